Background: an optimization exercise with open tools, aiming at small area and a short achievable clock period. Do not read the settings as production practice. In this exercise RTL edits were held to simulation tests only and were not proved equivalent to the original. The runs stand in the order in which they began. Some may have run side by side, so a run need not build on the results above it, and the first need not be the original design. The series may have gaps, and a smaller design here may also do less where the tests do not look. No activity file was given, so power comes from the tool's default toggle rates.

**flow/config.mk**
```make
export PLATFORM = sky130hd
export DESIGN_NAME = four_ports_fifo
export DESIGN_NICKNAME = four_ports_fifo
export VERILOG_FILES = /design/flow/design.v
export SDC_FILE = /design/flow/constraint.sdc
export NUM_CORES = 4
export LEC_CHECK = 0
export CAP_MARGIN = 20
export CORE_MARGIN = 2
export CORE_UTILIZATION = 22
export PLACE_DENSITY = 0.4
export SLEW_MARGIN = 20
```
**flow/constraint.sdc**
```tcl
create_clock -name core_clock -period 6.0 [get_ports {clk}]
set_input_delay 1.2000 -clock core_clock [delete_from_list [all_inputs] [get_ports {clk}]]
set_output_delay 1.2000 -clock core_clock [all_outputs]
set_load 0.01 [all_outputs]
```
**flow/design.v**
```verilog
module four_ports_fifo(
	input wire clk,
	input wire resetn,
	input wire [31:0] data0,
	input wire [31:0] data1,
	input wire [31:0] data2,
	input wire [31:0] data3,
	input wire [2:0] wen,
	input wire [2:0] ren,
	output reg [32:0] dout0,
	output reg [32:0] dout1,
	output reg [32:0] dout2,
	output reg [32:0] dout3,
	output wire empty,
	output wire full
);
	reg [31:0] bank0 [0:7];
	reg [31:0] bank1 [0:7];
	reg [31:0] bank2 [0:7];
	reg [31:0] bank3 [0:7];
	reg [4:0] wp;
	reg [4:0] rp;
	reg [5:0] count;
	reg        empty_r;    
	reg        full_r;     
	reg  [3:0] has;        
	reg  [3:0] room;       
	assign empty = empty_r;
	assign full  = full_r;
	wire [3:0] wgt;     
	assign wgt[0] = wen != 3'd0;
	assign wgt[1] = wen[2] | wen[1];
	assign wgt[2] = wen[2] | (wen[1] & wen[0]);
	assign wgt[3] = wen[2];
	reg acc;
	always @(*) begin
		case (wen)
			3'd1: acc = room[0];
			3'd2: acc = room[1];
			3'd3: acc = room[2];
			3'd4: acc = room[3];
			default: acc = 1'b0;
		endcase
	end
	wire [2:0] wa = acc ? wen : 3'd0;
	wire [1:0] wsel0 = 2'd0 - wp[1:0];
	wire [1:0] wsel1 = 2'd1 - wp[1:0];
	wire [1:0] wsel2 = 2'd2 - wp[1:0];
	wire [1:0] wsel3 = 2'd3 - wp[1:0];
	function [31:0] pick4;
		input [1:0] s;
		input [31:0] a, b, c, d;
		case (s)
			2'd0: pick4 = a;
			2'd1: pick4 = b;
			2'd2: pick4 = c;
			default: pick4 = d;
		endcase
	endfunction
	function sel_gt;
		input [1:0] s;
		input [3:0] g;
		case (s)
			2'd0: sel_gt = g[0];
			2'd1: sel_gt = g[1];
			2'd2: sel_gt = g[2];
			default: sel_gt = g[3];
		endcase
	endfunction
	wire [31:0] wd0 = pick4(wsel0, data0, data1, data2, data3);
	wire [31:0] wd1 = pick4(wsel1, data0, data1, data2, data3);
	wire [31:0] wd2 = pick4(wsel2, data0, data1, data2, data3);
	wire [31:0] wd3 = pick4(wsel3, data0, data1, data2, data3);
	wire bwe0 = acc & sel_gt(wsel0, wgt);
	wire bwe1 = acc & sel_gt(wsel1, wgt);
	wire bwe2 = acc & sel_gt(wsel2, wgt);
	wire bwe3 = acc & sel_gt(wsel3, wgt);
	wire [2:0] wrow0 = wp[4:2] + {2'b00, wp[1:0] > 2'd0};
	wire [2:0] wrow1 = wp[4:2] + {2'b00, wp[1:0] > 2'd1};
	wire [2:0] wrow2 = wp[4:2] + {2'b00, wp[1:0] > 2'd2};
	wire [2:0] wrow3 = wp[4:2];
	integer i;
	always @(posedge clk) begin
		for (i = 0; i < 8; i = i + 1) begin
			if (bwe0 && wrow0 == i) bank0[i] <= wd0;
			if (bwe1 && wrow1 == i) bank1[i] <= wd1;
			if (bwe2 && wrow2 == i) bank2[i] <= wd2;
			if (bwe3 && wrow3 == i) bank3[i] <= wd3;
		end
	end
	wire [2:0] rrow0 = rp[4:2] + {2'b00, rp[1:0] > 2'd0};
	wire [2:0] rrow1 = rp[4:2] + {2'b00, rp[1:0] > 2'd1};
	wire [2:0] rrow2 = rp[4:2] + {2'b00, rp[1:0] > 2'd2};
	wire [2:0] rrow3 = rp[4:2];
	wire [31:0] rd0 = bank0[rrow0];
	wire [31:0] rd1 = bank1[rrow1];
	wire [31:0] rd2 = bank2[rrow2];
	wire [31:0] rd3 = bank3[rrow3];
	wire [31:0] q0 = pick4(rp[1:0],        rd0, rd1, rd2, rd3);
	wire [31:0] q1 = pick4(rp[1:0] + 2'd1, rd0, rd1, rd2, rd3);
	wire [31:0] q2 = pick4(rp[1:0] + 2'd2, rd0, rd1, rd2, rd3);
	wire [31:0] q3 = pick4(rp[1:0] + 2'd3, rd0, rd1, rd2, rd3);
	wire [3:0] rgt;     
	assign rgt[0] = ren != 3'd0;
	assign rgt[1] = ren[2] | ren[1];
	assign rgt[2] = ren[2] | (ren[1] & ren[0]);
	assign rgt[3] = ren[2];
	wire [3:0] v = rgt & has;           
	wire [2:0] n = {v[3], v[1] & ~v[3], (v[0] & ~v[1]) | (v[2] & ~v[3])};
	always @(posedge clk) begin
		if (~resetn) begin
			dout0 <= 33'd0;
			dout1 <= 33'd0;
			dout2 <= 33'd0;
			dout3 <= 33'd0;
		end else begin
			dout0 <= v[0] ? {1'b1, q0} : 33'd0;
			dout1 <= v[1] ? {1'b1, q1} : 33'd0;
			dout2 <= v[2] ? {1'b1, q2} : 33'd0;
			dout3 <= v[3] ? {1'b1, q3} : 33'd0;
		end
	end
	wire [5:0] cnext = count + {3'b000, wa} - {3'b000, n};
	always @(posedge clk) begin
		if (~resetn) begin
			wp      <= 5'd0;
			rp      <= 5'd0;
			count   <= 6'd0;
			empty_r <= 1'b1;
			full_r  <= 1'b0;
			has     <= 4'b0000;
			room    <= 4'b1111;
		end else begin
			wp      <= wp + {2'b00, wa};
			rp      <= rp + {2'b00, n};
			count   <= cnext;
			empty_r <= cnext == 6'd0;
			full_r  <= cnext == 6'd32;
			has     <= {cnext > 6'd3, cnext > 6'd2, cnext > 6'd1, cnext > 6'd0};
			room    <= {cnext <= 6'd28, cnext <= 6'd29, cnext <= 6'd30, cnext <= 6'd31};
		end
	end
endmodule
```
**flow/run.sh**
```bash
#!/bin/bash
# synth_recipe.tcl (not shown) runs the flow's synth.tcl, then flattens the netlist and writes it again
# the make line also repeats each setting of config.mk as NAME=value (left out here)
make -C /OpenROAD-flow-scripts/flow DESIGN_CONFIG=/design/flow/config.mk WORK_HOME=/design/flow/orfs CLKGATE_MAP_FILE= SYNTH_SCRIPT=/design/flow/synth_recipe.tcl finish
```
==> results of run 1 <==
-- cells by family (layout without fill, tap and decap cells) --
kind of cell,Yosys count,in the layout
AOI/OAI and AO/OA,717,717
other,0,5
adders and majority gates,29,29
buffers and inverters,279,696
xor gates and xnor gates,20,20
and+or+nand+nor,638,638
DFF,1182,1182
muxes,363,363
-- per-stage QoR --
step	cell area (µm²)	hold WS (ns)
after CTS	61240	0.6143
after detailed placement	56780	0.5972
final	61250	0.6098
after global placement	56780	0.5951
after global routing	61240	0.6310
after floorplan	49980	0.5099
-- worst min-delay path by stage --
| stage | cells after the start | end | start | slack (ns) |
|---|---|---|---|---|
| after global routing | 2 | rp[3] | rp[3] | 0.63 |
| after floorplan | 2 | dout2[32] | has[2] | 0.51 |
| after global placement | 2 | rp[3] | rp[3] | 0.60 |
| after CTS | 2 | rp[3] | rp[3] | 0.61 |
| after detailed placement | 2 | rp[3] | rp[3] | 0.60 |
| final | 2 | rp[3] | rp[3] | 0.61 |
-- power breakdown --
| group | leakage (nW) | switching (mW) | internal [mW] | total [mW] |
|---|---|---|---|---|
| combinational | 6.60 | 8.49 | 3.80 | 12.3 |
| sequential | 10.5 | 0.389 | 9.88 | 10.3 |
| clock | 2.18 | 3.50 | 4.93 | 8.43 |
-- cell type report --
cell class | count | area share
diodes | 5 | 0.0002043
clock buffers | 193 | 0.06425
clock inverters | 59 | 0.008518
inverters | 42 | 0.002615
multi-input cells | 1767 | 0.2470
flip-flops and latches | 1182 | 0.5540
well taps | 2992 | 0.06112
repair buffers | 402 | 0.06230
-- cell usage in the layout, fill, tap and decap left out, types with 26 or more instances in the layout --
| cell | count |
|---|---|
| a21oi_1 | 114 |
| o2bb2ai_1 | 29 |
| dfxtp_1 | 152 |
| o22ai_1 | 89 |
| clkinv_1 | 26 |
| nor2b_1 | 42 |
| clkdlybuf4s50_1 | 269 |
| buf_4 | 123 |
| nor3_1 | 36 |
| o21ai_0 | 112 |
| edfxtp_1 | 1024 |
| o22a_1 | 27 |
| mux2i_1 | 140 |
| nand2b_1 | 34 |
| mux4_2 | 180 |
| inv_1 | 36 |
| a221oi_1 | 56 |
| a31oi_1 | 31 |
| a22o_1 | 26 |
| mux2_2 | 37 |
| nand3_1 | 85 |
| and3_1 | 30 |
| o21ai_1 | 27 |
| nand2_1 | 151 |
| nor2_1 | 121 |
| clkbuf_16 | 149 |
| clkbuf_1 | 39 |
-- sequential cells by signal, summed over array words and instances, names as in the netlist, 5 cells and up --
register and count:
rp 5, bank0 256, count 6, dout1 33
wp 5, dout0 33, dout2 33, bank3 256
bank2 256, dout3 33, bank1 256
-- metal layers --
metal,vias to the layer above,part of all wire
met2,875,0.53
met1,16870,0.41
met3,207,0.037
met5,-,0
li1,13610,-
met4,0,0.029
-- tightest hold or removal path, stage by stage, from the launching register on --
cell and delay, ns:
dfxtp_2 0.34, xnor2_1 0.13, and2_1 0.11
==> results.ini, run 1 <==
[routing]
via_count = 31550
initialDrtViolationCount = 2939
antenna_left = 0
wl_mm = 205.4
via_per_inst = 4.751
route.detailed.drc = 0
dr.pass1.iters = 5
routedWlPerCell_um = 30.93

[synth]
synth_top_family_by_area = multiplexers
yosysMostFrequentCell = edfxtp_1
synth_compound_area_frac = 0.1016
syn_inst = 3228
synthAdderAreaFrac = 0.008012
yosys-top-cells-count = edfxtp_1, mux4_2, dfxtp_1
synth_cell_types = 88
ys_warn_count = 5
synth_top_area_frac = 0.6153
synthFlopType = edfxtp_1
syn_nets = 3393
yosysSeqAreaShare = 0.6786
synth_mux_area_frac = 0.1189
synth_xor_area_frac = 0.004707
postSynthAreaPerCell_um2 = 15.48
synth_edf_count = 1024
synthArstFlopShare = 0
synthSimpleGateAreaFrac = 0.06272
ys_ff_latch = 1182
yosys.area.top_type = edfxtp_1
ys_top_cells_by_area = edfxtp_1, mux4_2, dfxtp_1, mux2i_1, o21ai_0
netlist_area_um2 = 49980

[flow_run]
max_cap_violations = 0

[critical_path]
critPathCaptureType = register
timing.rr.start = rp[1]
cp-start-kind = register
cpPeakStageDelay_ns = 0.84
worstPathCellList = inv_4 -> nand2_1 -> ha_4 -> ha_4 -> nor2b_1 -> a221oi_1 -> o21ai_0 -> o22ai_1 -> o221a_2 -> o21ai_0
critPathMaxFanout = 39
rr_endpoint = dout1[20]
cp.arrival_ns = 5.11
path_buf_inv = 1
crit_start = rp[1]
cp-endpoint = dout1[20]
criticalPathCategory = register to register
critPathTopFamily = compound AO/OA/AOI/OAI gates
crit_required_ns = 6.64
reg2reg_depth = 10
rrSetupSlack_ns = 1.52
cp.depth = 10
cpMaxStageDelayCell = nor2b_1

[power]
peakVddDrop_v = 0.0002779
power_density_nw_per_um2 = 505.9
leakage_nw = 19.32
finalPower_mw = 30.99

[die]
io_pins = 270
die_x_um = 480.6
core_um2 = 225300
die_h_um = 480.6
rows = 174
floorplan.initialDensity = 0.2218
die_area_um2 = 231000

[place]
dp.cells = 6385
post-place-ws_ns = 0.8628
place.gp.congestion = 0.8429
place_hpwl_mm = 146.8
io_buffers = 269

[cells_and_area]
final_cells = 6642
multi_input_area_um2 = 15130
nNetsFinal = 3697
drive_gt1_frac = 0.1756
fillerInstances = 22840
utilization = 0.2718
area_delta_synth_final_pct = 22.56
regArea_um2 = 33930

[global_routing]
grtUsageMet2 = 0.3158
grt_overflow = 0
antenna_found_initial = 9
grt_pass1_wl_mm = 276.1
grtUsageTotal = 0.1737
grt_busiest_layer = met2
use_met3 = 0.02177
grt_pass1_vias = 30930
grt_max_degree = 113
grt_use_met1 = 0.2122

[clocking]
ctsResizeCount = 0
cts_root_buffer = clkbuf_16
cts.sinks = 1182
clock_latency_ns = 0.79
cts.path.max_buffers = 3
tritoncts = yes
htreeDepth = 4
cts_buffers = 137
cts_setup_buffers = 0
cts_hold_buf = 0
path_clk_slew_ns = 0.05

[timing]
final-max-slew-violation-count = 0
period_share = 0.7463
relSlewSlack = 0.2000
rsz0062_at_grt = false
min_period_ns = 4.478
finalClockSkew_ns = 0.02782
hold_viol = 0
worst_slack_ns = 1.522
setup_violations = 0
max_freq_mhz = 223.3
tns_ns = 0
tightest_slew_ns = 1.200

[status]
status = finished clean

[hold_path]
holdCritPathClass = register to register

==> run 2: changes to the inputs <==
==> flow/design.v (replaced) <==
module four_ports_fifo(
	input wire clk,
	input wire resetn,
	input wire [31:0] data0,
	input wire [31:0] data1,
	input wire [31:0] data2,
	input wire [31:0] data3,
	input wire [2:0] wen,
	input wire [2:0] ren,
	output reg [32:0] dout0,
	output reg [32:0] dout1,
	output reg [32:0] dout2,
	output reg [32:0] dout3,
	output wire empty,
	output wire full
);
	reg [31:0] mem [0:31];    
	reg [3:0] wlo, rlo;
	reg [7:0] wsel [0:3];
	reg [7:0] rsel [0:3];
	reg [5:0] count;
	reg        empty_r;    
	reg        full_r;     
	reg  [3:0] has;        
	reg  [3:0] room;       
	assign empty = empty_r;
	assign full  = full_r;
	integer b, k, r, d, w, m;
	wire [3:0] wgt;     
	assign wgt[0] = wen != 3'd0;
	assign wgt[1] = wen[2] | wen[1];
	assign wgt[2] = wen[2] | (wen[1] & wen[0]);
	assign wgt[3] = wen[2];
	reg acc;
	always @(*) begin
		case (wen)
			3'd1: acc = room[0];
			3'd2: acc = room[1];
			3'd3: acc = room[2];
			3'd4: acc = room[3];
			default: acc = 1'b0;
		endcase
	end
	reg [31:0] wd [0:3];
	reg [3:0]  bwe;
	always @(*) begin
		for (b = 0; b < 4; b = b + 1) begin
			bwe[b] = 1'b0;
			for (k = 0; k < 4; k = k + 1)
				bwe[b] = bwe[b] | (wlo[(b - k) & 3] & wgt[k]);
			bwe[b] = bwe[b] & acc;
			wd[b] = ({32{wlo[(b - 0) & 3]}} & data0) |
			        ({32{wlo[(b - 1) & 3]}} & data1) |
			        ({32{wlo[(b - 2) & 3]}} & data2) |
			        ({32{wlo[(b - 3) & 3]}} & data3);
		end
	end
	always @(posedge clk) begin
		for (b = 0; b < 4; b = b + 1)
			for (r = 0; r < 8; r = r + 1)
				if (bwe[b] && wsel[b][r]) mem[4*r + b] <= wd[b];
	end
	reg [31:0] rd [0:3];
	always @(*) begin
		for (b = 0; b < 4; b = b + 1) begin
			rd[b] = 32'd0;
			for (r = 0; r < 8; r = r + 1)
				rd[b] = rd[b] | ({32{rsel[b][r]}} & mem[4*r + b]);
		end
	end
	wire [3:0] rgt;     
	assign rgt[0] = ren != 3'd0;
	assign rgt[1] = ren[2] | ren[1];
	assign rgt[2] = ren[2] | (ren[1] & ren[0]);
	assign rgt[3] = ren[2];
	wire [3:0] v = rgt & has & {4{resetn}};    
	reg [31:0] q [0:3];
	reg [3:0]  rc;      
	always @(*) begin
		for (k = 0; k < 4; k = k + 1) begin
			q[k] = 32'd0;
			for (b = 0; b < 4; b = b + 1)
				q[k] = q[k] | ({32{v[k] & rlo[(b - k) & 3]}} & rd[b]);
		end
		for (b = 0; b < 4; b = b + 1) begin
			rc[b] = 1'b0;
			for (k = 0; k < 4; k = k + 1)
				rc[b] = rc[b] | (rlo[(b - k) & 3] & v[k]);
		end
	end
	always @(posedge clk) begin
		dout0 <= {v[0], q[0]};
		dout1 <= {v[1], q[1]};
		dout2 <= {v[2], q[2]};
		dout3 <= {v[3], q[3]};
	end
	wire [4:0] wis;     
	assign wis[0] = ~acc;
	assign wis[1] = acc & (wen == 3'd1);
	assign wis[2] = acc & (wen == 3'd2);
	assign wis[3] = acc & (wen == 3'd3);
	assign wis[4] = acc & (wen == 3'd4);
	wire [4:0] nis;     
	assign nis[0] = ~v[0];
	assign nis[1] = v[0] & ~v[1];
	assign nis[2] = v[1] & ~v[2];
	assign nis[3] = v[2] & ~v[3];
	assign nis[4] = v[3];
	function ceq;
		input [5:0] cnt;
		input integer c;
		ceq = (c >= 0 && c <= 63) ? (cnt == c[5:0]) : 1'b0;
	endfunction
	function cge;
		input [5:0] cnt;
		input integer c;
		cge = (c <= 0) ? 1'b1 : (c > 63) ? 1'b0 : (cnt >= c[5:0]);
	endfunction
	reg [8:0] dis;      
	reg [5:0] cnext;
	reg       empty_n, full_n;
	reg [3:0] has_n, room_n;
	reg [3:0] wlo_n, rlo_n;
	always @(*) begin
		for (d = 0; d < 9; d = d + 1) begin
			dis[d] = 1'b0;
			for (w = 0; w < 5; w = w + 1)
				for (m = 0; m < 5; m = m + 1)
					if (w - m + 4 == d) dis[d] = dis[d] | (wis[w] & nis[m]);
		end
		cnext = 6'd0;
		empty_n = 1'b0;
		full_n = 1'b0;
		has_n = 4'd0;
		room_n = 4'd0;
		for (d = 0; d < 9; d = d + 1) begin
			cnext = cnext | ({6{dis[d]}} & (count + d - 4));
			empty_n = empty_n | (dis[d] & ceq(count, 4 - d));
			full_n  = full_n  | (dis[d] & ceq(count, 36 - d));
			for (k = 0; k < 4; k = k + 1) begin
				has_n[k]  = has_n[k]  | (dis[d] & cge(count, k + 5 - d));
				room_n[k] = room_n[k] | (dis[d] & ~cge(count, 36 - k - d));
			end
		end
		wlo_n = 4'd0;
		rlo_n = 4'd0;
		for (w = 0; w < 4; w = w + 1)
			for (b = 0; b < 4; b = b + 1) begin
				wlo_n[b] = wlo_n[b] | ((wis[w] | (w == 0 && wis[4])) & wlo[(b - w) & 3]);
				rlo_n[b] = rlo_n[b] | ((nis[w] | (w == 0 && nis[4])) & rlo[(b - w) & 3]);
			end
	end
	always @(posedge clk) begin
		if (~resetn) begin
			wlo     <= 4'b0001;
			rlo     <= 4'b0001;
			for (b = 0; b < 4; b = b + 1) begin
				wsel[b] <= 8'b00000001;
				rsel[b] <= 8'b00000001;
			end
			count   <= 6'd0;
			empty_r <= 1'b1;
			full_r  <= 1'b0;
			has     <= 4'b0000;
			room    <= 4'b1111;
		end else begin
			wlo     <= wlo_n;
			rlo     <= rlo_n;
			for (b = 0; b < 4; b = b + 1) begin
				if (bwe[b]) wsel[b] <= {wsel[b][6:0], wsel[b][7]};
				if (rc[b])  rsel[b] <= {rsel[b][6:0], rsel[b][7]};
			end
			count   <= cnext;
			empty_r <= empty_n;
			full_r  <= full_n;
			has     <= has_n;
			room    <= room_n;
		end
	end
endmodule
==> flow/flow/run.sh (new file) <==
#!/bin/bash
# The standard layout, with plain buffers (instead of the resizer's default pick,
# a delay cell) on the input and output ports.
set -euo pipefail
cat >> config.mk <<'EOC'
export BUFFER_PORTS_ARGS = -buffer_cell sky130_fd_sc_hd__buf_2
EOC
bash standard.sh > make_finish.log 2>&1
==> flow/standard.sh (new file) <==
#!/bin/bash
# synth_recipe.tcl (not shown) runs the flow's synth.tcl, then flattens the netlist and writes it again
# the make line also repeats each setting of config.mk as NAME=value (left out here)
make -C /OpenROAD-flow-scripts/flow DESIGN_CONFIG=/design/flow/config.mk WORK_HOME=/design/flow/orfs CLKGATE_MAP_FILE= SYNTH_SCRIPT=/design/flow/synth_recipe.tcl "${@:-finish}"
--- a/flow/config.mk
+++ b/flow/config.mk
@@ -9,4 +9,9 @@
 export CORE_MARGIN = 2
-export CORE_UTILIZATION = 22
-export PLACE_DENSITY = 0.4
+export CORE_UTILIZATION = 40
+export CTS_CLUSTER_DIAMETER = 100
+export CTS_CLUSTER_SIZE = 25
+export PLACE_DENSITY = 0.6
+export SETUP_SLACK_MARGIN = 3.4
 export SLEW_MARGIN = 20
+export TNS_END_PERCENT = 20
+export BUFFER_PORTS_ARGS = -buffer_cell sky130_fd_sc_hd__buf_2
removed: flow/run.sh
==> results.ini, run 2 <==
[die]
rows = 128  ; -26%
core_um2 = 121900  ; -46%
io_pins = 270  ; unchanged
die_h_um = 354.4  ; -26%
die_x_um = 354.4  ; -26%
die_area_um2 = 125600  ; -46%
floorplan.initialDensity = 0.4030  ; +0.1812

[critical_path]
cp.arrival_ns = 1.53  ; -3.58 ns
critPathCaptureType = output pin
criticalPathCategory = register to output pin
cp-start-kind = register
critPathMaxFanout = 1  ; -97%
critPathTopFamily = flip-flops
crit_required_ns = 4.80  ; -1.84 ns
cpMaxStageDelayCell = dfxtp_1
cpPeakStageDelay_ns = 0.61  ; -0.23 ns
path_buf_inv = 1  ; unchanged
worstPathCellList = buf_2
rrSetupSlack_ns = 3.33  ; +1.81 ns

[synth]
synthAdderAreaFrac = 0.003312  ; -0.004700
yosysMostFrequentCell = edfxtp_1
synthArstFlopShare = 0  ; unchanged
synth_xor_area_frac = 0.0007133  ; -0.003994
synth_top_area_frac = 0.6261  ; +0.01080
yosysSeqAreaShare = 0.7158  ; +0.03718
synth_compound_area_frac = 0.1820  ; +0.08043
synthSimpleGateAreaFrac = 0.06224  ; -0.0004787
synth_top_family_by_area = compound AO/OA/AOI/OAI gates
synth_cell_types = 75  ; -15%
yosys.area.top_type = edfxtp_1
ys_warn_count = 7  ; +2
synthFlopType = edfxtp_1
synth_edf_count = 1024  ; unchanged
ys_top_cells_by_area = edfxtp_1, a22oi_1, dfxtp_1, clkbuf_1, nand2_1
syn_nets = 3562  ; +5.0%
syn_inst = 3413  ; +5.7%
ys_ff_latch = 1244  ; +5.2%
postSynthAreaPerCell_um2 = 14.39  ; -7.1%
synth_mux_area_frac = 0.01246  ; -0.1064
netlist_area_um2 = 49110  ; -1.7%
yosys-top-cells-count = edfxtp_1, a22oi_1, clkbuf_1

[routing]
dr.pass1.iters = 7  ; +2
via_count = 35070  ; +11%
initialDrtViolationCount = 6650  ; +130%
routedWlPerCell_um = 34.55  ; +12%
via_per_inst = 6.642  ; +40%
antenna_left = 0  ; unchanged
route.detailed.drc = 0  ; unchanged
wl_mm = 182.5  ; -11%

[global_routing]
antenna_found_initial = 25  ; +16
grt_pass1_vias = 31120  ; +0.61%
grt_pass1_wl_mm = 248.1  ; -10%
grtUsageTotal = 0.2784  ; +0.1047
grt_overflow = 0  ; unchanged
grt_max_degree = 91  ; -19%

[power]
power_density_nw_per_um2 = 360.3  ; -29%
leakage_nw = 17.60  ; -8.9%
peakVddDrop_v = 0.0002421  ; -13%

[hold_path]
holdCritPathClass = register to register

[clocking]
cts.path.max_buffers = 3  ; unchanged
cts_root_buffer = clkbuf_16
tritoncts = yes
cts_hold_buf = 0  ; unchanged
cts_buffers = 57  ; -58%
cts.sinks = 1244  ; +5.2%
clock_latency_ns = 0.72  ; -0.07 ns
htreeDepth = 2  ; -2
path_clk_slew_ns = 0.10  ; +0.05 ns

[status]
status = finished clean

[timing]
rsz0062_at_grt = true
finalClockSkew_ns = 0.03300  ; +0.005179 ns
max_freq_mhz = 365.7  ; +64%
period_share = 0.4557  ; -0.2906
worst_slack_ns = 3.266  ; +1.744 ns
setup_violations = 0  ; unchanged
tns_ns = 0  ; unchanged
tightest_slew_ns = 1.163  ; -0.03683 ns
hold_viol = 0  ; unchanged
final-max-slew-violation-count = 0  ; unchanged
relSlewSlack = 0.2246  ; +0.02456
min_period_ns = 2.734  ; -1.744 ns

[cells_and_area]
final_common_cell = edfxtp_1
final_cells = 5281  ; -20%
fillerInstances = 10780  ; -53%
largest_reg_flops = 1024
nNetsFinal = 3752  ; +1.5%
drive_gt1_frac = 0.1608  ; -0.01476
area_delta_synth_final_pct = 11.79
final_cell_mix = edfxtp_1, a22oi_1, buf_2, nand2_1, dfxtp_1
regMostFlops = mem
final_area_um2 = 54900  ; -10%

[place]
post-place-ws_ns = 1.823  ; +0.9606 ns
place_hpwl_mm = 112.7  ; -23%
io_buffers = 269  ; unchanged
place_area_um2 = 51950  ; -8.5%
place.gp.congestion = 0.9168  ; +8.8%
dp.cells = 5075  ; -21%

[flow_run]
max_cap_violations = 0  ; unchanged

## run 2: metrics by stage
stage                     hold slack (ns)  total power, mW  utilization
after global placement             0.4790            14.74       0.4262
after global routing               0.6063            20.24       0.4504
after detailed placement           0.4908            14.77       0.4262
final                              0.5727            19.78       0.4505
after CTS                          0.5752            19.45       0.4468
after floorplan                    0.4604            12.74            -
## run 2: worst reg2reg max path, cell delays in order (launching register included)
cell and delay, ns:
dfxtp_4 0.78, buf_6 0.64, a22oi_1 0.23, nand2_1 0.68
## run 2: final timing paths
path | cells past startpoint | endpoint | start
min | 2 | wsel[2][7] | wsel[2][7]
max reg2reg | 3 | mem[16][19] | wlo[2]
max | 1 | empty | empty_r
min reg2reg | 2 | wsel[2][7] | wsel[2][7]
## run 2: repair_timing
item,CTS,global route
buffers inserted,30,26
pin swaps,42,12
endpoints found under the setup margin,1320,1012
gates resized for setup,73,47
cloned,36,2
## run 2: kinds of logic after synthesis
family                   count (synthesis)
AO/OA/AOI/OAI                         1190
XOR/XNOR                                 4
adder cells (fa/ha/maj)                 13
buffers and inverters                  299
flip-flops                            1244
multiplexers                            61
AND/OR/NAND/NOR                        602
## run 2: final cells by class
| type | count | area [µm²] | share of cell area |
|---|---|---|---|
| Clock inverter | 7 | 102.6 | 0.001869 |
| Inverter | 11 | 60.06 | 0.001094 |
| Antenna cell | 6 | 15.01 | 0.0002735 |
| Clock buffer | 99 | 1594 | 0.02903 |
| Timing Repair inverter | 1 | 7.507 | 0.0001367 |
| Multi-Input combinational cell | 1906 | 13470 | 0.2454 |
| Sequential cell | 1244 | 35180 | 0.6408 |
| Timing Repair Buffer | 382 | 2439 | 0.04442 |
| Tap cell | 1625 | 2033 | 0.03703 |
## run 2: report_power, final
group,leakage (nW),switching [mW],internal (mW)
combinational,5.76,3.34,1.29
clock,0.808,2.77,1.86
sequential,11.0,0.417,10.1
## run 2: layer usage
metal,up-vias,track usage,share of wire
li1,14330,-,-
met2,2710,0.4043,0.43
met4,10,0.07686,0.033
met1,17740,0.4102,0.40
met5,-,0,0.00035
met3,281,0.07491,0.14
==> run 3: changes to the inputs <==
==> flow/flow/run.sh (replaced) <==
#!/bin/bash
# The standard layout (standard.sh) with three changes to how it is made:
#  - the input and output ports get plain buf_2 buffers instead of the resizer's
#    default pick, a delay cell;
#  - after global placement, each register that drives an output port is moved
#    next to that port's buffer (pull_out_ffs.tcl); detailed placement legalizes it;
#  - timing repair may resize cells across footprints (MATCH_CELL_FOOTPRINT=0).
# make's full output goes to make_finish.log; ORFS writes each step's log under orfs/logs/.
set -euo pipefail
here=$(pwd)
cat >> config.mk <<EOC
export BUFFER_PORTS_ARGS = -buffer_cell sky130_fd_sc_hd__buf_2
export POST_GLOBAL_PLACE_TCL = $here/flow/pull_out_ffs.tcl
EOC
bash standard.sh MATCH_CELL_FOOTPRINT=0 finish > make_finish.log 2>&1
==> flow/flow/pull_out_ffs.tcl (new file) <==
# After global placement: move each register that drives an output port (through
# the port's buffer) next to that buffer, so the register-to-port wire is short.
# Detailed placement legalizes the moved cells afterwards.
set block [ord::get_db_block]
set moved 0
foreach bterm [$block getBTerms] {
  if {[$bterm getIoType] != "OUTPUT"} { continue }
  set net [$bterm getNet]
  if {$net == "NULL"} { continue }
  set buf "NULL"
  foreach it [$net getITerms] {
    if {[$it isOutputSignal]} { set buf [$it getInst] }
  }
  if {$buf == "NULL"} { continue }
  set ff "NULL"
  foreach it [$buf getITerms] {
    if {[$it isInputSignal]} {
      set n2 [$it getNet]
      if {$n2 == "NULL"} { continue }
      foreach it2 [$n2 getITerms] {
        if {[$it2 isOutputSignal]} { set ff [$it2 getInst] }
      }
    }
  }
  if {$ff == "NULL"} { continue }
  if {![[$ff getMaster] isSequential]} { continue }
  set loc [$buf getLocation]
  $ff setLocation [lindex $loc 0] [lindex $loc 1]
  incr moved
}
puts "pull_out_ffs: moved $moved registers next to their output buffers"
--- a/flow/config.mk
+++ b/flow/config.mk
@@ -13,5 +13,6 @@
 export PLACE_DENSITY = 0.6
-export SETUP_SLACK_MARGIN = 3.4
+export SETUP_SLACK_MARGIN = 3.6
 export SLEW_MARGIN = 20
-export TNS_END_PERCENT = 20
+export TNS_END_PERCENT = 100
 export BUFFER_PORTS_ARGS = -buffer_cell sky130_fd_sc_hd__buf_2
+export POST_GLOBAL_PLACE_TCL = /design/flow/flow/pull_out_ffs.tcl
==> results.ini, run 3 <==
[status]
status = finished clean

[die]
io_pins = 270  ; unchanged
floorplan.initialDensity = 0.4030  ; unchanged
die_h_um = 354.4  ; unchanged
rows = 128  ; unchanged
die_area_um2 = 125600  ; unchanged
die_x_um = 354.4  ; unchanged
core_um2 = 121900  ; unchanged

[routing]
met1_length_mm = 72.03  ; -1.2%
initialDrtViolationCount = 6050  ; -9.0%
wl_met3_mm = 27.36  ; +5.8%
via_per_inst = 6.584  ; -0.87%
routedWlPerCell_um = 33.96  ; -1.7%
antenna_left = 0  ; unchanged
dr.pass1.iters = 6  ; -1
highest_layer = met5
route.detailed.drc = 0  ; unchanged
wl_mm = 184.8  ; +1.3%
wl_met2_mm = 78.75  ; +1.4%
via_count = 35840  ; +2.2%

[hold_path]
hold_depth = 2  ; unchanged
holdCritPathClass = register to register

[timing]
tns_ns = 0  ; unchanged
min_period_ns = 2.636  ; -0.09792 ns
rsz0062_at_grt = true
final-max-slew-violation-count = 0  ; unchanged
max_freq_mhz = 379.3  ; +3.7%
finalClockSkew_ns = 0.03371  ; +0.0007142 ns
tightest_slew_ns = 0.9223  ; -0.2409 ns
relSlewSlack = 0.3852  ; +0.1606
setup_violations = 0  ; unchanged
holdWs_ns = 0.4993  ; -0.07337 ns
hold_viol = 0  ; unchanged
period_share = 0.4394  ; -0.01632

[global_routing]
grt_max_degree = 102  ; +12%
antenna_found_initial = 17  ; -32%
grt_pass1_wl_mm = 249.1  ; +0.38%
grtUsageTotal = 0.2775  ; -0.0009178
grt_overflow = 0  ; unchanged
grt_pass1_vias = 31780  ; +2.1%

[cells_and_area]
drive_gt1_frac = 0.2330  ; +0.07214
regMostFlops = mem
largest_reg_flops = 1024  ; unchanged
fillerInstances = 10310  ; -4.4%
nNetsFinal = 3917  ; +4.4%
final_area_um2 = 58450  ; +6.5%
final_cell_mix = edfxtp_1, a22oi_1, nand2_1, buf_2, buf_6
final_cells = 5443  ; +3.1%
final_common_cell = edfxtp_1
utilization = 0.4796  ; +0.02909
area_delta_synth_final_pct = 19.01

[synth]
synthFlopType = edfxtp_1
synth_top_area_frac = 0.6261  ; unchanged
synth_cell_types = 75  ; unchanged
synthArstFlopShare = 0  ; unchanged
synth_edf_count = 1024  ; unchanged
netlist_area_um2 = 49110  ; unchanged
syn_inst = 3413  ; unchanged
ys_top_cells_by_area = edfxtp_1, a22oi_1, dfxtp_1, clkbuf_1, nand2_1
syn_nets = 3562  ; unchanged
yosysSeqAreaShare = 0.7158  ; unchanged
postSynthAreaPerCell_um2 = 14.39  ; unchanged
yosysMostFrequentCell = edfxtp_1
ys_ff_latch = 1244  ; unchanged
yosys.area.top_type = edfxtp_1
yosys-top-cells-count = edfxtp_1, a22oi_1, clkbuf_1
ys_warn_count = 7  ; unchanged

[critical_path]
cp-start-kind = input port
cp.arrival_ns = 3.10  ; +1.57 ns
reg2reg_depth = 5  ; +2
criticalPathCategory = input port to register
critPathMaxFanout = 15  ; +14
critPathCaptureType = register
crit_required_ns = 6.47  ; +1.67 ns

[place]
dp.cells = 5071  ; -0.079%
place_area_um2 = 51930  ; about the same
io_buffers = 269  ; unchanged
place_hpwl_mm = 110.4  ; -2.0%

[flow_run]
max_cap_violations = 0  ; unchanged

[clocking]
cts.sinks = 1244  ; unchanged
clock_latency_ns = 0.73  ; about the same
htreeDepth = 2  ; unchanged
cts_buffers = 58  ; +1.8%
path_clk_slew_ns = 0.10  ; about the same
cts_hold_buf = 0  ; unchanged
cts.path.max_buffers = 3  ; unchanged
tritoncts = yes
cts_root_buffer = clkbuf_16

[power]
peakVddDrop_v = 0.0002843  ; +17%
leakage_nw = 19.00  ; +7.9%
power_density_nw_per_um2 = 348.1  ; -3.4%

## run 3: cell counts after synthesis
No cell type changed its count.
## run 3: critical path: stages
cell,delay (ns)
buf_12,0.11
mux2_4,0.32
a211oi_4,0.48
buf_6,0.22
buf_6,0.11
a21oi_4,0.07
clkbuf_16,0.24
and2_4,0.17
buf_12,0.15
## run 3: kinds of logic after synthesis
logic type | after synthesis | synth area share
multiplexers | 61 | 0.01246
flip-flops | 1244 | 0.7158
AND/OR/NAND/NOR | 602 | 0.06224
buffers and inverters | 299 | 0.02351
XOR/XNOR | 4 | 0.0007135
adder cells (fa/ha/maj) | 13 | 0.003312
AO/OA/AOI/OAI | 1190 | 0.1820
## run 3: cell type report
cell class / instances / area [µm²] / share of cell area
antenna: 2 / 5.005 / 0.00008563
clock buffer: 97 / 1598 / 0.02734
clock inverter: 11 / 160.2 / 0.002740
inverter: 11 / 58.81 / 0.001006
multi-input combinational: 1917 / 13860 / 0.2372
sequential: 1244 / 35290 / 0.6037
tap: 1625 / 2033 / 0.03479
timing repair buffer: 536 / 5445 / 0.09316
## run 3: worst paths after layout
path	from	end	slack [ns]
setup / recovery	wen[0]	mem[26][9]	3.36
hold / removal	rsel[3][7]	rsel[3][0]	0.50
setup reg to reg	count[3]	room[0]	3.52
hold reg to reg	rsel[3][7]	rsel[3][0]	0.50
## run 3: timing repair
item / CTS / global route
pin swaps: 83 / 45
buffers inserted: 113 / 89
resized for setup: 243 / 169
gates cloned: 41 / 19
endpoints found under the setup margin: 1647 / 1294
## run 3: layer usage
layer / vias to the layer above / global-route usage
met5: - / 0
met4: 10 / 0.06924
met3: 356 / 0.09254
met2: 2593 / 0.4058
met1: 18200 / 0.3974
li1: 14680 / -
## run 3: per-stage QoR
stage | worst slack, ns | power (mW)
2_1_floorplan | 2.855 | 12.76
3_5_place_dp | 1.769 | 14.66
6_report | 3.364 | 20.35
4_1_cts | 3.465 | 19.76
3_3_place_gp | 2.000 | 14.62
5_1_grt | 3.386 | 20.87
## run 3: report_power, final
part | total [mW] | internal, mW | switching, mW
clock network | 4.70 | 1.92 | 2.78
logic | 5.18 | 1.68 | 3.50
registers | 10.5 | 10.1 | 0.345
==> run 4: changes to the inputs <==
==> flow/design.v (replaced) <==
module four_ports_fifo(
	input wire clk,
	input wire resetn,
	input wire [31:0] data0,
	input wire [31:0] data1,
	input wire [31:0] data2,
	input wire [31:0] data3,
	input wire [2:0] wen,
	input wire [2:0] ren,
	output reg [32:0] dout0,
	output reg [32:0] dout1,
	output reg [32:0] dout2,
	output reg [32:0] dout3,
	output wire empty,
	output wire full
);
	reg [31:0] mem [0:31];    
	reg [3:0] wlo, rlo;
	reg [7:0] wsel [0:3];
	reg [7:0] rsel [0:3];
	reg [31:0] th;
	wire [3:0] has  = th[3:0];                           
	wire [4:1] room = ~{th[28], th[29], th[30], th[31]};   
	assign empty = ~th[0];
	assign full  = th[31];
	integer b, k, r, w, m, j;
	reg [32:0] crg;
	wire [4:1] wdec;
	assign wdec[4] = wen[2];
	assign wdec[3] = ~wen[2] & (wen[1:0] == 2'd3);
	assign wdec[2] = ~wen[2] & (wen[1:0] == 2'd2);
	assign wdec[1] = ~wen[2] & (wen[1:0] == 2'd1);
	wire [4:1] acw = wdec & room;
	wire acc = |acw;
	reg [31:0] wd [0:3];
	reg [3:0]  bwe;
	reg [4:1]  qb [0:3];
	always @(*) begin
		for (b = 0; b < 4; b = b + 1) begin
			for (w = 1; w < 5; w = w + 1) begin
				qb[b][w] = 1'b0;
				for (k = 0; k < w; k = k + 1)
					qb[b][w] = qb[b][w] | wlo[(b - k) & 3];
				qb[b][w] = qb[b][w] & room[w];
			end
			bwe[b] = |(wdec & qb[b]);
			wd[b] = ({32{wlo[(b - 0) & 3]}} & data0) |
			        ({32{wlo[(b - 1) & 3]}} & data1) |
			        ({32{wlo[(b - 2) & 3]}} & data2) |
			        ({32{wlo[(b - 3) & 3]}} & data3);
		end
	end
	always @(posedge clk) begin
		for (b = 0; b < 4; b = b + 1)
			for (r = 0; r < 8; r = r + 1)
				if (bwe[b] && wsel[b][r]) mem[4*r + b] <= wd[b];
	end
	reg [31:0] rd [0:3];
	always @(*) begin
		for (b = 0; b < 4; b = b + 1) begin
			rd[b] = 32'd0;
			for (r = 0; r < 8; r = r + 1)
				rd[b] = rd[b] | ({32{rsel[b][r]}} & mem[4*r + b]);
		end
	end
	wire [4:0] rdec;
	assign rdec[4] = ren[2];
	assign rdec[3] = ~ren[2] & (ren[1:0] == 2'd3);
	assign rdec[2] = ~ren[2] & (ren[1:0] == 2'd2);
	assign rdec[1] = ~ren[2] & (ren[1:0] == 2'd1);
	assign rdec[0] = ~ren[2] & (ren[1:0] == 2'd0);
	wire [3:0] rgt = {rdec[4], |rdec[4:3], |rdec[4:2], |rdec[4:1]};    
	wire [3:0] v = rgt & has & {4{resetn}};    
	reg [31:0] q [0:3];
	reg [3:0]  rc;      
	always @(*) begin
		for (k = 0; k < 4; k = k + 1) begin
			q[k] = 32'd0;
			for (b = 0; b < 4; b = b + 1)
				q[k] = q[k] | ({32{v[k] & rlo[(b - k) & 3]}} & rd[b]);
		end
		for (b = 0; b < 4; b = b + 1) begin
			rc[b] = 1'b0;
			for (k = 0; k < 4; k = k + 1)
				rc[b] = rc[b] | (rlo[(b - k) & 3] & v[k]);
		end
	end
	always @(posedge clk) begin
		dout0 <= {v[0], q[0]};
		dout1 <= {v[1], q[1]};
		dout2 <= {v[2], q[2]};
		dout3 <= {v[3], q[3]};
	end
	wire [4:0] wis = {acw, ~acc};    
	wire [4:0] nis;     
	assign nis[0] = ~v[0];
	assign nis[1] = v[0] & ~v[1];
	assign nis[2] = v[1] & ~v[2];
	assign nis[3] = v[2] & ~v[3];
	assign nis[4] = v[3];
	reg [31:0] th_n;
	reg [3:0] wlo_nx, rlo_nx;
	integer c;
	always @(*) begin
		for (j = 1; j < 33; j = j + 1) begin
			crg[j] = 1'b0;
			for (m = 0; m < 5; m = m + 1)
				if (m + j <= 32) crg[j] = crg[j] | (rdec[m] & th[m + j - 1]);
		end
		for (c = 1; c < 33; c = c + 1) begin
			th_n[c - 1] = 1'b0;
			for (w = 0; w < 5; w = w + 1)
				th_n[c - 1] = th_n[c - 1] | (wis[w] & ((c - w <= 0) ? 1'b1 : crg[(c - w) & 63]));
		end
		wlo_nx = 4'd0;
		rlo_nx = 4'd0;
		for (w = 0; w < 4; w = w + 1)
			for (b = 0; b < 4; b = b + 1) begin
				wlo_nx[b] = wlo_nx[b] | ((wis[w] | (w == 0 && wis[4])) & wlo[(b - w) & 3]);
				rlo_nx[b] = rlo_nx[b] | ((nis[w] | (w == 0 && nis[4])) & rlo[(b - w) & 3]);
			end
	end
	always @(posedge clk) begin
		if (~resetn) begin
			wlo     <= 4'b0001;
			rlo     <= 4'b0001;
			for (b = 0; b < 4; b = b + 1) begin
				wsel[b] <= 8'b00000001;
				rsel[b] <= 8'b00000001;
			end
			th      <= 32'd0;
		end else begin
			wlo     <= wlo_nx;
			rlo     <= rlo_nx;
			for (b = 0; b < 4; b = b + 1) begin
				if (bwe[b]) wsel[b] <= {wsel[b][6:0], wsel[b][7]};
				if (rc[b])  rsel[b] <= {rsel[b][6:0], rsel[b][7]};
			end
			th      <= th_n;
		end
	end
endmodule
--- a/flow/flow/run.sh
+++ b/flow/flow/run.sh
@@ -1,3 +1,3 @@
 #!/bin/bash
-# The standard layout (standard.sh) with three changes to how it is made:
+# The standard layout (standard.sh) with these changes to how it is made:
 #  - the input and output ports get plain buf_2 buffers instead of the resizer's
@@ -6,3 +6,5 @@
 #    next to that port's buffer (pull_out_ffs.tcl); detailed placement legalizes it;
-#  - timing repair may resize cells across footprints (MATCH_CELL_FOOTPRINT=0).
+#  - timing repair may resize cells across footprints (MATCH_CELL_FOOTPRINT=0);
+#  - after global routing, cells off the critical paths are downsized while the
+#    worst slack stays as reached (recover_area.tcl).
 # make's full output goes to make_finish.log; ORFS writes each step's log under orfs/logs/.
@@ -13,2 +15,3 @@
 export POST_GLOBAL_PLACE_TCL = $here/flow/pull_out_ffs.tcl
+export POST_GLOBAL_ROUTE_TCL = $here/flow/recover_area.tcl
 EOC
==> flow/flow/recover_area.tcl (new file) <==
# Area recovery at the timing already reached (runs after global routing): for this
# step only, add setup clock uncertainty equal to the current worst setup slack (less a
# small guard), let the resizer downsize cells on paths that keep non-negative slack
# under it, then remove the uncertainty again. Routing guides are updated afterwards.
set ws [sta::worst_slack -max]
puts "recover_area: worst slack before [format %.3f $ws] ns"
set u [expr {$ws - 0.02}]
if {$u > 0} {
  global_route -start_incremental
  set_clock_uncertainty -setup $u [all_clocks]
  repair_timing -recover_power 100 -verbose
  set_clock_uncertainty -setup 0 [all_clocks]
  global_route -end_incremental
  estimate_parasitics -global_routing
  write_guides $::env(RESULTS_DIR)/route.guide
}
puts "recover_area: worst slack after [format %.3f [sta::worst_slack -max]] ns"
--- a/flow/config.mk
+++ b/flow/config.mk
@@ -18 +18,2 @@
 export POST_GLOBAL_PLACE_TCL = /design/flow/flow/pull_out_ffs.tcl
+export POST_GLOBAL_ROUTE_TCL = /design/flow/flow/recover_area.tcl
==> results.ini, run 4 <==
[die]
floorplan.initialDensity = 0.4026  ; about the same
core_um2 = 123600  ; +1.4%
die_x_um = 356.8  ; +0.67%
io_pins = 270  ; unchanged
die_area_um2 = 127300  ; +1.3%
rows = 129  ; +0.78%
die_h_um = 356.8  ; +0.67%

[clocking]
cts.path.max_buffers = 3  ; unchanged
path_clk_slew_ns = 0.10  ; about the same
ctsResizeCount = 189  ; -22%
cts_setup_buffers = 114  ; +0.88%
htreeDepth = 2  ; unchanged
cts_root_buffer = clkbuf_16
cts.sinks = 1260  ; +1.3%
clock_latency_ns = 0.72  ; about the same
cts_buffers = 57  ; -1.7%
tritoncts = yes
cts_hold_buf = 0  ; unchanged

[routing]
via_count = 35280  ; -1.5%
routedWlPerCell_um = 33.91  ; -0.14%
dr.pass1.iters = 6  ; unchanged
wl_mm = 182.9  ; -1.0%
initialDrtViolationCount = 5739  ; -5.1%
antenna_left = 0  ; unchanged
route.detailed.drc = 0  ; unchanged
via_per_inst = 6.540  ; -0.67%

[cells_and_area]
final_common_cell = edfxtp_1
final_area_um2 = 57410  ; -1.8%
final_cell_mix = edfxtp_1, a22oi_1, dfxtp_1, clkbuf_1, nand2_1
utilization = 0.4643  ; -0.01526
nNetsFinal = 3837  ; -2.0%
regMostFlops = mem
largest_reg_flops = 1024  ; unchanged
final_cells = 5395  ; -0.88%
regArea_um2 = 35510  ; +0.64%
fillerInstances = 10890  ; +5.6%
area_delta_synth_final_pct = 15.32
multi_input_area_um2 = 14000  ; +0.98%
drive_gt1_frac = 0.1837  ; -0.04923

[global_routing]
grt_pass1_wl_mm = 247.3  ; -0.73%
antenna_found_initial = 25  ; +8
grt_pass1_vias = 31320  ; -1.4%
grt_overflow = 0  ; unchanged
grtUsageTotal = 0.2746  ; -0.002877
grt_max_degree = 75  ; -26%

[synth]
synthArstFlopShare = 0  ; unchanged
ys_warn_count = 8  ; +1
yosysMostFrequentCell = edfxtp_1
synthFlopType = edfxtp_1
yosys-top-cells-count = edfxtp_1, a22oi_1, dfxtp_1
syn_nets = 3491  ; -2.0%
yosys.area.top_type = edfxtp_1
synth_top_area_frac = 0.6177  ; -0.008388
postSynthAreaPerCell_um2 = 14.84  ; +3.1%
ys_top_cells_by_area = edfxtp_1, a22oi_1, dfxtp_1, mux2i_1, o221ai_1
netlist_area_um2 = 49780  ; +1.4%
ys_ff_latch = 1260  ; +1.3%
synth_cell_types = 73  ; -2.7%
syn_inst = 3355  ; -1.7%
synth_edf_count = 1024  ; unchanged
yosysSeqAreaShare = 0.7126  ; -0.003154

[power]
power_density_nw_per_um2 = 301.6  ; -13%
leakage_nw = 18.45  ; -2.9%
finalPower_mw = 17.31  ; -15%
peakVddDrop_v = 0.0002404  ; -15%

[timing]
relSlewSlack = 0.3892  ; +0.004011
hold_viol = 0  ; unchanged
period_share = 0.4218  ; -0.01759
final-max-slew-violation-count = 0  ; unchanged
finalClockSkew_ns = 0.03508  ; +0.001374 ns
tns_ns = 0  ; unchanged
min_period_ns = 2.531  ; -0.1055 ns
tightest_slew_ns = 0.9162  ; -0.006016 ns
holdWs_ns = 0.5827  ; +0.08340 ns
max_freq_mhz = 395.1  ; +4.2%
setup_violations = 0  ; unchanged
worst_slack_ns = 3.469  ; +0.1055 ns

[hold_path]
holdCritPathClass = register to register

[critical_path]
criticalPathCategory = input port to register
cp-start-kind = input port
critPathCaptureType = register
critPathMaxFanout = 25  ; +10
cp.arrival_ns = 3.08  ; -0.02 ns
crit_required_ns = 6.55  ; +0.08 ns

[place]
dp.cells = 5032  ; -0.77%
io_buffers = 269  ; unchanged
place_area_um2 = 52710  ; +1.5%
post-place-ws_ns = 1.648  ; -0.1215 ns
place_hpwl_mm = 112.9  ; +2.3%

[flow_run]
max_cap_violations = 0  ; unchanged

[status]
status = finished clean

## run 4: power by group
part | internal, mW | switching, mW | leakage (nW) | total, mW
clock | 1.86 | 2.73 | 0.801 | 4.58
combinational | 0.746 | 1.86 | 6.39 | 2.61
sequential | 9.95 | 0.168 | 11.3 | 10.1
## run 4: cell type report
| class | instances | area share |
|---|---|---|
| diodes | 8 | 0.0003487 |
| inverters | 8 | 0.0006539 |
| well taps | 1637 | 0.03568 |
| repair buffers | 539 | 0.07147 |
| clock inverters | 6 | 0.001417 |
| flip-flops and latches | 1260 | 0.6186 |
| multi-input cells | 1835 | 0.2438 |
| clock buffers | 102 | 0.02796 |
## run 4: logic make-up after synthesis
family,Yosys count,share of synthesized area
AOI/OAI and AO/OA,1211,0.1879
buffers and inverters,296,0.02486
and+or+nand+nor,484,0.05291
DFF,1260,0.7126
muxes,104,0.02172
## run 4: metal layers
layer	global-route usage	share of wire	up-vias
met5	0	0.00019	-
met2	0.4138	0.44	2396
li1	-	-	14630
met1	0.3872	0.39	17950
met3	0.06123	0.13	295
met4	0.1066	0.045	6
## run 4: worst paths after layout
kind | from | endpoint | slack, ns | cells past startpoint
setup / recovery | ren[1] | dout0[14] | 3.47 | 7
hold / removal | wsel[1][4] | wsel[1][5] | 0.58 | 2
setup reg to reg | rsel[2][2] | dout3[30] | 3.48 | 5
hold reg to reg | wsel[1][4] | wsel[1][5] | 0.58 | 2
## run 4: critical path, cell delays in order
cell and delay, ns:
clkbuf_4 0.22, buf_6 0.22, or3_4 0.42, and3_4 0.21
and2_2 0.36, a22oi_1 0.23, o221ai_2 0.20
==> run 5: changes to the inputs <==
--- a/flow/design.v
+++ b/flow/design.v
@@ -18,3 +18,3 @@
 	reg [3:0] wlo, rlo;
-	reg [7:0] wsel [0:3];
+	reg [2:0] wrow [0:3];
 	reg [7:0] rsel [0:3];
@@ -55,3 +55,3 @@
 			for (r = 0; r < 8; r = r + 1)
-				if (bwe[b] && wsel[b][r]) mem[4*r + b] <= wd[b];
+				if (bwe[b] && wrow[b] == r) mem[4*r + b] <= wd[b];
 	end
@@ -127,3 +127,3 @@
 			for (b = 0; b < 4; b = b + 1) begin
-				wsel[b] <= 8'b00000001;
+				wrow[b] <= 3'd0;
 				rsel[b] <= 8'b00000001;
@@ -135,3 +135,3 @@
 			for (b = 0; b < 4; b = b + 1) begin
-				if (bwe[b]) wsel[b] <= {wsel[b][6:0], wsel[b][7]};
+				if (bwe[b]) wrow[b] <= wrow[b] + 3'd1;
 				if (rc[b])  rsel[b] <= {rsel[b][6:0], rsel[b][7]};
--- a/flow/config.mk
+++ b/flow/config.mk
@@ -7,10 +7,10 @@
 export LEC_CHECK = 0
-export CAP_MARGIN = 20
+export CAP_MARGIN = 10
 export CORE_MARGIN = 2
-export CORE_UTILIZATION = 40
+export CORE_UTILIZATION = 50
 export CTS_CLUSTER_DIAMETER = 100
 export CTS_CLUSTER_SIZE = 25
-export PLACE_DENSITY = 0.6
+export PLACE_DENSITY = 0.65
 export SETUP_SLACK_MARGIN = 3.6
-export SLEW_MARGIN = 20
+export SLEW_MARGIN = 10
 export TNS_END_PERCENT = 100
==> results.ini, run 5 <==
[timing]
hold_viol = 0  ; unchanged
min_period_ns = 2.611  ; +0.08056 ns
holdWs_ns = 0.5681  ; -0.01462 ns
finalClockSkew_ns = 0.06791  ; +0.03283 ns
relSlewSlack = 0.1644  ; -0.2248
max_freq_mhz = 383.0  ; -3.1%
tns_ns = 0  ; unchanged
final-max-slew-violation-count = 0  ; unchanged
setup_violations = 0  ; unchanged
tightest_slew_ns = 1.251  ; +0.3352 ns
period_share = 0.4352  ; +0.01343
worst_slack_ns = 3.389  ; -0.08056 ns

[cells_and_area]
final_cells = 4985  ; -7.6%
final_cell_mix = edfxtp_1, a22oi_1, dfxtp_1, clkbuf_1, nand2_1
largest_reg_flops = 1024  ; unchanged
regMostFlops = mem
multi_input_area_um2 = 14100  ; +0.74%
final_common_cell = edfxtp_1
nNetsFinal = 3809  ; -0.73%
final_area_um2 = 56600  ; -1.4%
utilization = 0.5784  ; +0.1141
regArea_um2 = 35120  ; -1.1%
area_delta_synth_final_pct = 15.15
drive_gt1_frac = 0.1737  ; -0.01003
fillerInstances = 7512  ; -31%

[clocking]
htreeDepth = 2  ; unchanged
tritoncts = yes
clock_latency_ns = 0.72  ; about the same
cts_root_buffer = clkbuf_16
cts.sinks = 1240  ; -1.6%
cts.path.max_buffers = 3  ; unchanged
cts_setup_buffers = 121  ; +6.1%
cts_buffers = 56  ; -1.8%
ctsResizeCount = 140  ; -26%
cts_hold_buf = 0  ; unchanged
path_clk_slew_ns = 0.10  ; about the same

[synth]
syn_inst = 3320  ; -1.0%
postSynthAreaPerCell_um2 = 14.80  ; -0.23%
synthFlopType = edfxtp_1
ys_warn_count = 8  ; unchanged
yosysMostFrequentCell = edfxtp_1
yosys.area.top_type = edfxtp_1
ys_top_cells_by_area = edfxtp_1, a22oi_1, dfxtp_1, o221ai_1, clkbuf_1
ys_ff_latch = 1240  ; -1.6%
synth_edf_count = 1024  ; unchanged
synth_top_area_frac = 0.6256  ; +0.007925
yosysSeqAreaShare = 0.7136  ; +0.0009968
yosys-top-cells-count = edfxtp_1, a22oi_1, clkbuf_1
syn_nets = 3480  ; -0.32%
synthArstFlopShare = 0  ; unchanged
synth_cell_types = 69  ; -5.5%
netlist_area_um2 = 49150  ; -1.3%

[hold_path]
hold_start = wrow[1][1]
hold_depth = 2  ; unchanged
holdCritPathClass = register to register
holdPathEnd = wrow[1][1]

[critical_path]
cpMaxStageDelayCell = or2_2
rrSetupSlack_ns = 3.49  ; about the same
worstPathCellList = buf_6 -> nand2_1 -> or2_2 -> o221ai_1
critPathTopFamily = simple AND/OR/NAND/NOR gates
path_buf_inv = 1  ; -1
rr_endpoint = mem[18][19]
crit_required_ns = 6.52  ; -0.03 ns
cp.arrival_ns = 3.13  ; +0.05 ns
critPathMaxFanout = 20  ; -20%
reg2reg_depth = 3  ; -2
cp.depth = 4  ; -3
cpPeakStageDelay_ns = 0.64  ; +0.22 ns
critPathCaptureType = register
timing.rr.start = wlo[1]
criticalPathCategory = input port to register
cp-start-kind = input port

[power]
power_density_nw_per_um2 = 311.0  ; +3.1%
finalPower_mw = 17.60  ; +1.7%
leakage_nw = 18.22  ; -1.2%
peakVddDrop_v = 0.0002195  ; -8.7%

[flow_run]
max_cap_violations = 0  ; unchanged

[routing]
wl_mm = 178.0  ; -2.7%
route.detailed.drc = 0  ; unchanged
initialDrtViolationCount = 6506  ; +13%
antenna_left = 0  ; unchanged
routedWlPerCell_um = 35.70  ; +5.3%
via_per_inst = 7.123  ; +8.9%
dr.pass1.iters = 9  ; +3
via_count = 35510  ; +0.65%

[die]
floorplan.initialDensity = 0.5023  ; +0.09969
die_x_um = 317.5  ; -11%
rows = 115  ; -11%
die_h_um = 317.5  ; -11%
die_area_um2 = 100800  ; -21%
io_pins = 270  ; unchanged
core_um2 = 97840  ; -21%

[global_routing]
grt_overflow = 0  ; unchanged
grt_max_degree = 98  ; +31%
grt_pass1_vias = 32290  ; +3.1%
grt_pass1_wl_mm = 240.8  ; -2.6%
antenna_found_initial = 14  ; -44%
grtUsageTotal = 0.3335  ; +0.05887

[place]
dp.cells = 4621  ; -8.2%
place_area_um2 = 51970  ; -1.4%
post-place-ws_ns = 1.430  ; -0.2177 ns
place_hpwl_mm = 106.2  ; -5.9%
io_buffers = 269  ; unchanged

[status]
status = finished clean

[run 5: changes by cell type after synthesis, moves of 8 or more]
cell      previous run  this run
a22oi_1            891       909
and2_1              46        18
clkbuf_1           229       258
buf_6               10         2
buf_2               25        16
and3_1               6        27
a221o_1             23         0
buf_1               18         5
o221ai_1           107       137
ha_1                 0        24
dfxtp_1            236       216
mux2i_1             95        60
o22ai_1             46        20
inv_1                6        15
[run 5: tightest hold or removal path, stage by stage, from the launching register on]
cell and delay [ns]:
dfxtp_1 0.35, mux2i_1 0.13, nor2_1 0.05
[run 5: cells by family after synthesis]
logic type | Yosys count | synth area share
flops | 1240 | 0.7136
compound gates | 1198 | 0.1862
simple gates | 480 | 0.05290
buf+inv | 299 | 0.02362
mux | 75 | 0.01685
fa+ha+maj | 24 | 0.006110
xor+xnor | 4 | 0.0007127
[run 5: worst max path at each step]
stage          startpoint         end  slack [ns]
6_report           resetn    dout1[7]        3.39
4_1_cts            ren[1]   dout0[29]        3.50
3_5_place_dp       ren[2]    dout2[7]        1.43
2_1_floorplan      wen[0]  mem[10][0]        3.05
3_3_place_gp       wen[2]  mem[3][24]        1.64
[run 5: final cells by class]
class | count | area share
clock inverters | 7 | 0.001901
flip-flops and latches | 1240 | 0.6206
well taps | 1287 | 0.02845
multi-input cells | 1819 | 0.2492
repair buffers | 514 | 0.07046
diodes | 2 | 0.00008843
clock buffers | 98 | 0.02792
repair inverters | 1 | 0.00008843
inverters | 17 | 0.001326
[run 5: where the power goes]
part           leakage [nW]  switching (mW)  internal (mW)
sequential             11.1           0.272           9.99
combinational          6.33            2.04          0.814
clock                 0.797            2.64           1.85
[run 5: metal layers]
layer	track usage	up-vias	share of wire
met5	0	-	0.00036
met4	0.1357	8	0.058
met3	0.09871	480	0.14
met2	0.5087	2718	0.44
met1	0.4497	17820	0.36
li1	-	14490	-
==> run 6: changes to the inputs <==
--- a/flow/design.v
+++ b/flow/design.v
@@ -18,3 +18,3 @@
 	reg [3:0] wlo, rlo;
-	reg [2:0] wrow [0:3];
+	reg [7:0] wsel [0:3];
 	reg [7:0] rsel [0:3];
@@ -55,3 +55,3 @@
 			for (r = 0; r < 8; r = r + 1)
-				if (bwe[b] && wrow[b] == r) mem[4*r + b] <= wd[b];
+				if (bwe[b] && wsel[b][r]) mem[4*r + b] <= wd[b];
 	end
@@ -127,3 +127,3 @@
 			for (b = 0; b < 4; b = b + 1) begin
-				wrow[b] <= 3'd0;
+				wsel[b] <= 8'b00000001;
 				rsel[b] <= 8'b00000001;
@@ -135,3 +135,3 @@
 			for (b = 0; b < 4; b = b + 1) begin
-				if (bwe[b]) wrow[b] <= wrow[b] + 3'd1;
+				if (bwe[b]) wsel[b] <= {wsel[b][6:0], wsel[b][7]};
 				if (rc[b])  rsel[b] <= {rsel[b][6:0], rsel[b][7]};
==> results.ini, run 6 <==
[die]
core_um2 = 98560  ; +0.74%
io_pins = 270  ; unchanged
die_h_um = 319.5  ; +0.63%
die_x_um = 319.5  ; +0.63%
die_area_um2 = 102100  ; +1.3%
floorplan.initialDensity = 0.5051  ; +0.002731
rows = 115  ; unchanged

[global_routing]
grt_overflow = 0  ; unchanged
grtUsageTotal = 0.3347  ; +0.001238
antenna_found_initial = 20  ; +6
grt_pass1_wl_mm = 243.1  ; +0.93%
grt_max_degree = 73  ; -26%
grt_pass1_vias = 31950  ; -1.1%

[cells_and_area]
largest_reg_flops = 1024  ; unchanged
regMostFlops = mem
regArea_um2 = 35520  ; +1.1%
final_cell_mix = edfxtp_1, a22oi_1, dfxtp_1, clkbuf_1, nand2_1
area_delta_synth_final_pct = 14.15
nNetsFinal = 3817  ; +0.21%
drive_gt1_frac = 0.1756  ; +0.001855
final_common_cell = edfxtp_1
fillerInstances = 7494  ; -0.24%
multi_input_area_um2 = 13950  ; -1.0%

[clocking]
cts.sinks = 1260  ; +1.6%
clock_latency_ns = 0.72  ; about the same
cts_root_buffer = clkbuf_16
path_clk_slew_ns = 0.11  ; about the same
cts_buffers = 58  ; +3.6%
cts_setup_buffers = 100  ; -17%
ctsResizeCount = 142  ; +1.4%
cts_hold_buf = 0  ; unchanged
cts.path.max_buffers = 3  ; unchanged
tritoncts = yes
htreeDepth = 2  ; unchanged

[routing]
wl_mm = 179.2  ; +0.71%
routedWlPerCell_um = 35.70  ; about the same
via_per_inst = 7.119  ; about the same
antenna_left = 0  ; unchanged
via_count = 35740  ; +0.64%
initialDrtViolationCount = 6067  ; -6.7%
route.detailed.drc = 0  ; unchanged
dr.pass1.iters = 9  ; unchanged

[synth]
synthArstFlopShare = 0  ; unchanged
ys_ff_latch = 1260  ; +1.6%
synth_edf_count = 1024  ; unchanged
syn_inst = 3355  ; +1.1%
yosysSeqAreaShare = 0.7126  ; -0.0009968
ys_warn_count = 8  ; unchanged
netlist_area_um2 = 49780  ; +1.3%
yosysMostFrequentCell = edfxtp_1
postSynthAreaPerCell_um2 = 14.84  ; +0.23%
ys_top_cells_by_area = edfxtp_1, a22oi_1, dfxtp_1, mux2i_1, o221ai_1
synthFlopType = edfxtp_1
yosys-top-cells-count = edfxtp_1, a22oi_1, dfxtp_1
synth_cell_types = 73  ; +5.8%
syn_nets = 3491  ; +0.32%
synth_top_area_frac = 0.6177  ; -0.007925
yosys.area.top_type = edfxtp_1

[timing]
max_freq_mhz = 393.3  ; +2.7%
worst_slack_ns = 3.457  ; +0.06850 ns
final-max-slew-violation-count = 0  ; unchanged
tns_ns = 0  ; unchanged
hold_viol = 0  ; unchanged
finalClockSkew_ns = 0.02681  ; -0.04111 ns
min_period_ns = 2.543  ; -0.06850 ns
tightest_slew_ns = 1.060  ; -0.1911 ns
relSlewSlack = 0.2931  ; +0.1288
period_share = 0.4238  ; -0.01142
setup_violations = 0  ; unchanged

[power]
power_density_nw_per_um2 = 304.9  ; -2.0%
power.switching_mw = 4.719  ; -4.7%
p_int_mw = 12.60  ; -0.37%
peakVddDrop_v = 0.0002417  ; +10%
p_seq_frac = 0.587  ; +0.004
leakage_nw = 18.33  ; +0.62%
netSwitchingFraction = 0.2724  ; -0.008897
p_comb_frac = 0.144  ; -0.018
p_clk_frac = 0.268  ; +0.013

[critical_path]
critPathTopFamily = buffers and inverters
cpPeakStageDelay_ns = 0.34  ; -0.30 ns
cp.arrival_ns = 2.95  ; -0.18 ns
critPathMaxFanout = 9  ; -55%
worstPathCellList = buf_8 -> nor4b_4 -> buf_6 -> a22oi_2 -> clkbuf_1 -> nand4_4 -> buf_8 -> clkbuf_16 -> and2_2 -> buf_6
criticalPathCategory = input port to register
path_buf_inv = 6  ; +5
critPathCaptureType = register
cp-start-kind = input port
cpMaxStageDelayCell = nor4b_4
crit_required_ns = 6.41  ; -0.11 ns

[place]
post-place-ws_ns = 1.529  ; +0.09848 ns
place_hpwl_mm = 107.2  ; +1.0%
io_buffers = 269  ; unchanged

[hold_path]
holdCritPathClass = register to register

[flow_run]
max_cap_violations = 0  ; unchanged

[status]
status = finished clean

-- run 6: through the flow --
stage	cells	hold WS, ns	utilization	total power [mW]	instance area, µm²
2_1_floorplan	3355	0.4655	-	11.38	50200
3_3_place_gp	4656	0.4944	0.5287	12.39	52110
3_5_place_dp	4656	0.4962	0.5287	12.47	52110
4_1_cts	4907	0.6048	0.5711	17.15	56290
6_report	5020	0.6057	0.5765	17.32	56820
-- run 6: kinds of logic after synthesis --
| group | count (synthesis) | share of synthesized area |
|---|---|---|
| DFF | 1260 | 0.7126 |
| AOI/OAI and AO/OA | 1211 | 0.1879 |
| and+or+nand+nor | 484 | 0.05291 |
| buffers and inverters | 296 | 0.02486 |
| muxes | 104 | 0.02172 |
-- run 6: cell type report --
class,instances,area share
Sequential cell,1260,0.6252
Antenna cell,2,0.00008808
Multi-Input combinational cell,1839,0.2456
Timing Repair Buffer,514,0.06916
Inverter,8,0.0006165
Clock inverter,8,0.001321
Tap cell,1287,0.02834
Clock buffer,102,0.02975
-- run 6: per-layer routing --
layer  vias to the layer above  wire length [µm]  GRT usage
met5                         -               102          0
met4                        14              9584     0.1408
met3                       431             24380    0.08409
met2                      2772             79410     0.5070
met1                     17930             65760     0.4622
li1                      14590                 -          -
-- run 6: path summary, 6_finish.rpt --
path / startpoint / slack [ns] / end / cells after the start
max reg2reg: th[31] / 3.53 / mem[3][7] / 10
min: wsel[3][3] / 0.61 / wsel[3][3] / 2
min reg2reg: wsel[3][3] / 0.61 / wsel[3][3] / 2
max: wen[1] / 3.46 / mem[3][7] / 10
-- run 6: worst register-to-register path, delay by kind of cell, from the launching register on --
family | cells | cell delay, ns
AOI/OAI and AO/OA | 1 | 0.10
buffers and inverters | 6 | 1.04
DFF | 1 | 0.34
and+or+nand+nor | 3 | 0.68
-- run 6: power groups by stage --
stage | clock network, mW | logic (mW) | registers, mW
after floorplan | 0 | 1.13 | 10.3
after global placement | 0 | 2.01 | 10.4
after detailed placement | 0 | 2.11 | 10.4
after CTS | 4.64 | 2.35 | 10.2
final | 4.65 | 2.50 | 10.2
==> run 7: changes to the inputs <==
--- a/flow/flow/run.sh
+++ b/flow/flow/run.sh
@@ -5,3 +5,4 @@
 #  - after global placement, each register that drives an output port is moved
-#    next to that port's buffer (pull_out_ffs.tcl); detailed placement legalizes it;
+#    70% of the way towards that port's buffer (pull_out_ffs.tcl); detailed
+#    placement legalizes it;
 #  - timing repair may resize cells across footprints (MATCH_CELL_FOOTPRINT=0);
--- a/flow/flow/pull_out_ffs.tcl
+++ b/flow/flow/pull_out_ffs.tcl
@@ -1,4 +1,5 @@
 # After global placement: move each register that drives an output port (through
-# the port's buffer) next to that buffer, so the register-to-port wire is short.
-# Detailed placement legalizes the moved cells afterwards.
+# the port's buffer) most of the way (70%) from where it was placed towards that
+# buffer, so the register-to-port wire is short while the wire into the register
+# stays moderate. Detailed placement legalizes the moved cells afterwards.
 set block [ord::get_db_block]
@@ -27,5 +28,8 @@
   set loc [$buf getLocation]
-  $ff setLocation [lindex $loc 0] [lindex $loc 1]
+  set cur [$ff getLocation]
+  set x [expr {int([lindex $cur 0] + 0.7 * ([lindex $loc 0] - [lindex $cur 0]))}]
+  set y [expr {int([lindex $cur 1] + 0.7 * ([lindex $loc 1] - [lindex $cur 1]))}]
+  $ff setLocation $x $y
   incr moved
 }
-puts "pull_out_ffs: moved $moved registers next to their output buffers"
+puts "pull_out_ffs: moved $moved registers towards their output buffers"
==> results.ini, run 7 <==
[place]
place_hpwl_mm = 107.0  ; -0.23%
io_buffers = 269  ; unchanged

[clocking]
ctsResizeCount = 127  ; -11%
cts.path.max_buffers = 3  ; unchanged
cts_root_buffer = clkbuf_16
clock_latency_ns = 0.67  ; -0.05 ns
cts.sinks = 1260  ; unchanged
cts_buffers = 57  ; -1.7%
cts_hold_buf = 0  ; unchanged
tritoncts = yes
path_clk_slew_ns = 0.10  ; about the same
htreeDepth = 2  ; unchanged
cts_setup_buffers = 46  ; -54%

[global_routing]
antenna_found_initial = 16  ; -20%
grt_overflow = 0  ; unchanged
grt_pass1_vias = 31670  ; -0.87%
grt_max_degree = 73  ; unchanged
grt_pass1_wl_mm = 238.8  ; -1.7%
grtUsageTotal = 0.3278  ; -0.006976

[synth]
synth_top_area_frac = 0.6177  ; unchanged
yosysSeqAreaShare = 0.7126  ; unchanged
syn_nets = 3491  ; unchanged
yosysMostFrequentCell = edfxtp_1
yosys-top-cells-count = edfxtp_1, a22oi_1, dfxtp_1
ys_top_cells_by_area = edfxtp_1, a22oi_1, dfxtp_1, mux2i_1, o221ai_1
netlist_area_um2 = 49780  ; unchanged
synth_cell_types = 73  ; unchanged
synth_edf_count = 1024  ; unchanged
postSynthAreaPerCell_um2 = 14.84  ; unchanged
ys_warn_count = 8  ; unchanged
ys_ff_latch = 1260  ; unchanged
synthFlopType = edfxtp_1
syn_inst = 3355  ; unchanged
yosys.area.top_type = edfxtp_1
synthArstFlopShare = 0  ; unchanged

[routing]
via_count = 35650  ; -0.26%
wl_mm = 179.5  ; +0.16%
route.detailed.drc = 0  ; unchanged
routedWlPerCell_um = 35.98  ; +0.77%
initialDrtViolationCount = 6229  ; +2.7%
dr.pass1.iters = 8  ; -1
antenna_left = 0  ; unchanged
via_per_inst = 7.143  ; +0.34%

[cells_and_area]
largest_reg_flops = 1024  ; unchanged
final_cell_mix = edfxtp_1, a22oi_1, dfxtp_1, clkbuf_1, nand2_1
fillerInstances = 7622  ; +1.7%
drive_gt1_frac = 0.1575  ; -0.01809
final_common_cell = edfxtp_1
multi_input_area_um2 = 13830  ; -0.85%
regMostFlops = mem
area_delta_synth_final_pct = 12.99
nNetsFinal = 3784  ; -0.86%
utilization = 0.5707  ; -0.005826
regArea_um2 = 35520  ; about the same

[hold_path]
hold_depth = 2  ; unchanged
holdCritPathClass = register to register

[critical_path]
critPathCaptureType = register
reg2reg_depth = 4  ; -6
cp.arrival_ns = 3.11  ; +0.16 ns
critPathMaxFanout = 29  ; +20
criticalPathCategory = input port to register
cp-start-kind = input port
crit_required_ns = 6.51  ; +0.10 ns

[timing]
period_share = 0.4323  ; +0.008487
finalClockSkew_ns = 0.02409  ; -0.002718 ns
final-max-slew-violation-count = 0  ; unchanged
min_period_ns = 2.594  ; +0.05092 ns
tns_ns = 0  ; unchanged
setup_violations = 0  ; unchanged
max_freq_mhz = 385.6  ; -2.0%
tightest_slew_ns = 1.070  ; +0.009339 ns
hold_viol = 0  ; unchanged
relSlewSlack = 0.2869  ; -0.006227
holdWs_ns = 0.5746  ; -0.03115 ns

[die]
floorplan.initialDensity = 0.5051  ; unchanged
die_area_um2 = 102100  ; unchanged
die_h_um = 319.5  ; unchanged
rows = 115  ; unchanged
core_um2 = 98560  ; unchanged
io_pins = 270  ; unchanged
die_x_um = 319.5  ; unchanged

[power]
finalPower_mw = 17.16  ; -0.94%
leakage_nw = 18.04  ; -1.6%
power_density_nw_per_um2 = 305.1  ; about the same
peakVddDrop_v = 0.0002389  ; -1.2%

[status]
status = finished clean

[flow_run]
max_cap_violations = 0  ; unchanged

-- run 7: cell counts after synthesis --
No cell type changed its count.
-- run 7: cell families after synthesis --
group           after synthesis  share of synthesized area
flops                      1260                     0.7126
mux                         104                    0.02172
simple gates                484                    0.05291
buf+inv                     296                    0.02486
compound gates             1211                     0.1879
-- run 7: final cells by class --
cell class / count / share of cell area
flip-flops and latches: 1260 / 0.6315
multi-input cells: 1849 / 0.2460
repair buffers: 472 / 0.06255
clock buffers: 100 / 0.02898
well taps: 1287 / 0.02863
clock inverters: 7 / 0.001401
inverters: 8 / 0.0006673
diodes: 7 / 0.0003114
-- run 7: path summary, 6_finish.rpt --
check,slack (ns),startpoint,end
max reg2reg,3.43,rsel[0][4],dout2[3]
max,3.41,ren[1],dout1[17]
min reg2reg,0.57,wsel[3][1],wsel[3][1]
min,0.57,wsel[3][1],wsel[3][1]
-- run 7: per-stage QoR --
stage / cell area, µm² / instances / worst slack [ns]
final: 56250 / 4990 / 3.406
after global placement: 52110 / 4656 / 2.061
after detailed placement: 52110 / 4656 / 1.694
after floorplan: 50200 / 3355 / 2.928
after CTS: 55140 / 4846 / 3.324
-- run 7: report_power, final --
group / internal (mW) / switching, mW / leakage, nW
sequential: 9.95 / 0.235 / 11.3
clock: 1.90 / 2.63 / 0.820
combinational: 0.668 / 1.78 / 5.96
total: 12.5 / 4.64 / 18.0
-- run 7: critical path, stage by stage --
cell	delay [ns]
buf_6	0.25
o21a_1	0.43
nand3_2	0.55
o221ai_1	0.65
-- run 7: layer usage --
layer	vias to the layer above	GRT usage	wire length, µm	part of all wire
met5	-	0	76	0.00042
met4	12	0.1316	10580	0.059
met3	435	0.08289	24470	0.14
met2	2800	0.5012	78850	0.44
met1	17860	0.4506	65560	0.37
li1	14540	-	-	-
==> run 8: changes to the inputs <==
--- a/flow/design.v
+++ b/flow/design.v
@@ -72,3 +72,4 @@
 	wire [3:0] rgt = {rdec[4], |rdec[4:3], |rdec[4:2], |rdec[4:1]};    
-	wire [3:0] v = rgt & has & {4{resetn}};    
+	wire [3:0] vr = rgt & has;                 
+	wire [3:0] v = vr & {4{resetn}};           
 	reg [31:0] q [0:3];
@@ -79,3 +80,3 @@
 			for (b = 0; b < 4; b = b + 1)
-				q[k] = q[k] | ({32{v[k] & rlo[(b - k) & 3]}} & rd[b]);
+				q[k] = q[k] | ({32{vr[k] & rlo[(b - k) & 3]}} & rd[b]);
 		end
@@ -88,6 +89,6 @@
 	always @(posedge clk) begin
-		dout0 <= {v[0], q[0]};
-		dout1 <= {v[1], q[1]};
-		dout2 <= {v[2], q[2]};
-		dout3 <= {v[3], q[3]};
+		dout0 <= {v[0], q[0] & {32{resetn}}};
+		dout1 <= {v[1], q[1] & {32{resetn}}};
+		dout2 <= {v[2], q[2] & {32{resetn}}};
+		dout3 <= {v[3], q[3] & {32{resetn}}};
 	end
--- a/flow/flow/run.sh
+++ b/flow/flow/run.sh
@@ -5,4 +5,3 @@
 #  - after global placement, each register that drives an output port is moved
-#    70% of the way towards that port's buffer (pull_out_ffs.tcl); detailed
-#    placement legalizes it;
+#    next to that port's buffer (pull_out_ffs.tcl); detailed placement legalizes it;
 #  - timing repair may resize cells across footprints (MATCH_CELL_FOOTPRINT=0);
--- a/flow/flow/pull_out_ffs.tcl
+++ b/flow/flow/pull_out_ffs.tcl
@@ -1,5 +1,4 @@
 # After global placement: move each register that drives an output port (through
-# the port's buffer) most of the way (70%) from where it was placed towards that
-# buffer, so the register-to-port wire is short while the wire into the register
-# stays moderate. Detailed placement legalizes the moved cells afterwards.
+# the port's buffer) next to that buffer, so the register-to-port wire is short.
+# Detailed placement legalizes the moved cells afterwards.
 set block [ord::get_db_block]
@@ -28,8 +27,5 @@
   set loc [$buf getLocation]
-  set cur [$ff getLocation]
-  set x [expr {int([lindex $cur 0] + 0.7 * ([lindex $loc 0] - [lindex $cur 0]))}]
-  set y [expr {int([lindex $cur 1] + 0.7 * ([lindex $loc 1] - [lindex $cur 1]))}]
-  $ff setLocation $x $y
+  $ff setLocation [lindex $loc 0] [lindex $loc 1]
   incr moved
 }
-puts "pull_out_ffs: moved $moved registers towards their output buffers"
+puts "pull_out_ffs: moved $moved registers next to their output buffers"
==> results.ini, run 8 <==
[status]
status = finished clean

[global_routing]
grt_pass1_wl_mm = 241.6  ; +1.1%
grt_overflow = 0  ; unchanged
grt_max_degree = 94  ; +29%
grt_pass1_vias = 32640  ; +3.1%
grtUsageTotal = 0.3270  ; -0.0007546
antenna_found_initial = 16  ; unchanged

[synth]
yosys-top-cells-count = edfxtp_1, a22oi_1, nor2_1
synth_cell_types = 60  ; -18%
ys_top_cells_by_area = edfxtp_1, a22oi_1, dfxtp_1, o22ai_1, nor2_1
yosysMostFrequentCell = edfxtp_1
netlist_area_um2 = 50320  ; +1.1%
ys_warn_count = 8  ; unchanged
ys_ff_latch = 1260  ; unchanged
syn_nets = 3753  ; +7.5%
synthArstFlopShare = 0  ; unchanged
synthFlopType = edfxtp_1
yosysSeqAreaShare = 0.7049  ; -0.007707
yosys.area.top_type = edfxtp_1
synth_top_area_frac = 0.6110  ; -0.006681
postSynthAreaPerCell_um2 = 13.91  ; -6.2%
synth_edf_count = 1024  ; unchanged
syn_inst = 3617  ; +7.8%

[critical_path]
cpMaxStageDelayCell = nor2_1
critPathMaxFanout = 33  ; +14%
criticalPathCategory = input port to register
critPathTopFamily = simple AND/OR/NAND/NOR gates
worstPathCellList = buf_6 -> or3_4 -> buf_4 -> nand3_2 -> o22ai_1 -> nor2_1 -> nor2_1
rrSetupSlack_ns = 3.47  ; +0.04 ns
cp.arrival_ns = 3.11  ; about the same
crit_required_ns = 6.57  ; +0.06 ns
crit_path_frequent_cell = nor2_1
path_buf_inv = 2  ; +1
critPathCaptureType = register
cp-start-kind = input port
cpPeakStageDelay_ns = 0.52  ; -0.13 ns

[place]
place_hpwl_mm = 101.4  ; -5.2%
dp.cells = 4927  ; +5.8%
place_area_um2 = 52970  ; +1.7%
io_buffers = 269  ; unchanged

[clocking]
cts_setup_buffers = 107  ; +130%
cts_hold_buf = 0  ; unchanged
clock_latency_ns = 0.73  ; +0.06 ns
cts_root_buffer = clkbuf_16
tritoncts = yes
cts.sinks = 1260  ; unchanged
htreeDepth = 2  ; unchanged
cts_buffers = 58  ; +1.8%
ctsResizeCount = 144  ; +13%
path_clk_slew_ns = 0.10  ; about the same
cts.path.max_buffers = 3  ; unchanged

[power]
finalPower_mw = 17.42  ; +1.5%
leakage_nw = 18.22  ; +0.97%
power_density_nw_per_um2 = 306.4  ; +0.41%
p_int_mw = 12.58  ; +0.53%
p_seq_frac = 0.580  ; -0.013
netSwitchingFraction = 0.2775  ; +0.006923
power.switching_mw = 4.834  ; +4.1%
p_clk_frac = 0.266  ; +0.002
peakVddDrop_v = 0.0002157  ; -9.7%
p_comb_frac = 0.153  ; +0.011

[routing]
wl_mm = 176.7  ; -1.6%
routedWlPerCell_um = 33.80  ; -6.1%
via_count = 36620  ; +2.7%
initialDrtViolationCount = 6242  ; +0.21%
dr.pass1.iters = 6  ; -2
antenna_left = 0  ; unchanged
via_per_inst = 7.004  ; -2.0%
route.detailed.drc = 0  ; unchanged

[die]
io_pins = 270  ; unchanged
core_um2 = 100000  ; +1.5%
floorplan.initialDensity = 0.5032  ; -0.001818
die_h_um = 321.3  ; +0.54%
die_area_um2 = 103200  ; +1.1%
die_x_um = 321.3  ; +0.54%
rows = 116  ; +0.87%

[flow_run]
max_cap_violations = 0  ; unchanged

[cells_and_area]
final_common_cell = edfxtp_1
final_area_um2 = 56860  ; +1.1%
regMostFlops = mem
largest_reg_flops = 1024  ; unchanged
drive_gt1_frac = 0.1505  ; -0.006919
final_cell_mix = edfxtp_1, a22oi_1, nor2_1, o22ai_1, dfxtp_1
final_cells = 5229  ; +4.8%
area_delta_synth_final_pct = 12.98  ; about the same
nNetsFinal = 4005  ; +5.8%

[timing]
max_freq_mhz = 393.1  ; +2.0%
min_period_ns = 2.544  ; -0.04968 ns
finalClockSkew_ns = 0.03412  ; +0.01003 ns
final-max-slew-violation-count = 0  ; unchanged
hold_viol = 0  ; unchanged
period_share = 0.4240  ; -0.008280
relSlewSlack = 0.3872  ; +0.1003
tns_ns = 0  ; unchanged
tightest_slew_ns = 0.9114  ; -0.1582 ns
setup_violations = 0  ; unchanged

[hold_path]
holdCritPathClass = register to register

## run 8: metrics by stage
step / hold slack [ns] / worst slack, ns / utilization
after floorplan: 0.4640 / 2.905 / -
after global placement: 0.4757 / 2.011 / 0.5297
after detailed placement: 0.4903 / 1.998 / 0.5297
after CTS: 0.5136 / 3.510 / 0.5710
final: 0.5108 / 3.456 / 0.5686
## run 8: logic make-up after synthesis
| family | count (synthesis) | synth area share |
|---|---|---|
| buf+inv | 321 | 0.02608 |
| mux | 97 | 0.01989 |
| compound gates | 1232 | 0.1787 |
| simple gates | 707 | 0.07046 |
| flops | 1260 | 0.7049 |
## run 8: routing by layer
layer	track usage	up-vias	wire (µm)
li1	-	15130	-
met1	0.4711	18230	67200
met2	0.4777	2855	76230
met3	0.09476	403	26180
met4	0.1067	10	7042
met5	0	-	63
## run 8: power by group through the flow
stage,combinational [mW],sequential (mW),clock (mW)
2_1_floorplan,1.35,10.2,0
3_3_place_gp,2.27,10.3,0
3_5_place_dp,2.31,10.3,0
4_1_cts,2.51,10.1,4.65
6_report,2.67,10.1,4.64
## run 8: worst paths after layout
path,start,end,cells past startpoint
setup reg to reg,wlo[1],mem[13][10],3
hold / removal,rsel[0][3],rsel[0][3],2
setup / recovery,ren[1],dout0[24],7
hold reg to reg,rsel[0][3],rsel[0][3],2
## run 8: layout make-up
type                            count  area [µm²]
Timing Repair Buffer              464        3253
Fill cell                        7869       43150
Multi-Input combinational cell   2078       14660
Timing Repair inverter              1       7.507
Tap cell                         1298        1624
Antenna cell                       12       30.03
Sequential cell                  1260       35500
Clock buffer                      101        1634
Inverter                            6       41.29
Clock inverter                      9       111.4
## run 8: tightest hold or removal path: stages, from the launching register on
cell	delay, ns
dfxtp_1	0.34
mux2i_1	0.07
nor2_1	0.07
==> run 9: changes to the inputs <==
--- a/flow/design.v
+++ b/flow/design.v
@@ -72,4 +72,3 @@
 	wire [3:0] rgt = {rdec[4], |rdec[4:3], |rdec[4:2], |rdec[4:1]};    
-	wire [3:0] vr = rgt & has;                 
-	wire [3:0] v = vr & {4{resetn}};           
+	wire [3:0] v = rgt & has & {4{resetn}};    
 	reg [31:0] q [0:3];
@@ -80,3 +79,3 @@
 			for (b = 0; b < 4; b = b + 1)
-				q[k] = q[k] | ({32{vr[k] & rlo[(b - k) & 3]}} & rd[b]);
+				q[k] = q[k] | ({32{v[k] & rlo[(b - k) & 3]}} & rd[b]);
 		end
@@ -89,6 +88,6 @@
 	always @(posedge clk) begin
-		dout0 <= {v[0], q[0] & {32{resetn}}};
-		dout1 <= {v[1], q[1] & {32{resetn}}};
-		dout2 <= {v[2], q[2] & {32{resetn}}};
-		dout3 <= {v[3], q[3] & {32{resetn}}};
+		dout0 <= {v[0], q[0]};
+		dout1 <= {v[1], q[1]};
+		dout2 <= {v[2], q[2]};
+		dout3 <= {v[3], q[3]};
 	end
--- a/flow/config.mk
+++ b/flow/config.mk
@@ -13,3 +13,3 @@
 export PLACE_DENSITY = 0.65
-export SETUP_SLACK_MARGIN = 3.6
+export SETUP_SLACK_MARGIN = 3.75
 export SLEW_MARGIN = 10
==> results.ini, run 9 <==
[synth]
yosysMostFrequentCell = edfxtp_1
yosysSeqAreaShare = 0.7126  ; +0.007707
ys_ff_latch = 1260  ; unchanged
postSynthAreaPerCell_um2 = 14.84  ; +6.6%
synthFlopType = edfxtp_1
netlist_area_um2 = 49780  ; -1.1%
syn_nets = 3491  ; -7.0%
ys_warn_count = 8  ; unchanged
synth_edf_count = 1024  ; unchanged
yosys-top-cells-count = edfxtp_1, a22oi_1, dfxtp_1
yosys.area.top_type = edfxtp_1
synthArstFlopShare = 0  ; unchanged
ys_top_cells_by_area = edfxtp_1, a22oi_1, dfxtp_1, mux2i_1, o221ai_1
synth_cell_types = 73  ; +22%
synth_top_area_frac = 0.6177  ; +0.006681
syn_inst = 3355  ; -7.2%

[routing]
dr.pass1.iters = 6  ; unchanged
routedWlPerCell_um = 35.62  ; +5.4%
antenna_left = 0  ; unchanged
route.detailed.drc = 0  ; unchanged
met1_length_mm = 67.28  ; +0.13%
highest_layer = met5
via_per_inst = 7.103  ; +1.4%
initialDrtViolationCount = 5938  ; -4.9%
wl_met2_mm = 78.08  ; +2.4%
wl_met3_mm = 25.85  ; -1.3%
wl_mm = 181.0  ; +2.4%
via_count = 36090  ; -1.5%

[critical_path]
timing.rr.start = wlo[3]
rrSetupSlack_ns = 3.48  ; about the same
cp.arrival_ns = 3.23  ; +0.12 ns
critPathMaxFanout = 26  ; -21%
cp-start-kind = input port
cpPeakStageDelay_ns = 0.77  ; +0.25 ns
path_buf_inv = 2  ; unchanged
crit_required_ns = 6.59  ; +0.02 ns
worstPathCellList = buf_8 -> nand2_8 -> nor2_1 -> clkbuf_4 -> a22oi_2 -> o221ai_1
cpMaxStageDelayCell = nor2_1
critPathTopFamily = simple AND/OR/NAND/NOR gates
critPathCaptureType = register
criticalPathCategory = input port to register
reg2reg_depth = 6  ; +3
rr_endpoint = mem[19][4]

[timing]
finalClockSkew_ns = 0.04746  ; +0.01334 ns
max_freq_mhz = 380.0  ; -3.3%
period_share = 0.4386  ; +0.01458
worst_slack_ns = 3.369  ; -0.08748 ns
hold_viol = 0  ; unchanged
setup_violations = 0  ; unchanged
tightest_slew_ns = 1.039  ; +0.1276 ns
relSlewSlack = 0.3073  ; -0.07989
min_period_ns = 2.631  ; +0.08748 ns
holdWs_ns = 0.6002  ; +0.08941 ns
tns_ns = 0  ; unchanged
final-max-slew-violation-count = 0  ; unchanged

[cells_and_area]
nNetsFinal = 3879  ; -3.1%
final_cells = 5081  ; -2.8%
final_cell_mix = edfxtp_1, a22oi_1, dfxtp_1, nand2_1, buf_6
largest_reg_flops = 1024  ; unchanged
area_delta_synth_final_pct = 17.78
regMostFlops = mem
drive_gt1_frac = 0.2131  ; +0.06259
final_common_cell = edfxtp_1
fillerInstances = 7361  ; -6.5%

[global_routing]
grt_overflow = 0  ; unchanged
antenna_found_initial = 21  ; +5
grt_max_degree = 100  ; +6.4%
grt_pass1_wl_mm = 249.0  ; +3.1%
grtUsageTotal = 0.3419  ; +0.01493
grt_pass1_vias = 33300  ; +2.0%

[die]
die_h_um = 319.5  ; -0.54%
core_um2 = 98560  ; -1.4%
rows = 115  ; -0.86%
floorplan.initialDensity = 0.5051  ; +0.001818
die_x_um = 319.5  ; -0.54%
io_pins = 270  ; unchanged
die_area_um2 = 102100  ; -1.1%

[power]
peakVddDrop_v = 0.0002138  ; -0.88%
power_density_nw_per_um2 = 298.4  ; -2.6%
leakage_nw = 19.14  ; +5.1%

[place]
dp.cells = 4642  ; -5.8%
place_hpwl_mm = 106.3  ; +4.8%
post-place-ws_ns = 1.706  ; -0.2928 ns
io_buffers = 269  ; unchanged

[clocking]
cts_root_buffer = clkbuf_16
cts_buffers = 57  ; -1.7%
tritoncts = yes
cts_setup_buffers = 220  ; +110%
cts.sinks = 1260  ; unchanged
cts_hold_buf = 0  ; unchanged
htreeDepth = 2  ; unchanged
cts.path.max_buffers = 3  ; unchanged
clock_latency_ns = 0.69  ; -0.04 ns
ctsResizeCount = 246  ; +71%
path_clk_slew_ns = 0.10  ; about the same

[hold_path]
holdPathEnd = wsel[1][6]
holdCritPathClass = register to register
hold_depth = 2  ; unchanged
hold_start = wsel[1][6]

[flow_run]
max_cap_violations = 0  ; unchanged

[status]
status = finished clean

run 9: changes by cell type after synthesis, sizes merged, moves of 23 or more:
cell,change
nand4,+68
a22oi,+113
nor2,-235
clkbuf,-49
and4,-70
a221o,+23
o221ai,+106
o22ai,-267
run 9: cells by family after synthesis:
| logic type | Yosys count | synth area share |
|---|---|---|
| DFF | 1260 | 0.7126 |
| AOI/OAI and AO/OA | 1211 | 0.1879 |
| and+or+nand+nor | 484 | 0.05291 |
| buffers and inverters | 296 | 0.02486 |
| muxes | 104 | 0.02172 |
run 9: cell type report:
type,count,area [µm²],share of cell area
Clock inverter,5,78.83,0.001344
Timing Repair Buffer,570,5411,0.09230
Sequential cell,1260,35560,0.6064
Clock buffer,102,1659,0.02830
Tap cell,1287,1610,0.02746
Antenna cell,3,7.507,0.0001280
Multi-Input combinational cell,1846,14270,0.2434
Inverter,8,37.54,0.0006402
run 9: per-stage QoR:
stage | utilization | total power, mW | instance area (µm²)
after floorplan | - | 11.44 | 50840
after global placement | 0.5324 | 12.43 | 52470
after detailed placement | 0.5324 | 12.51 | 52470
after CTS | 0.5970 | 17.35 | 58840
final | 0.5949 | 17.50 | 58630
run 9: power by group:
| group | internal, mW | switching [mW] | total [mW] |
|---|---|---|---|
| Combinational | 0.848 | 1.85 | 2.70 |
| Sequential | 9.95 | 0.248 | 10.2 |
| Clock | 1.95 | 2.65 | 4.60 |
run 9: worst max path at each step:
stage	startpoint	end	cells past startpoint
2_1_floorplan	wen[0]	mem[13][0]	6
3_3_place_gp	wen[0]	mem[2][25]	5
4_1_cts	wen[0]	mem[14][17]	11
3_5_place_dp	ren[1]	dout2[12]	5
6_report	resetn	dout0[22]	6
run 9: tightest hold or removal path, stage by stage, from the launching register on:
cell     delay, ns
dfxtp_1       0.37
mux2i_1       0.14
nor2_1        0.05
run 9: per-layer routing:
metal,vias to the layer above,GRT usage
met3,397,0.09359
met2,2744,0.5093
met5,-,0
met4,4,0.1496
met1,18220,0.4722
li1,14730,-
==> run 10: changes to the inputs <==
--- a/flow/config.mk
+++ b/flow/config.mk
@@ -9,7 +9,7 @@
 export CORE_MARGIN = 2
-export CORE_UTILIZATION = 50
+export CORE_UTILIZATION = 60
 export CTS_CLUSTER_DIAMETER = 100
 export CTS_CLUSTER_SIZE = 25
-export PLACE_DENSITY = 0.65
-export SETUP_SLACK_MARGIN = 3.75
+export PLACE_DENSITY = 0.72
+export SETUP_SLACK_MARGIN = 3.6
 export SLEW_MARGIN = 10
==> results.ini, run 10 <==
[synth]
yosys.area.top_type = edfxtp_1
synth_edf_count = 1024  ; unchanged
synthFlopType = edfxtp_1
syn_nets = 3491  ; unchanged
yosysMostFrequentCell = edfxtp_1
syn_inst = 3355  ; unchanged
ys_warn_count = 8  ; unchanged
synthArstFlopShare = 0  ; unchanged
yosysSeqAreaShare = 0.7126  ; unchanged
yosys-top-cells-count = edfxtp_1, a22oi_1, dfxtp_1
synth_cell_types = 73  ; unchanged
netlist_area_um2 = 49780  ; unchanged
ys_ff_latch = 1260  ; unchanged
ys_top_cells_by_area = edfxtp_1, a22oi_1, dfxtp_1, mux2i_1, o221ai_1
synth_top_area_frac = 0.6177  ; unchanged
postSynthAreaPerCell_um2 = 14.84  ; unchanged

[power]
finalPower_mw = 17.04  ; -2.6%
power_density_nw_per_um2 = 303.5  ; +1.7%
p_int_mw = 12.45  ; -2.3%
power.switching_mw = 4.594  ; -3.3%
peakVddDrop_v = 0.0002723  ; +27%
netSwitchingFraction = 0.2696  ; -0.002071
p_seq_frac = 0.597  ; +0.014
leakage_nw = 18.11  ; -5.4%
p_comb_frac = 0.142  ; -0.012
p_clk_frac = 0.261  ; -0.002

[timing]
relSlewSlack = 0.2920  ; -0.01532
min_period_ns = 2.551  ; -0.08043 ns
tightest_slew_ns = 1.062  ; +0.02299 ns
setup_violations = 0  ; unchanged
tns_ns = 0  ; unchanged
hold_viol = 0  ; unchanged
holdWs_ns = 0.6305  ; +0.03033 ns
final-max-slew-violation-count = 0  ; unchanged
max_freq_mhz = 392.0  ; +3.2%
period_share = 0.4252  ; -0.01341
finalClockSkew_ns = 0.04375  ; -0.003708 ns
worst_slack_ns = 3.449  ; +0.08043 ns

[critical_path]
rrSetupSlack_ns = 3.45  ; -0.03 ns
crit_start = rsel[2][4]
critPathCaptureType = register
critPathMaxFanout = 23  ; -12%
cp.arrival_ns = 3.07  ; -0.16 ns
criticalPathCategory = register to register
crit_required_ns = 6.52  ; -0.07 ns
cp-start-kind = register
timing.rr.start = rsel[2][4]

[cells_and_area]
drive_gt1_frac = 0.1623  ; -0.05082
final_cells = 4790  ; -5.7%
fillerInstances = 5490  ; -25%
final_cell_mix = edfxtp_1, a22oi_1, dfxtp_1, clkbuf_1, nand2_1
multi_input_area_um2 = 14010  ; -1.9%
regMostFlops = mem
final_area_um2 = 56150  ; -4.2%
utilization = 0.6838  ; +0.08895
nNetsFinal = 3804  ; -1.9%
regArea_um2 = 35510  ; -0.12%
largest_reg_flops = 1024  ; unchanged
final_common_cell = edfxtp_1
area_delta_synth_final_pct = 12.79

[clocking]
cts_hold_buf = 0  ; unchanged
htreeDepth = 2  ; unchanged
path_clk_slew_ns = 0.10  ; about the same
cts_buffers = 56  ; -1.8%
tritoncts = yes
cts_root_buffer = clkbuf_16
ctsResizeCount = 135  ; -45%
clock_latency_ns = 0.69  ; about the same
cts.path.max_buffers = 3  ; unchanged
cts_setup_buffers = 100  ; -55%
cts.sinks = 1260  ; unchanged

[die]
rows = 105  ; -8.7%
die_x_um = 292.0  ; -8.6%
floorplan.initialDensity = 0.6063  ; +0.1012
core_um2 = 82110  ; -17%
die_area_um2 = 85290  ; -16%
die_h_um = 292.0  ; -8.6%
io_pins = 270  ; unchanged

[routing]
route.detailed.drc = 0  ; unchanged
via_per_inst = 7.574  ; +6.6%
dr.pass1.iters = 9  ; +3
antenna_left = 0  ; unchanged
via_count = 36280  ; +0.53%
initialDrtViolationCount = 7085  ; +19%
routedWlPerCell_um = 36.72  ; +3.1%
wl_mm = 175.9  ; -2.8%

[global_routing]
grt_pass1_vias = 32930  ; -1.1%
grt_max_degree = 99  ; -1.0%
grt_pass1_wl_mm = 238.7  ; -4.1%
antenna_found_initial = 14  ; -33%
grt_overflow = 0  ; unchanged
grtUsageTotal = 0.3932  ; +0.05128

[hold_path]
holdCritPathClass = register to register
hold_start = wsel[3][1]

[place]
post-place-ws_ns = 1.803  ; +0.09708 ns
place_hpwl_mm = 102.9  ; -3.3%
place_area_um2 = 51890  ; -1.1%
dp.cells = 4447  ; -4.2%
io_buffers = 269  ; unchanged

[status]
status = finished clean

[flow_run]
max_cap_violations = 0  ; unchanged

-- run 10: cell counts after synthesis --
Identical to the previous run, type by type.
-- run 10: path summary, 6_finish.rpt --
kind                     end  cells past startpoint
setup / recovery   dout3[14]                      4
hold / removal    wsel[3][1]                      2
setup reg to reg   dout3[14]                      4
hold reg to reg   wsel[3][1]                      2
-- run 10: cells by family (layout without fill, tap and decap cells) --
| logic type | count (synthesis) | count (layout) | synth area share |
|---|---|---|---|
| AOI/OAI and AO/OA | 1211 | 1211 | 0.1879 |
| DFF | 1260 | 1260 | 0.7126 |
| buffers and inverters | 296 | 605 | 0.02486 |
| other | 0 | 5 | 0 |
| and+or+nand+nor | 484 | 535 | 0.05291 |
| muxes | 104 | 104 | 0.02172 |
-- run 10: cell type report --
type,count,area share
repair buffers,492,0.06420
clock inverters,4,0.0007577
inverters,8,0.0007131
multi-input cells,1850,0.2494
well taps,1070,0.02384
diodes,5,0.0002228
flip-flops and latches,1260,0.6325
clock buffers,101,0.02835
-- run 10: power by group through the flow --
stage / registers [mW] / clock network, mW / logic, mW
detailed placement: 10.3 / 0 / 2.03
global placement: 10.3 / 0 / 1.95
floorplan: 10.3 / 0 / 1.13
CTS: 10.2 / 4.41 / 2.23
finish: 10.2 / 4.45 / 2.42
-- run 10: routing by layer --
metal	routed length (µm)	GRT usage	vias to the layer above
li1	-	-	14580
met1	58740	0.5228	17740
met2	75530	0.5775	3356
met3	29060	0.1390	596
met4	12360	0.1927	12
met5	221	0.01361	-
-- run 10: worst max-delay path: stages, from the launching register on --
cell and delay, ns:
dfxtp_1 0.74, buf_2 0.64, a22oi_1 0.13, and3_1 0.35, o221ai_1 0.52
==> run 11: changes to the inputs <==
--- a/flow/config.mk
+++ b/flow/config.mk
@@ -9,6 +9,6 @@
 export CORE_MARGIN = 2
-export CORE_UTILIZATION = 60
+export CORE_UTILIZATION = 50
 export CTS_CLUSTER_DIAMETER = 100
-export CTS_CLUSTER_SIZE = 25
-export PLACE_DENSITY = 0.72
+export CTS_CLUSTER_SIZE = 28
+export PLACE_DENSITY = 0.65
 export SETUP_SLACK_MARGIN = 3.6
==> results.ini, run 11 <==
[synth]
ys_ff_latch = 1260  ; unchanged
yosysMostFrequentCell = edfxtp_1
yosys-top-cells-count = edfxtp_1, a22oi_1, dfxtp_1
ys_top_cells_by_area = edfxtp_1, a22oi_1, dfxtp_1, mux2i_1, o221ai_1
synth_edf_count = 1024  ; unchanged
synth_top_area_frac = 0.6177  ; unchanged
yosysSeqAreaShare = 0.7126  ; unchanged
netlist_area_um2 = 49780  ; unchanged
postSynthAreaPerCell_um2 = 14.84  ; unchanged
synthArstFlopShare = 0  ; unchanged
synth_cell_types = 73  ; unchanged
syn_inst = 3355  ; unchanged
synthFlopType = edfxtp_1
yosys.area.top_type = edfxtp_1
syn_nets = 3491  ; unchanged
ys_warn_count = 8  ; unchanged

[die]
die_area_um2 = 102100  ; +20%
floorplan.initialDensity = 0.5051  ; -0.1012
die_x_um = 319.5  ; +9.4%
core_um2 = 98560  ; +20%
die_h_um = 319.5  ; +9.4%
io_pins = 270  ; unchanged
rows = 115  ; +9.5%

[routing]
routedWlPerCell_um = 35.66  ; -2.9%
antenna_left = 0  ; unchanged
route.detailed.drc = 0  ; unchanged
via_count = 35400  ; -2.4%
via_per_inst = 7.129  ; -5.9%
wl_mm = 177.0  ; +0.65%
dr.pass1.iters = 8  ; -1
initialDrtViolationCount = 5991  ; -15%

[timing]
setup_violations = 0  ; unchanged
max_freq_mhz = 395.3  ; +0.83%
hold_viol = 0  ; unchanged
min_period_ns = 2.530  ; -0.02106 ns
worst_slack_ns = 3.470  ; +0.02106 ns
holdWs_ns = 0.5948  ; -0.03565 ns
finalClockSkew_ns = 0.04374  ; -0.00001300 ns
tns_ns = 0  ; unchanged
final-max-slew-violation-count = 0  ; unchanged
tightest_slew_ns = 1.080  ; +0.01831 ns
relSlewSlack = 0.2798  ; -0.01221
period_share = 0.4217  ; -0.003510

[clocking]
htreeDepth = 2  ; unchanged
path_clk_slew_ns = 0.11  ; about the same
cts_hold_buf = 0  ; unchanged
clock_latency_ns = 0.70  ; about the same
cts.sinks = 1260  ; unchanged
cts_buffers = 53  ; -5.4%
tritoncts = yes
cts_root_buffer = clkbuf_16
ctsResizeCount = 144  ; +6.7%
cts.path.max_buffers = 3  ; unchanged
cts_setup_buffers = 107  ; +7.0%

[critical_path]
rr_endpoint = dout1[18]
critPathCaptureType = register
reg2reg_depth = 4  ; unchanged
cp.arrival_ns = 2.96  ; -0.11 ns
cpMaxStageDelayCell = dfxtp_2
critPathMaxFanout = 34  ; +48%
timing.rr.start = rsel[0][1]
crit_path_frequent_cell = a22oi_1
criticalPathCategory = register to register
cp-start-kind = register
crit_required_ns = 6.43  ; -0.09 ns
rrSetupSlack_ns = 3.47  ; +0.02 ns
worstPathCellList = a22oi_1 -> nand4_1 -> a22oi_1 -> o221ai_1
cpPeakStageDelay_ns = 0.64  ; -0.10 ns

[power]
power_density_nw_per_um2 = 303.9  ; +0.12%
p_clk_frac = 0.263  ; +0.002
netSwitchingFraction = 0.2723  ; +0.002683
p_int_mw = 12.43  ; -0.16%
leakage_nw = 17.96  ; -0.82%
power.switching_mw = 4.650  ; +1.2%
p_seq_frac = 0.596  ; about the same
peakVddDrop_v = 0.0002204  ; -19%
p_comb_frac = 0.142  ; about the same

[cells_and_area]
final_common_cell = edfxtp_1
fillerInstances = 7577  ; +38%
final_area_um2 = 56200  ; about the same
largest_reg_flops = 1024  ; unchanged
drive_gt1_frac = 0.1560  ; -0.006269
area_delta_synth_final_pct = 12.89  ; about the same
regMostFlops = mem
nNetsFinal = 3763  ; -1.1%
final_cell_mix = edfxtp_1, a22oi_1, dfxtp_1, clkbuf_1, nand2_1

[hold_path]
holdPathEnd = wsel[3][2]
hold_start = wsel[3][2]
hold_depth = 2  ; unchanged
holdCritPathClass = register to register

[place]
place_area_um2 = 52110  ; +0.42%
io_buffers = 269  ; unchanged
place_hpwl_mm = 107.2  ; +4.3%
post-place-ws_ns = 1.529  ; -0.2740 ns

[flow_run]
max_cap_violations = 0  ; unchanged

[global_routing]
grt_overflow = 0  ; unchanged
grt_max_degree = 73  ; -26%
antenna_found_initial = 17  ; +3
grtUsageTotal = 0.3349  ; -0.05831
grt_pass1_wl_mm = 243.5  ; +2.0%
grt_pass1_vias = 32030  ; -2.7%

[status]
status = finished clean

==> run 11: cell families (layout without fill, tap and decap cells) <==
family,Yosys count,after routing,share of synthesized area
DFF,1260,1260,0.7126
AOI/OAI and AO/OA,1211,1211,0.1879
and+or+nand+nor,484,523,0.05291
buffers and inverters,296,574,0.02486
muxes,104,104,0.02172
other,0,6,0
==> run 11: power groups by stage <==
stage | clock [mW] | combinational, mW | sequential (mW)
after detailed placement | 0 | 2.11 | 10.4
after global placement | 0 | 2.01 | 10.4
after floorplan | 0 | 1.13 | 10.3
after CTS | 4.49 | 2.34 | 10.2
final | 4.49 | 2.42 | 10.2
==> run 11: per-layer routing <==
metal / vias to the layer above / wire length, µm / GRT usage
met2: 2724 / 77700 / 0.5083
met1: 17790 / 65770 / 0.4643
met4: 8 / 10060 / 0.1451
met3: 409 / 23460 / 0.07744
met5: - / 54 / 0
li1: 14470 / - / -
==> run 11: worst max-delay path, delay by kind of cell (launching register included) <==
family          cells  cell delay [ns]
compound gates      3             1.06
simple gates        1             0.54
flops               1             0.64
==> run 11: cell type report <==
class	instances	area (µm²)	area share
sequential	1260	35520	0.6321
timing repair buffer	466	3483	0.06198
antenna	6	15.01	0.0002672
clock buffer	91	1543	0.02745
tap	1287	1610	0.02865
inverter	8	35.03	0.0006234
multi-input combinational	1838	13860	0.2467
clock inverter	9	126.4	0.002249
==> run 11: worst max-delay path by stage <==
stage	start	endpoint	depth (start not counted)
detailed placement	ren[0]	dout2[3]	5
floorplan	wen[0]	mem[13][0]	6
CTS	wen[1]	mem[15][16]	7
finish	rsel[0][1]	dout1[18]	4
global placement	ren[0]	dout2[26]	5
==> run 11: through the flow <==
step                      instances  power, mW    util
after floorplan                3355      11.38       -
after global placement         4656      12.39  0.5287
after detailed placement       4656      12.47  0.5287
after CTS                      4905      16.99  0.5716
final                          4965      17.08  0.5702

[afterwards: timing with drivers on the ports]
Ports are ideal in the flow. The routed layouts listed here were re-timed in OpenROAD.
Step 1, drivers: a clkbuf_16 drives clk and a buf_2 each remaining input, both assumed.
Step 2 adds t to the input delays and takes it off the output delays; t is the mean of the earliest and latest rising clock arrival at the registers after step 1. Input paths then give back, and output paths get back, about the clock's delay inside the block.
Three values: ideal, step 1, step 2; two values: the first two.
run | shift t [ns] | setup slack, ns | hold WS [ns] | slew at the worst register clock pin (ns)
run 1 | 0.851 | 1.522 / 1.522 / 0.823 | 0.610 / 0.610 / 0.610 | 0.07 / 0.07
run 2 | 0.786 | 3.266 / 3.187 / 2.529 | 0.573 / 0.573 / 0.573 | 0.11 / 0.11
run 3 | 0.792 | 3.364 / 3.328 / 2.537 | 0.499 / 0.499 / 0.499 | 0.11 / 0.11
run 4 | 0.773 | 3.469 / 3.399 / 2.626 | 0.583 / 0.583 / 0.583 | 0.11 / 0.11
run 5 | 0.759 | 3.389 / 3.369 / 2.610 | 0.568 / 0.568 / 0.568 | 0.11 / 0.11
run 6 | 0.774 | 3.457 / 3.422 / 2.649 | 0.606 / 0.606 / 0.606 | 0.11 / 0.11
run 7 | 0.736 | 3.406 / 3.369 / 2.634 | 0.575 / 0.575 / 0.575 | 0.11 / 0.11
run 8 | 0.786 | 3.456 / 3.459 / 2.673 | 0.511 / 0.511 / 0.511 | 0.12 / 0.12
run 9 | 0.748 | 3.369 / 3.285 / 2.537 | 0.600 / 0.600 / 0.600 | 0.11 / 0.11
run 10 | 0.738 | 3.449 / 3.374 / 2.635 | 0.630 / 0.630 / 0.630 | 0.11 / 0.11
run 11 | 0.748 | 3.470 / 3.437 / 2.689 | 0.595 / 0.595 / 0.595 | 0.12 / 0.12
After both steps setup and hold are still met in every run listed. For run 4, which loses most, drivers alone change the setup slack by -0.070 ns; drivers and shift together by -0.843 ns.
